Background: an optimization exercise with open tools, aiming at small area. Do not read the settings as production practice.
The RTL was checked by simulation tests, not by an equivalence proof against the original design.
Runs are listed by start time; runs that overlapped did not see each other's results, and the first one shown may already differ from the original design.
Some runs may be left out. An edit can pass the tests and still lose a function that they never use.
Power is estimated from default activity; no workload was simulated.

==> flow/design.v <==
`timescale 1ns/10ps
module xula2 (
    clock,
    resetn,
    led,
    bcm14_txd,
    bcm15_rxd
);
input clock;
input resetn;
output [7:0] led;
reg [7:0] led;
input bcm14_txd;
output bcm15_rxd;
wire bcm15_rxd;
wire [8:0] lft2;
wire [8:0] lft3;
wire [8:0] lft0;
wire [8:0] lft1;
wire [8:0] lft6;
wire [8:0] lft7;
wire [8:0] lft4;
wire [8:0] lft5;
wire [8:0] lft8;
wire [8:0] lft9;
reg [31:0] myregister8;
reg [31:0] myregister9;
reg [31:0] myregister0;
reg [31:0] myregister1;
reg [31:0] myregister2;
reg [31:0] myregister3;
reg [31:0] myregister4;
reg [31:0] myregister5;
reg [31:0] myregister6;
reg [31:0] myregister7;
reg [27:0] memmap_mem_addr;
wire [8:0] rht14;
wire signed [9:0] res8;
wire signed [9:0] res9;
wire signed [9:0] res2;
wire signed [9:0] res3;
wire signed [9:0] res0;
wire signed [9:0] res1;
wire signed [9:0] res6;
wire signed [9:0] res7;
wire signed [9:0] res4;
wire signed [9:0] res5;
reg upd13;
reg upd12;
reg upd11;
reg upd10;
wire [8:0] z12;
wire [8:0] z13;
reg upd15;
reg upd14;
wire [2:0] flgs9;
wire [2:0] flgs8;
wire [2:0] flgs1;
wire [2:0] flgs0;
wire [2:0] flgs3;
wire [2:0] flgs2;
wire [2:0] flgs5;
wire [8:0] z14;
wire [2:0] flgs7;
wire [2:0] flgs6;
wire [2:0] flgs11;
wire [2:0] flgs10;
wire [2:0] flgs13;
wire [8:0] z15;
wire [2:0] flgs15;
wire [2:0] flgs14;
reg [31:0] myregister12;
reg [31:0] myregister13;
reg [31:0] myregister10;
reg [31:0] myregister11;
reg [31:0] myregister14;
reg [31:0] myregister15;
wire [8:0] z10;
wire signed [9:0] res10;
wire signed [9:0] res11;
wire signed [9:0] res12;
wire [8:0] z11;
wire signed [9:0] res14;
wire signed [9:0] res15;
reg glbl_tick_sec;
reg done12;
wire [8:0] z8;
wire [8:0] z9;
wire [8:0] rht9;
wire [8:0] rht6;
wire [8:0] rht7;
wire [8:0] z6;
wire [8:0] z7;
wire [8:0] z0;
wire [8:0] z1;
wire [8:0] z2;
wire [8:0] z3;
reg signed [9:0] lift12;
reg signed [9:0] lift13;
reg signed [9:0] lift10;
reg signed [9:0] lift11;
reg signed [9:0] lift14;
wire [2:0] flgs4;
wire [31:0] data_to_host6;
wire [31:0] data_to_host7;
wire [31:0] data_to_host4;
wire [31:0] data_to_host5;
wire [31:0] data_to_host2;
wire [31:0] data_to_host3;
wire [31:0] data_to_host0;
wire [31:0] data_to_host1;
reg done5;
reg done4;
reg done7;
reg done6;
reg [7:0] tone;
wire [8:0] rht8;
reg done3;
reg done2;
reg done9;
reg done8;
wire [8:0] z4;
wire [2:0] flgs12;
wire [8:0] z5;
wire [8:0] rht4;
wire [8:0] rht5;
wire [8:0] rht2;
wire [8:0] rht3;
wire [8:0] rht0;
wire [8:0] rht1;
reg memmap_done;
reg upd9;
reg upd8;
reg upd7;
reg upd6;
reg upd5;
wire [8:0] sam14;
reg upd3;
reg upd2;
reg upd1;
reg upd0;
wire [8:0] sam13;
reg [31:0] memmap_read_data;
wire reset;
wire [8:0] rht15;
wire [8:0] rht10;
wire [8:0] rht11;
wire [8:0] rht12;
wire [8:0] rht13;
reg [31:0] memmap_write_data;
reg done15;
reg done14;
reg done11;
reg done10;
reg done13;
reg memmap_write;
reg done0;
wire [8:0] sam3;
reg memmap_read;
reg signed [9:0] lift15;
wire signed [9:0] res13;
wire [8:0] sam9;
wire [8:0] sam8;
reg done1;
reg upd4;
wire [8:0] sam12;
reg [7:0] ledreg;
wire [8:0] sam11;
wire [8:0] sam2;
wire [8:0] sam10;
wire [8:0] sam15;
wire [8:0] lft10;
wire [8:0] lft11;
wire [8:0] lft12;
wire [8:0] lft13;
wire [8:0] lft14;
wire [8:0] lft15;
reg signed [9:0] lift0;
reg signed [9:0] lift1;
reg signed [9:0] lift2;
reg signed [9:0] lift3;
reg signed [9:0] lift4;
reg signed [9:0] lift5;
reg signed [9:0] lift6;
reg signed [9:0] lift7;
reg signed [9:0] lift8;
reg signed [9:0] lift9;
wire [8:0] sam1;
wire [8:0] sam0;
wire [8:0] sam7;
wire [8:0] sam6;
wire [8:0] sam5;
wire [8:0] sam4;
reg cmd_inst_fifobus_write;
reg cmd_inst_ready;
wire cmd_inst_fifobus_empty;
wire cmd_inst_fifobus_read_valid;
reg [3:0] cmd_inst_state;
wire [7:0] cmd_inst_fifobus_read_data;
reg [7:0] cmd_inst_bytemon;
reg [7:0] cmd_inst_fifobus_write_data;
wire cmd_inst_fifobus_full;
wire [31:0] cmd_inst_address;
wire [31:0] cmd_inst_data;
reg [3:0] cmd_inst_bb_per_addr;
reg cmd_inst_fifobus_read;
reg cmd_inst_error;
reg [5:0] cmd_inst_mmc_inst_tocnt;
reg [2:0] cmd_inst_mmc_inst_state;
wire [7:0] uart_inst_fbusrx_read_data;
wire uart_inst_fbusrx_read;
reg uart_inst_fbusrx_empty;
reg uart_inst_baudce16;
reg uart_inst_tx;
wire uart_inst_rx;
reg uart_inst_baudce;
reg uart_inst_fbustx_full;
wire uart_inst_fbusrx_read_valid;
wire [7:0] uart_inst_fbustx_write_data;
wire uart_inst_fbustx_write;
reg uart_inst_rx_inst_midbit;
reg [7:0] uart_inst_rx_inst_rxbyte;
reg uart_inst_rx_inst_rxinprog;
reg uart_inst_rx_inst_rxd;
reg [7:0] uart_inst_rx_inst_fbusrx_write_data;
reg [1:0] uart_inst_rx_inst_state;
reg [3:0] uart_inst_rx_inst_mcnt;
reg [3:0] uart_inst_rx_inst_bitcnt;
reg uart_inst_rx_inst_fbusrx_write;
reg [7:0] uart_inst_tx_inst_txbyte;
reg uart_inst_tx_inst_fbustx_empty;
reg uart_inst_tx_inst_fbustx_read;
reg [3:0] uart_inst_tx_inst_bitcnt;
reg [2:0] uart_inst_tx_inst_state;
wire [7:0] uart_inst_tx_inst_fbustx_read_data;
reg [10:0] uart_inst_baud_inst_cnt;
reg [3:0] uart_inst_baud_inst_cnt16;
reg [2:0] uart_inst_fifo_rx_inst_nvacant;
reg uart_inst_fifo_rx_inst_fbus_full;
reg [1:0] uart_inst_fifo_rx_inst_addr;
reg [2:0] uart_inst_fifo_rx_inst_ntenant;
wire uart_inst_fifo_rx_inst_fbus_clear;
wire [2:0] uart_inst_fifo_rx_inst_fbus_count;
reg [2:0] uart_inst_fifo_tx_inst_nvacant;
reg [1:0] uart_inst_fifo_tx_inst_addr;
reg [2:0] uart_inst_fifo_tx_inst_ntenant;
wire uart_inst_fifo_tx_inst_fbus_clear;
wire [2:0] uart_inst_fifo_tx_inst_fbus_count;
wire uart_inst_fifo_tx_inst_fbus_read_valid;
reg [13:0] tick_inst_mscnt;
reg [9:0] tick_inst_seccnt;
reg tick_inst_g2_increment;
reg [7:0] cmd_inst_packet [0:12-1];
reg [7:0] uart_inst_fifo_rx_inst_mem [0:4-1];
reg [7:0] uart_inst_fifo_tx_inst_mem [0:4-1];
reg uart_inst_synctx_inst_staps [0:3-1];
reg uart_inst_syncrx_inst_staps [0:3-1];
assign uart_inst_fifo_rx_inst_fbus_clear = 1'd0;
assign uart_inst_fifo_tx_inst_fbus_clear = 1'd0;
assign cmd_inst_address[32-1:24] = cmd_inst_packet[2];
assign cmd_inst_address[24-1:16] = cmd_inst_packet[3];
assign cmd_inst_address[16-1:8] = cmd_inst_packet[4];
assign cmd_inst_address[8-1:0] = cmd_inst_packet[5];
assign cmd_inst_data[32-1:24] = cmd_inst_packet[8];
assign cmd_inst_data[24-1:16] = cmd_inst_packet[9];
assign cmd_inst_data[16-1:8] = cmd_inst_packet[10];
assign cmd_inst_data[8-1:0] = cmd_inst_packet[11];
always @(posedge clock) begin: XULA2_JPEG0_RTL
    if ((upd0 == 1)) begin
        done0 <= 0;
        case (flgs0)
            'h7: begin
                lift0 <= ($signed(sam0) - ($signed($signed(lft0) >>> 1) + $signed($signed(rht0) >>> 1)));
            end
            'h5: begin
                lift0 <= ($signed(sam0) + ($signed($signed(lft0) >>> 1) + $signed($signed(rht0) >>> 1)));
            end
            'h6: begin
                lift0 <= ($signed(sam0) + $signed((($signed(lft0) + $signed(rht0)) + 2) >>> 2));
            end
            'h4: begin
                lift0 <= ($signed(sam0) - $signed((($signed(lft0) + $signed(rht0)) + 2) >>> 2));
            end
        endcase
    end
    else begin
        done0 <= 1;
    end
end
assign flgs15 = myregister15[30-1:27];
assign rht15 = myregister15[27-1:18];
assign sam15 = myregister15[18-1:9];
assign lft15 = myregister15[9-1:0];
assign res10 = lift10[9-1:0];
assign res11 = lift11[9-1:0];
assign res12 = lift12[9-1:0];
assign res13 = lift13[9-1:0];
assign res14 = lift14[9-1:0];
assign res15 = lift15[9-1:0];
assign z1 = res1;
assign res2 = lift2[9-1:0];
always @(cmd_inst_ready, cmd_inst_fifobus_empty) begin: XULA2_CMD_INST_BEH_FIFO_READ
    if ((cmd_inst_ready && (!cmd_inst_fifobus_empty))) begin
        cmd_inst_fifobus_read = 1'b1;
    end
    else begin
        cmd_inst_fifobus_read = 1'b0;
    end
end
always @(posedge clock, negedge reset) begin: XULA2_CMD_INST_MMC_INST_BEH_SM
    if (reset == 0) begin
        cmd_inst_mmc_inst_tocnt <= 0;
        cmd_inst_mmc_inst_state <= 3'b000;
    end
    else begin
        case (cmd_inst_mmc_inst_state)
            3'b000: begin
                if ((!memmap_done)) begin
                    cmd_inst_mmc_inst_state <= 3'b001;
                end
                else if (memmap_write) begin
                    cmd_inst_mmc_inst_state <= 3'b010;
                end
                else if (memmap_read) begin
                    cmd_inst_mmc_inst_state <= 3'b100;
                end
            end
            3'b001: begin
                if (memmap_done) begin
                    cmd_inst_mmc_inst_tocnt <= 0;
                    if (memmap_write) begin
                        cmd_inst_mmc_inst_state <= 3'b110;
                    end
                    else if (memmap_read) begin
                        cmd_inst_mmc_inst_state <= 3'b101;
                    end
                end
            end
            3'b010: begin
                cmd_inst_mmc_inst_state <= 3'b110;
                cmd_inst_mmc_inst_tocnt <= 0;
            end
            3'b100: begin
                cmd_inst_mmc_inst_state <= 3'b101;
            end
            3'b101: begin
                if (memmap_done) begin
                    cmd_inst_mmc_inst_state <= 3'b110;
                end
            end
            3'b110: begin
                if ((!(memmap_write || memmap_read))) begin
                    cmd_inst_mmc_inst_state <= 3'b000;
                end
            end
            default: begin
                if (1'b0 !== 1) begin
                    $display("*** AssertionError ***");
                end
            end
        endcase
    end
end
always @(posedge clock, negedge reset) begin: XULA2_CMD_INST_BEH_STATE_MACHINE
    integer ii;
    reg [8-1:0] bytecnt;
    integer val;
    integer idx;
    if (reset == 0) begin
        cmd_inst_fifobus_write <= 0;
        memmap_read <= 0;
        memmap_write <= 0;
        cmd_inst_bytemon <= 0;
        memmap_mem_addr <= 0;
        memmap_write_data <= 0;
        cmd_inst_packet[0] <= 0;
        cmd_inst_packet[1] <= 0;
        cmd_inst_packet[2] <= 0;
        cmd_inst_packet[3] <= 0;
        cmd_inst_packet[4] <= 0;
        cmd_inst_packet[5] <= 0;
        cmd_inst_packet[6] <= 0;
        cmd_inst_packet[7] <= 0;
        cmd_inst_packet[8] <= 0;
        cmd_inst_packet[9] <= 0;
        cmd_inst_packet[10] <= 0;
        cmd_inst_packet[11] <= 0;
        cmd_inst_state <= 4'b0000;
        cmd_inst_error <= 0;
        cmd_inst_ready <= 0;
        cmd_inst_fifobus_write_data <= 0;
        cmd_inst_bb_per_addr <= 0;
        bytecnt = 0;
    end
    else begin
        case (cmd_inst_state)
            4'b0000: begin
                cmd_inst_state <= 4'b0001;
                cmd_inst_ready <= 1'b1;
                bytecnt = 0;
            end
            4'b0001: begin
                if (cmd_inst_fifobus_read_valid) begin
                    for (ii=0; ii<2; ii=ii+1) begin
                        case (ii)
                            0: idx = 0;
                            default: idx = 7;
                        endcase
                        case (ii)
                            0: val = 222;
                            default: val = 202;
                        endcase
                        if (($signed({1'b0, bytecnt}) == idx)) begin
                            if (($signed({1'b0, cmd_inst_fifobus_read_data}) != val)) begin
                                cmd_inst_error <= 1'b1;
                                cmd_inst_state <= 4'b1001;
                            end
                        end
                    end
                    cmd_inst_packet[bytecnt] <= cmd_inst_fifobus_read_data;
                    bytecnt = (bytecnt + 1);
                end
                if ((bytecnt == 12)) begin
                    cmd_inst_ready <= 1'b0;
                    cmd_inst_state <= 4'b0010;
                end
            end
            4'b0010: begin
                cmd_inst_bb_per_addr <= cmd_inst_address[32-1:28];
                memmap_mem_addr <= cmd_inst_address[28-1:0];
                if (memmap_done !== 1) begin
                    $display("*** AssertionError ***");
                end
                bytecnt = 0;
                case (cmd_inst_packet[1])
                    'h1: begin
                        cmd_inst_state <= 4'b0101;
                    end
                    'h2: begin
                        memmap_write_data <= cmd_inst_data;
                        cmd_inst_state <= 4'b0011;
                    end
                    default: begin
                        cmd_inst_error <= 1'b1;
                        cmd_inst_state <= 4'b1001;
                    end
                endcase
            end
            4'b0011: begin
                if (memmap_done) begin
                    memmap_write <= 1'b1;
                    cmd_inst_state <= 4'b0100;
                end
            end
            4'b0100: begin
                memmap_write <= 1'b0;
                if (memmap_done) begin
                    cmd_inst_state <= 4'b0101;
                end
            end
            4'b0101: begin
                if (memmap_done) begin
                    memmap_read <= 1'b1;
                    cmd_inst_state <= 4'b0110;
                end
            end
            4'b0110: begin
                memmap_read <= 1'b0;
                if (memmap_done) begin
                    cmd_inst_packet[(8 + 0)] <= memmap_read_data[32-1:24];
                    cmd_inst_packet[(8 + 1)] <= memmap_read_data[24-1:16];
                    cmd_inst_packet[(8 + 2)] <= memmap_read_data[16-1:8];
                    cmd_inst_packet[(8 + 3)] <= memmap_read_data[8-1:0];
                    cmd_inst_state <= 4'b0111;
                end
            end
            4'b0111: begin
                cmd_inst_fifobus_write <= 1'b0;
                if ((bytecnt < 12)) begin
                    if ((!cmd_inst_fifobus_full)) begin
                        cmd_inst_fifobus_write <= 1'b1;
                        cmd_inst_fifobus_write_data <= cmd_inst_packet[bytecnt];
                        bytecnt = (bytecnt + 1);
                    end
                    cmd_inst_state <= 4'b1000;
                end
                else begin
                    cmd_inst_state <= 4'b1010;
                end
            end
            4'b1000: begin
                cmd_inst_fifobus_write <= 1'b0;
                cmd_inst_state <= 4'b0111;
            end
            4'b1001: begin
                if ((!cmd_inst_fifobus_read_valid)) begin
                    cmd_inst_state <= 4'b1010;
                    cmd_inst_ready <= 1'b0;
                end
            end
            4'b1010: begin
                cmd_inst_error <= 1'b0;
                cmd_inst_ready <= 1'b0;
                cmd_inst_state <= 4'b0000;
            end
            default: begin
                if (1'b0 !== 1) begin
                    $display("*** AssertionError ***");
                end
            end
        endcase
        cmd_inst_bytemon <= bytecnt;
    end
end
assign z14 = res14;
assign z12 = res12;
always @(posedge clock) begin: XULA2_JPEG4_RTL
    if ((upd4 == 1)) begin
        done4 <= 0;
        case (flgs4)
            'h7: begin
                lift4 <= ($signed(sam4) - ($signed($signed(lft4) >>> 1) + $signed($signed(rht4) >>> 1)));
            end
            'h5: begin
                lift4 <= ($signed(sam4) + ($signed($signed(lft4) >>> 1) + $signed($signed(rht4) >>> 1)));
            end
            'h6: begin
                lift4 <= ($signed(sam4) + $signed((($signed(lft4) + $signed(rht4)) + 2) >>> 2));
            end
            'h4: begin
                lift4 <= ($signed(sam4) - $signed((($signed(lft4) + $signed(rht4)) + 2) >>> 2));
            end
        endcase
    end
    else begin
        done4 <= 1;
    end
end
always @(posedge clock) begin: XULA2_BEH_MY_REGISTERS
    if (memmap_write) begin
        case (memmap_mem_addr)
            'h0: begin
                myregister0 <= memmap_write_data;
            end
            'h4: begin
                myregister1 <= memmap_write_data;
            end
            default: begin
                case (memmap_mem_addr)
                    'h8: begin
                        myregister2 <= memmap_write_data;
                    end
                    'hc: begin
                        myregister3 <= memmap_write_data;
                    end
                endcase
            end
        endcase
        case (memmap_mem_addr)
            'h10: begin
                myregister4 <= memmap_write_data;
            end
            'h14: begin
                myregister5 <= memmap_write_data;
            end
            default: begin
                case (memmap_mem_addr)
                    'h18: begin
                        myregister6 <= memmap_write_data;
                    end
                    'h1c: begin
                        myregister7 <= memmap_write_data;
                    end
                endcase
            end
        endcase
        case (memmap_mem_addr)
            'h20: begin
                myregister8 <= memmap_write_data;
            end
            'h24: begin
                myregister9 <= memmap_write_data;
            end
            default: begin
                case (memmap_mem_addr)
                    'h28: begin
                        myregister10 <= memmap_write_data;
                    end
                    'h2c: begin
                        myregister11 <= memmap_write_data;
                    end
                endcase
            end
        endcase
        case (memmap_mem_addr)
            'h30: begin
                myregister12 <= memmap_write_data;
            end
            'h34: begin
                myregister13 <= memmap_write_data;
            end
            default: begin
                case (memmap_mem_addr)
                    'h38: begin
                        myregister14 <= memmap_write_data;
                    end
                    'h3c: begin
                        myregister15 <= memmap_write_data;
                    end
                    'h40: begin
                    end
                    'h44: begin
                    end
                endcase
            end
        endcase
    end
end
always @(posedge clock, negedge reset) begin: XULA2_BEH_UPD
    if (reset == 0) begin
        upd0 <= 0;
        upd1 <= 0;
        upd2 <= 0;
        upd3 <= 0;
        upd4 <= 0;
        upd5 <= 0;
        upd6 <= 0;
        upd7 <= 0;
        upd8 <= 0;
        upd9 <= 0;
        upd10 <= 0;
        upd11 <= 0;
        upd12 <= 0;
        upd13 <= 0;
        upd14 <= 0;
        upd15 <= 0;
    end
    else if (memmap_write) begin
        if ((memmap_mem_addr == 'h40)) begin
            upd0 <= 1;
            upd1 <= 1;
            upd2 <= 1;
            upd3 <= 1;
            upd4 <= 1;
            upd5 <= 1;
            upd6 <= 1;
            upd7 <= 1;
            upd8 <= 1;
            upd9 <= 1;
            upd10 <= 1;
            upd11 <= 1;
            upd12 <= 1;
            upd13 <= 1;
            upd14 <= 1;
            upd15 <= 1;
        end
        if ((memmap_mem_addr == 'h44)) begin
            upd0 <= 0;
            upd1 <= 0;
            upd2 <= 0;
            upd3 <= 0;
            upd4 <= 0;
            upd5 <= 0;
            upd6 <= 0;
            upd7 <= 0;
            upd8 <= 0;
            upd9 <= 0;
            upd10 <= 0;
            upd11 <= 0;
            upd12 <= 0;
            upd13 <= 0;
            upd14 <= 0;
            upd15 <= 0;
        end
    end
end
assign data_to_host0 = ((z1 << 16) | z0);
assign data_to_host1 = ((z3 << 16) | z2);
assign data_to_host2 = ((z5 << 16) | z4);
assign data_to_host3 = ((z7 << 16) | z6);
assign data_to_host4 = ((z9 << 16) | z8);
assign data_to_host5 = ((z11 << 16) | z10);
assign data_to_host6 = ((z13 << 16) | z12);
assign data_to_host7 = ((z15 << 16) | z14);
always @(posedge clock, negedge reset) begin: XULA2_BEH_LED_CONTROL
    if (reset == 0) begin
        memmap_done <= 0;
        ledreg <= 0;
    end
    else begin
        memmap_done <= (!(memmap_write || memmap_read));
        if ((memmap_write && (memmap_mem_addr == 128))) begin
            ledreg <= memmap_write_data;
        end
    end
end
assign flgs3 = myregister3[30-1:27];
assign rht3 = myregister3[27-1:18];
assign sam3 = myregister3[18-1:9];
assign lft3 = myregister3[9-1:0];
assign flgs2 = myregister2[30-1:27];
assign rht2 = myregister2[27-1:18];
assign sam2 = myregister2[18-1:9];
assign lft2 = myregister2[9-1:0];
always @(posedge clock) begin: XULA2_JPEG9_RTL
    if ((upd9 == 1)) begin
        done9 <= 0;
        case (flgs9)
            'h7: begin
                lift9 <= ($signed(sam9) - ($signed($signed(lft9) >>> 1) + $signed($signed(rht9) >>> 1)));
            end
            'h5: begin
                lift9 <= ($signed(sam9) + ($signed($signed(lft9) >>> 1) + $signed($signed(rht9) >>> 1)));
            end
            'h6: begin
                lift9 <= ($signed(sam9) + $signed((($signed(lft9) + $signed(rht9)) + 2) >>> 2));
            end
            'h4: begin
                lift9 <= ($signed(sam9) - $signed((($signed(lft9) + $signed(rht9)) + 2) >>> 2));
            end
        endcase
    end
    else begin
        done9 <= 1;
    end
end
assign flgs14 = myregister14[30-1:27];
assign rht14 = myregister14[27-1:18];
assign sam14 = myregister14[18-1:9];
assign lft14 = myregister14[9-1:0];
assign flgs7 = myregister7[30-1:27];
assign rht7 = myregister7[27-1:18];
assign sam7 = myregister7[18-1:9];
assign lft7 = myregister7[9-1:0];
assign flgs6 = myregister6[30-1:27];
assign rht6 = myregister6[27-1:18];
assign sam6 = myregister6[18-1:9];
assign lft6 = myregister6[9-1:0];
assign flgs5 = myregister5[30-1:27];
assign rht5 = myregister5[27-1:18];
assign sam5 = myregister5[18-1:9];
assign lft5 = myregister5[9-1:0];
always @(posedge clock) begin: XULA2_JPEG3_RTL
    if ((upd3 == 1)) begin
        done3 <= 0;
        case (flgs3)
            'h7: begin
                lift3 <= ($signed(sam3) - ($signed($signed(lft3) >>> 1) + $signed($signed(rht3) >>> 1)));
            end
            'h5: begin
                lift3 <= ($signed(sam3) + ($signed($signed(lft3) >>> 1) + $signed($signed(rht3) >>> 1)));
            end
            'h6: begin
                lift3 <= ($signed(sam3) + $signed((($signed(lft3) + $signed(rht3)) + 2) >>> 2));
            end
            'h4: begin
                lift3 <= ($signed(sam3) - $signed((($signed(lft3) + $signed(rht3)) + 2) >>> 2));
            end
        endcase
    end
    else begin
        done3 <= 1;
    end
end
always @(posedge clock) begin: XULA2_JPEG2_RTL
    if ((upd2 == 1)) begin
        done2 <= 0;
        case (flgs2)
            'h7: begin
                lift2 <= ($signed(sam2) - ($signed($signed(lft2) >>> 1) + $signed($signed(rht2) >>> 1)));
            end
            'h5: begin
                lift2 <= ($signed(sam2) + ($signed($signed(lft2) >>> 1) + $signed($signed(rht2) >>> 1)));
            end
            'h6: begin
                lift2 <= ($signed(sam2) + $signed((($signed(lft2) + $signed(rht2)) + 2) >>> 2));
            end
            'h4: begin
                lift2 <= ($signed(sam2) - $signed((($signed(lft2) + $signed(rht2)) + 2) >>> 2));
            end
        endcase
    end
    else begin
        done2 <= 1;
    end
end
assign flgs9 = myregister9[30-1:27];
assign rht9 = myregister9[27-1:18];
assign sam9 = myregister9[18-1:9];
assign lft9 = myregister9[9-1:0];
assign flgs8 = myregister8[30-1:27];
assign rht8 = myregister8[27-1:18];
assign sam8 = myregister8[18-1:9];
assign lft8 = myregister8[9-1:0];
always @(posedge clock) begin: XULA2_JPEG7_RTL
    if ((upd7 == 1)) begin
        done7 <= 0;
        case (flgs7)
            'h7: begin
                lift7 <= ($signed(sam7) - ($signed($signed(lft7) >>> 1) + $signed($signed(rht7) >>> 1)));
            end
            'h5: begin
                lift7 <= ($signed(sam7) + ($signed($signed(lft7) >>> 1) + $signed($signed(rht7) >>> 1)));
            end
            'h6: begin
                lift7 <= ($signed(sam7) + $signed((($signed(lft7) + $signed(rht7)) + 2) >>> 2));
            end
            'h4: begin
                lift7 <= ($signed(sam7) - $signed((($signed(lft7) + $signed(rht7)) + 2) >>> 2));
            end
        endcase
    end
    else begin
        done7 <= 1;
    end
end
always @(posedge clock) begin: XULA2_JPEG6_RTL
    if ((upd6 == 1)) begin
        done6 <= 0;
        case (flgs6)
            'h7: begin
                lift6 <= ($signed(sam6) - ($signed($signed(lft6) >>> 1) + $signed($signed(rht6) >>> 1)));
            end
            'h5: begin
                lift6 <= ($signed(sam6) + ($signed($signed(lft6) >>> 1) + $signed($signed(rht6) >>> 1)));
            end
            'h6: begin
                lift6 <= ($signed(sam6) + $signed((($signed(lft6) + $signed(rht6)) + 2) >>> 2));
            end
            'h4: begin
                lift6 <= ($signed(sam6) - $signed((($signed(lft6) + $signed(rht6)) + 2) >>> 2));
            end
        endcase
    end
    else begin
        done6 <= 1;
    end
end
always @(posedge clock) begin: XULA2_JPEG5_RTL
    if ((upd5 == 1)) begin
        done5 <= 0;
        case (flgs5)
            'h7: begin
                lift5 <= ($signed(sam5) - ($signed($signed(lft5) >>> 1) + $signed($signed(rht5) >>> 1)));
            end
            'h5: begin
                lift5 <= ($signed(sam5) + ($signed($signed(lft5) >>> 1) + $signed($signed(rht5) >>> 1)));
            end
            'h6: begin
                lift5 <= ($signed(sam5) + $signed((($signed(lft5) + $signed(rht5)) + 2) >>> 2));
            end
            'h4: begin
                lift5 <= ($signed(sam5) - $signed((($signed(lft5) + $signed(rht5)) + 2) >>> 2));
            end
        endcase
    end
    else begin
        done5 <= 1;
    end
end
assign z9 = res9;
assign flgs0 = myregister0[30-1:27];
assign rht0 = myregister0[27-1:18];
assign sam0 = myregister0[18-1:9];
assign lft0 = myregister0[9-1:0];
always @(posedge clock, negedge reset) begin: XULA2_TICK_INST_G1_RTL_COUNT
    if (reset == 0) begin
        tick_inst_mscnt <= 0;
    end
    else begin
        if (1'b1) begin
            if (($signed({1'b0, tick_inst_mscnt}) == (12000 - 1))) begin
                tick_inst_mscnt <= 0;
            end
            else begin
                tick_inst_mscnt <= (tick_inst_mscnt + 1);
            end
        end
    end
end
always @(posedge clock) begin: XULA2_TICK_INST_G1_RTL_OVERFLOW
    if ((1'b1 && ($signed({1'b0, tick_inst_mscnt}) == (12000 - 2)))) begin
        tick_inst_g2_increment <= 1'b1;
    end
    else begin
        tick_inst_g2_increment <= 1'b0;
    end
end
always @(posedge clock, negedge reset) begin: XULA2_TICK_INST_G2_RTL_COUNT
    if (reset == 0) begin
        tick_inst_seccnt <= 0;
    end
    else begin
        if (tick_inst_g2_increment) begin
            if (($signed({1'b0, tick_inst_seccnt}) == (1000 - 1))) begin
                tick_inst_seccnt <= 0;
            end
            else begin
                tick_inst_seccnt <= (tick_inst_seccnt + 1);
            end
        end
    end
end
always @(posedge clock) begin: XULA2_TICK_INST_G2_RTL_OVERFLOW
    if ((tick_inst_g2_increment && ($signed({1'b0, tick_inst_seccnt}) == (1000 - 2)))) begin
        glbl_tick_sec <= 1'b1;
    end
    else begin
        glbl_tick_sec <= 1'b0;
    end
end
assign uart_inst_rx = uart_inst_syncrx_inst_staps[(3 - 1)];
always @(posedge clock) begin: XULA2_UART_INST_SYNCRX_INST_BEH_SYNC_STAGES
    integer ii;
    uart_inst_syncrx_inst_staps[0] <= bcm14_txd;
    for (ii=1; ii<3; ii=ii+1) begin
        uart_inst_syncrx_inst_staps[ii] <= uart_inst_syncrx_inst_staps[(ii - 1)];
    end
end
always @(posedge clock, negedge reset) begin: XULA2_UART_INST_BAUD_INST_RTLBAUD16
    if (reset == 0) begin
        uart_inst_baud_inst_cnt <= 0;
        uart_inst_baudce16 <= 0;
    end
    else begin
        if ((uart_inst_baud_inst_cnt >= 529)) begin
            uart_inst_baud_inst_cnt <= (uart_inst_baud_inst_cnt - 529);
            uart_inst_baudce16 <= 1'b1;
        end
        else begin
            uart_inst_baud_inst_cnt <= (uart_inst_baud_inst_cnt + 96);
            uart_inst_baudce16 <= 1'b0;
        end
    end
end
always @(posedge clock, negedge reset) begin: XULA2_UART_INST_BAUD_INST_RTLBAUD
    if (reset == 0) begin
        uart_inst_baud_inst_cnt16 <= 0;
        uart_inst_baudce <= 0;
    end
    else begin
        if (uart_inst_baudce16) begin
            uart_inst_baud_inst_cnt16 <= (uart_inst_baud_inst_cnt16 + 1);
            if ((uart_inst_baud_inst_cnt16 == 0)) begin
                uart_inst_baudce <= 1'b1;
            end
            else begin
                uart_inst_baudce <= 1'b0;
            end
        end
        else begin
            uart_inst_baudce <= 1'b0;
        end
    end
end
always @(posedge clock) begin: XULA2_UART_INST_RX_INST_RTLMID
    uart_inst_rx_inst_rxd <= uart_inst_rx;
    if (((uart_inst_rx_inst_rxd && (!uart_inst_rx)) && (uart_inst_rx_inst_state == 2'b00))) begin
        uart_inst_rx_inst_mcnt <= 0;
        uart_inst_rx_inst_rxinprog <= 1'b1;
    end
    else if ((uart_inst_rx_inst_rxinprog && (uart_inst_rx_inst_state == 2'b11))) begin
        uart_inst_rx_inst_rxinprog <= 1'b0;
    end
    else if (uart_inst_baudce16) begin
        uart_inst_rx_inst_mcnt <= (uart_inst_rx_inst_mcnt + 1);
    end
    if ((uart_inst_rx_inst_rxinprog && (uart_inst_rx_inst_mcnt == 7) && uart_inst_baudce16)) begin
        uart_inst_rx_inst_midbit <= 1'b1;
    end
    else begin
        uart_inst_rx_inst_midbit <= 1'b0;
    end
end
always @(posedge clock, negedge reset) begin: XULA2_UART_INST_RX_INST_RTLRX
    if (reset == 0) begin
        uart_inst_rx_inst_bitcnt <= 0;
        uart_inst_rx_inst_fbusrx_write_data <= 0;
        uart_inst_rx_inst_state <= 2'b00;
        uart_inst_rx_inst_rxbyte <= 0;
        uart_inst_rx_inst_fbusrx_write <= 0;
    end
    else begin
        uart_inst_rx_inst_fbusrx_write <= 1'b0;
        case (uart_inst_rx_inst_state)
            2'b00: begin
                if ((uart_inst_rx_inst_midbit && (!uart_inst_rx))) begin
                    uart_inst_rx_inst_state <= 2'b01;
                end
            end
            2'b01: begin
                if (uart_inst_rx_inst_midbit) begin
                    uart_inst_rx_inst_rxbyte[uart_inst_rx_inst_bitcnt] <= uart_inst_rx;
                    uart_inst_rx_inst_bitcnt <= (uart_inst_rx_inst_bitcnt + 1);
                end
                else if ((uart_inst_rx_inst_bitcnt == 8)) begin
                    uart_inst_rx_inst_state <= 2'b10;
                    uart_inst_rx_inst_bitcnt <= 0;
                end
            end
            2'b10: begin
                if (uart_inst_rx_inst_midbit) begin
                    uart_inst_rx_inst_state <= 2'b11;
                    uart_inst_rx_inst_fbusrx_write <= 1'b1;
                    uart_inst_rx_inst_fbusrx_write_data <= uart_inst_rx_inst_rxbyte;
                end
            end
            2'b11: begin
                uart_inst_rx_inst_state <= 2'b00;
                uart_inst_rx_inst_bitcnt <= 0;
            end
        endcase
    end
end
always @(posedge clock, negedge reset) begin: XULA2_UART_INST_TX_INST_RTLTX
    if (reset == 0) begin
        uart_inst_tx_inst_bitcnt <= 0;
        uart_inst_tx_inst_txbyte <= 0;
        uart_inst_tx_inst_state <= 3'b000;
        uart_inst_tx_inst_fbustx_read <= 0;
        uart_inst_tx <= 1;
    end
    else begin
        uart_inst_tx_inst_fbustx_read <= 1'b0;
        case (uart_inst_tx_inst_state)
            3'b000: begin
                if (((!uart_inst_tx_inst_fbustx_empty) && uart_inst_baudce)) begin
                    uart_inst_tx_inst_txbyte <= uart_inst_tx_inst_fbustx_read_data;
                    uart_inst_tx_inst_fbustx_read <= 1'b1;
                    uart_inst_tx_inst_state <= 3'b001;
                end
            end
            3'b001: begin
                if (uart_inst_baudce) begin
                    uart_inst_tx_inst_bitcnt <= 0;
                    uart_inst_tx <= 1'b0;
                    uart_inst_tx_inst_state <= 3'b010;
                end
            end
            3'b010: begin
                if (uart_inst_baudce) begin
                    uart_inst_tx_inst_bitcnt <= (uart_inst_tx_inst_bitcnt + 1);
                    uart_inst_tx <= uart_inst_tx_inst_txbyte[uart_inst_tx_inst_bitcnt];
                end
                else if ((uart_inst_tx_inst_bitcnt == 8)) begin
                    uart_inst_tx_inst_state <= 3'b011;
                    uart_inst_tx_inst_bitcnt <= 0;
                end
            end
            3'b011: begin
                if (uart_inst_baudce) begin
                    uart_inst_tx <= 1'b1;
                    uart_inst_tx_inst_state <= 3'b100;
                end
            end
            3'b100: begin
                if (uart_inst_baudce) begin
                    uart_inst_tx_inst_state <= 3'b000;
                end
            end
            default: begin
                if (1'b0 !== 1) begin
                    $display("*** AssertionError ***");
                end
            end
        endcase
    end
end
always @(posedge clock, negedge reset) begin: XULA2_UART_INST_FIFO_TX_INST_RTL_OCCUPANCY
    if (reset == 0) begin
        uart_inst_fifo_tx_inst_nvacant <= 4;
        uart_inst_fifo_tx_inst_ntenant <= 0;
    end
    else begin
        if (uart_inst_fifo_tx_inst_fbus_clear) begin
            uart_inst_fifo_tx_inst_nvacant <= 4;
            uart_inst_fifo_tx_inst_ntenant <= 0;
        end
        else if ((uart_inst_tx_inst_fbustx_read && (!uart_inst_fbustx_write))) begin
            uart_inst_fifo_tx_inst_nvacant <= (uart_inst_fifo_tx_inst_nvacant + 1);
            uart_inst_fifo_tx_inst_ntenant <= (uart_inst_fifo_tx_inst_ntenant - 1);
        end
        else if ((uart_inst_fbustx_write && (!uart_inst_tx_inst_fbustx_read))) begin
            uart_inst_fifo_tx_inst_nvacant <= (uart_inst_fifo_tx_inst_nvacant - 1);
            uart_inst_fifo_tx_inst_ntenant <= (uart_inst_fifo_tx_inst_ntenant + 1);
        end
    end
end
assign uart_inst_tx_inst_fbustx_read_data = uart_inst_fifo_tx_inst_mem[uart_inst_fifo_tx_inst_addr];
assign uart_inst_fifo_tx_inst_fbus_count = uart_inst_fifo_tx_inst_ntenant;
assign uart_inst_fifo_tx_inst_fbus_read_valid = (uart_inst_tx_inst_fbustx_read && (!uart_inst_tx_inst_fbustx_empty));
always @(posedge clock, negedge reset) begin: XULA2_UART_INST_FIFO_TX_INST_RTL_FIFO
    if (reset == 0) begin
        uart_inst_fbustx_full <= 0;
        uart_inst_tx_inst_fbustx_empty <= 1;
        uart_inst_fifo_tx_inst_addr <= 0;
    end
    else begin
        if (uart_inst_fifo_tx_inst_fbus_clear) begin
            uart_inst_fifo_tx_inst_addr <= 0;
            uart_inst_tx_inst_fbustx_empty <= 1'b1;
            uart_inst_fbustx_full <= 1'b0;
        end
        else if ((uart_inst_tx_inst_fbustx_read && (!uart_inst_fbustx_write))) begin
            uart_inst_fbustx_full <= 1'b0;
            if ((uart_inst_fifo_tx_inst_addr == 0)) begin
                uart_inst_tx_inst_fbustx_empty <= 1'b1;
            end
            else begin
                uart_inst_fifo_tx_inst_addr <= (uart_inst_fifo_tx_inst_addr - 1);
            end
        end
        else if ((uart_inst_fbustx_write && (!uart_inst_tx_inst_fbustx_read))) begin
            uart_inst_tx_inst_fbustx_empty <= 1'b0;
            if ((!uart_inst_tx_inst_fbustx_empty)) begin
                uart_inst_fifo_tx_inst_addr <= (uart_inst_fifo_tx_inst_addr + 1);
            end
            if (($signed({1'b0, uart_inst_fifo_tx_inst_addr}) == (4 - 2))) begin
                uart_inst_fbustx_full <= 1'b1;
            end
        end
    end
end
always @(posedge clock) begin: XULA2_UART_INST_FIFO_TX_INST_RTL_SRL_IN
    integer jj;
    if (uart_inst_fbustx_write) begin
        uart_inst_fifo_tx_inst_mem[0] <= uart_inst_fbustx_write_data;
        for (jj=1; jj<4; jj=jj+1) begin
            uart_inst_fifo_tx_inst_mem[jj] <= uart_inst_fifo_tx_inst_mem[(jj - 1)];
        end
    end
end
assign uart_inst_fbusrx_read = cmd_inst_fifobus_read;
assign cmd_inst_fifobus_empty = uart_inst_fbusrx_empty;
assign cmd_inst_fifobus_read_data = uart_inst_fbusrx_read_data;
assign cmd_inst_fifobus_read_valid = uart_inst_fbusrx_read_valid;
assign bcm15_rxd = uart_inst_synctx_inst_staps[(3 - 1)];
always @(posedge clock) begin: XULA2_UART_INST_SYNCTX_INST_BEH_SYNC_STAGES
    integer ii;
    uart_inst_synctx_inst_staps[0] <= uart_inst_tx;
    for (ii=1; ii<3; ii=ii+1) begin
        uart_inst_synctx_inst_staps[ii] <= uart_inst_synctx_inst_staps[(ii - 1)];
    end
end
always @(posedge clock, negedge reset) begin: XULA2_UART_INST_FIFO_RX_INST_RTL_OCCUPANCY
    if (reset == 0) begin
        uart_inst_fifo_rx_inst_nvacant <= 4;
        uart_inst_fifo_rx_inst_ntenant <= 0;
    end
    else begin
        if (uart_inst_fifo_rx_inst_fbus_clear) begin
            uart_inst_fifo_rx_inst_nvacant <= 4;
            uart_inst_fifo_rx_inst_ntenant <= 0;
        end
        else if ((uart_inst_fbusrx_read && (!uart_inst_rx_inst_fbusrx_write))) begin
            uart_inst_fifo_rx_inst_nvacant <= (uart_inst_fifo_rx_inst_nvacant + 1);
            uart_inst_fifo_rx_inst_ntenant <= (uart_inst_fifo_rx_inst_ntenant - 1);
        end
        else if ((uart_inst_rx_inst_fbusrx_write && (!uart_inst_fbusrx_read))) begin
            uart_inst_fifo_rx_inst_nvacant <= (uart_inst_fifo_rx_inst_nvacant - 1);
            uart_inst_fifo_rx_inst_ntenant <= (uart_inst_fifo_rx_inst_ntenant + 1);
        end
    end
end
assign uart_inst_fbusrx_read_data = uart_inst_fifo_rx_inst_mem[uart_inst_fifo_rx_inst_addr];
assign uart_inst_fifo_rx_inst_fbus_count = uart_inst_fifo_rx_inst_ntenant;
assign uart_inst_fbusrx_read_valid = (uart_inst_fbusrx_read && (!uart_inst_fbusrx_empty));
always @(posedge clock, negedge reset) begin: XULA2_UART_INST_FIFO_RX_INST_RTL_FIFO
    if (reset == 0) begin
        uart_inst_fifo_rx_inst_fbus_full <= 0;
        uart_inst_fbusrx_empty <= 1;
        uart_inst_fifo_rx_inst_addr <= 0;
    end
    else begin
        if (uart_inst_fifo_rx_inst_fbus_clear) begin
            uart_inst_fifo_rx_inst_addr <= 0;
            uart_inst_fbusrx_empty <= 1'b1;
            uart_inst_fifo_rx_inst_fbus_full <= 1'b0;
        end
        else if ((uart_inst_fbusrx_read && (!uart_inst_rx_inst_fbusrx_write))) begin
            uart_inst_fifo_rx_inst_fbus_full <= 1'b0;
            if ((uart_inst_fifo_rx_inst_addr == 0)) begin
                uart_inst_fbusrx_empty <= 1'b1;
            end
            else begin
                uart_inst_fifo_rx_inst_addr <= (uart_inst_fifo_rx_inst_addr - 1);
            end
        end
        else if ((uart_inst_rx_inst_fbusrx_write && (!uart_inst_fbusrx_read))) begin
            uart_inst_fbusrx_empty <= 1'b0;
            if ((!uart_inst_fbusrx_empty)) begin
                uart_inst_fifo_rx_inst_addr <= (uart_inst_fifo_rx_inst_addr + 1);
            end
            if (($signed({1'b0, uart_inst_fifo_rx_inst_addr}) == (4 - 2))) begin
                uart_inst_fifo_rx_inst_fbus_full <= 1'b1;
            end
        end
    end
end
always @(posedge clock) begin: XULA2_UART_INST_FIFO_RX_INST_RTL_SRL_IN
    integer jj;
    if (uart_inst_rx_inst_fbusrx_write) begin
        uart_inst_fifo_rx_inst_mem[0] <= uart_inst_rx_inst_fbusrx_write_data;
        for (jj=1; jj<4; jj=jj+1) begin
            uart_inst_fifo_rx_inst_mem[jj] <= uart_inst_fifo_rx_inst_mem[(jj - 1)];
        end
    end
end
assign uart_inst_fbustx_write = (cmd_inst_fifobus_write & (!uart_inst_fbustx_full));
assign uart_inst_fbustx_write_data = cmd_inst_fifobus_write_data;
assign cmd_inst_fifobus_full = uart_inst_fbustx_full;
assign res3 = lift3[9-1:0];
assign reset = resetn;
assign z15 = res15;
assign z13 = res13;
assign z10 = res10;
assign z11 = res11;
assign z3 = res3;
assign flgs1 = myregister1[30-1:27];
assign rht1 = myregister1[27-1:18];
assign sam1 = myregister1[18-1:9];
assign lft1 = myregister1[9-1:0];
always @(posedge clock, negedge reset) begin: XULA2_BEH_ASSIGN
    if (reset == 0) begin
        tone <= 0;
        led <= 0;
    end
    else begin
        if (glbl_tick_sec) begin
            tone <= ((~tone) & 1);
        end
        led <= (ledreg | tone[5-1:0]);
    end
end
assign z4 = res4;
assign flgs13 = myregister13[30-1:27];
assign rht13 = myregister13[27-1:18];
assign sam13 = myregister13[18-1:9];
assign lft13 = myregister13[9-1:0];
assign z6 = res6;
always @(posedge clock) begin: XULA2_JPEG8_RTL
    if ((upd8 == 1)) begin
        done8 <= 0;
        case (flgs8)
            'h7: begin
                lift8 <= ($signed(sam8) - ($signed($signed(lft8) >>> 1) + $signed($signed(rht8) >>> 1)));
            end
            'h5: begin
                lift8 <= ($signed(sam8) + ($signed($signed(lft8) >>> 1) + $signed($signed(rht8) >>> 1)));
            end
            'h6: begin
                lift8 <= ($signed(sam8) + $signed((($signed(lft8) + $signed(rht8)) + 2) >>> 2));
            end
            'h4: begin
                lift8 <= ($signed(sam8) - $signed((($signed(lft8) + $signed(rht8)) + 2) >>> 2));
            end
        endcase
    end
    else begin
        done8 <= 1;
    end
end
assign res6 = lift6[9-1:0];
assign res7 = lift7[9-1:0];
assign res4 = lift4[9-1:0];
always @(posedge clock) begin: XULA2_JPEG12_RTL
    if ((upd12 == 1)) begin
        done12 <= 0;
        case (flgs12)
            'h7: begin
                lift12 <= ($signed(sam12) - ($signed($signed(lft12) >>> 1) + $signed($signed(rht12) >>> 1)));
            end
            'h5: begin
                lift12 <= ($signed(sam12) + ($signed($signed(lft12) >>> 1) + $signed($signed(rht12) >>> 1)));
            end
            'h6: begin
                lift12 <= ($signed(sam12) + $signed((($signed(lft12) + $signed(rht12)) + 2) >>> 2));
            end
            'h4: begin
                lift12 <= ($signed(sam12) - $signed((($signed(lft12) + $signed(rht12)) + 2) >>> 2));
            end
        endcase
    end
    else begin
        done12 <= 1;
    end
end
assign res8 = lift8[9-1:0];
assign res9 = lift9[9-1:0];
assign z8 = res8;
always @(posedge clock) begin: XULA2_JPEG11_RTL
    if ((upd11 == 1)) begin
        done11 <= 0;
        case (flgs11)
            'h7: begin
                lift11 <= ($signed(sam11) - ($signed($signed(lft11) >>> 1) + $signed($signed(rht11) >>> 1)));
            end
            'h5: begin
                lift11 <= ($signed(sam11) + ($signed($signed(lft11) >>> 1) + $signed($signed(rht11) >>> 1)));
            end
            'h6: begin
                lift11 <= ($signed(sam11) + $signed((($signed(lft11) + $signed(rht11)) + 2) >>> 2));
            end
            'h4: begin
                lift11 <= ($signed(sam11) - $signed((($signed(lft11) + $signed(rht11)) + 2) >>> 2));
            end
        endcase
    end
    else begin
        done11 <= 1;
    end
end
assign z2 = res2;
assign res5 = lift5[9-1:0];
always @(posedge clock) begin: XULA2_JPEG10_RTL
    if ((upd10 == 1)) begin
        done10 <= 0;
        case (flgs10)
            'h7: begin
                lift10 <= ($signed(sam10) - ($signed($signed(lft10) >>> 1) + $signed($signed(rht10) >>> 1)));
            end
            'h5: begin
                lift10 <= ($signed(sam10) + ($signed($signed(lft10) >>> 1) + $signed($signed(rht10) >>> 1)));
            end
            'h6: begin
                lift10 <= ($signed(sam10) + $signed((($signed(lft10) + $signed(rht10)) + 2) >>> 2));
            end
            'h4: begin
                lift10 <= ($signed(sam10) - $signed((($signed(lft10) + $signed(rht10)) + 2) >>> 2));
            end
        endcase
    end
    else begin
        done10 <= 1;
    end
end
assign z5 = res5;
assign res1 = lift1[9-1:0];
assign flgs4 = myregister4[30-1:27];
assign rht4 = myregister4[27-1:18];
assign sam4 = myregister4[18-1:9];
assign lft4 = myregister4[9-1:0];
assign res0 = lift0[9-1:0];
assign z0 = res0;
always @(posedge clock, negedge reset) begin: XULA2_BEH_MY_RET_REG
    if (reset == 0) begin
        memmap_read_data <= 0;
    end
    else if (memmap_read) begin
        if ((memmap_mem_addr == 72)) begin
            memmap_read_data <= data_to_host0;
        end
        if ((memmap_mem_addr == 76)) begin
            memmap_read_data <= data_to_host1;
        end
        if ((memmap_mem_addr == 80)) begin
            memmap_read_data <= data_to_host2;
        end
        if ((memmap_mem_addr == 84)) begin
            memmap_read_data <= data_to_host3;
        end
        if ((memmap_mem_addr == 88)) begin
            memmap_read_data <= data_to_host4;
        end
        if ((memmap_mem_addr == 92)) begin
            memmap_read_data <= data_to_host5;
        end
        if ((memmap_mem_addr == 96)) begin
            memmap_read_data <= data_to_host6;
        end
        if ((memmap_mem_addr == 100)) begin
            memmap_read_data <= data_to_host7;
        end
    end
end
assign z7 = res7;
always @(posedge clock) begin: XULA2_JPEG13_RTL
    if ((upd13 == 1)) begin
        done13 <= 0;
        case (flgs13)
            'h7: begin
                lift13 <= ($signed(sam13) - ($signed($signed(lft13) >>> 1) + $signed($signed(rht13) >>> 1)));
            end
            'h5: begin
                lift13 <= ($signed(sam13) + ($signed($signed(lft13) >>> 1) + $signed($signed(rht13) >>> 1)));
            end
            'h6: begin
                lift13 <= ($signed(sam13) + $signed((($signed(lft13) + $signed(rht13)) + 2) >>> 2));
            end
            'h4: begin
                lift13 <= ($signed(sam13) - $signed((($signed(lft13) + $signed(rht13)) + 2) >>> 2));
            end
        endcase
    end
    else begin
        done13 <= 1;
    end
end
assign flgs12 = myregister12[30-1:27];
assign rht12 = myregister12[27-1:18];
assign sam12 = myregister12[18-1:9];
assign lft12 = myregister12[9-1:0];
assign flgs11 = myregister11[30-1:27];
assign rht11 = myregister11[27-1:18];
assign sam11 = myregister11[18-1:9];
assign lft11 = myregister11[9-1:0];
assign flgs10 = myregister10[30-1:27];
assign rht10 = myregister10[27-1:18];
assign sam10 = myregister10[18-1:9];
assign lft10 = myregister10[9-1:0];
always @(posedge clock) begin: XULA2_JPEG1_RTL
    if ((upd1 == 1)) begin
        done1 <= 0;
        case (flgs1)
            'h7: begin
                lift1 <= ($signed(sam1) - ($signed($signed(lft1) >>> 1) + $signed($signed(rht1) >>> 1)));
            end
            'h5: begin
                lift1 <= ($signed(sam1) + ($signed($signed(lft1) >>> 1) + $signed($signed(rht1) >>> 1)));
            end
            'h6: begin
                lift1 <= ($signed(sam1) + $signed((($signed(lft1) + $signed(rht1)) + 2) >>> 2));
            end
            'h4: begin
                lift1 <= ($signed(sam1) - $signed((($signed(lft1) + $signed(rht1)) + 2) >>> 2));
            end
        endcase
    end
    else begin
        done1 <= 1;
    end
end
always @(posedge clock) begin: XULA2_JPEG15_RTL
    if ((upd15 == 1)) begin
        done15 <= 0;
        case (flgs15)
            'h7: begin
                lift15 <= ($signed(sam15) - ($signed($signed(lft15) >>> 1) + $signed($signed(rht15) >>> 1)));
            end
            'h5: begin
                lift15 <= ($signed(sam15) + ($signed($signed(lft15) >>> 1) + $signed($signed(rht15) >>> 1)));
            end
            'h6: begin
                lift15 <= ($signed(sam15) + $signed((($signed(lft15) + $signed(rht15)) + 2) >>> 2));
            end
            'h4: begin
                lift15 <= ($signed(sam15) - $signed((($signed(lft15) + $signed(rht15)) + 2) >>> 2));
            end
        endcase
    end
    else begin
        done15 <= 1;
    end
end
always @(posedge clock) begin: XULA2_JPEG14_RTL
    if ((upd14 == 1)) begin
        done14 <= 0;
        case (flgs14)
            'h7: begin
                lift14 <= ($signed(sam14) - ($signed($signed(lft14) >>> 1) + $signed($signed(rht14) >>> 1)));
            end
            'h5: begin
                lift14 <= ($signed(sam14) + ($signed($signed(lft14) >>> 1) + $signed($signed(rht14) >>> 1)));
            end
            'h6: begin
                lift14 <= ($signed(sam14) + $signed((($signed(lft14) + $signed(rht14)) + 2) >>> 2));
            end
            'h4: begin
                lift14 <= ($signed(sam14) - $signed((($signed(lft14) + $signed(rht14)) + 2) >>> 2));
            end
        endcase
    end
    else begin
        done14 <= 1;
    end
end
endmodule
==> flow/run.sh <==
#!/bin/bash
# synth_recipe.tcl (not shown) runs the flow's synth.tcl, then flattens the netlist and writes it again
# the make line also repeats each setting of config.mk as NAME=value (left out here)
make -C /OpenROAD-flow-scripts/flow DESIGN_CONFIG=/design/flow/config.mk WORK_HOME=/design/flow/orfs CLKGATE_MAP_FILE= SYNTH_SCRIPT=/design/flow/synth_recipe.tcl finish
==> flow/config.mk <==
export PLATFORM = sky130hd
export DESIGN_NAME = xula2
export DESIGN_NICKNAME = xula2
export VERILOG_FILES = /design/flow/design.v
export SDC_FILE = /design/flow/constraint.sdc
export NUM_CORES = 4
export LEC_CHECK = 0
export CAP_MARGIN = 20
export CORE_MARGIN = 2
export CORE_UTILIZATION = 40
export SLEW_MARGIN = 20
==> flow/constraint.sdc <==
create_clock -name core_clock -period 10.0 [get_ports {clock}]
set_input_delay 2.0000 -clock core_clock [delete_from_list [all_inputs] [get_ports {clock}]]
set_output_delay 2.0000 -clock core_clock [all_outputs]
set_load 0.01 [all_outputs]
==> results of run 1 <==
cells in the final DEF, fill, tap and decap left out, types with 46 or more instances in the layout:
cell type / count
a21oi_1: 337
o31ai_1: 46
ha_1: 456
nand2b_1: 90
edfxtp_1: 688
a21o_1: 65
and2_1: 54
nor2b_1: 101
nor3_1: 80
a211oi_1: 56
nor2_1: 403
o22ai_1: 71
o21ai_0: 395
nand3_1: 171
mux2i_1: 75
clkbuf_16: 113
mux2_2: 112
buf_4: 70
inv_1: 436
nand2_1: 512
a31oi_1: 82
xnor2_1: 227
fa_1: 144
dfrtp_1: 289
xor2_1: 189
state kept, by name, indices dropped and copies added, names as in the netlist, 14 cells and up:
signal / cells
myregister2: 30
myregister11: 30
myregister15: 30
memmap_write_data: 30
uart_inst_fifo_rx_inst_mem: 32
myregister0: 30
myregister1: 30
myregister12: 30
myregister13: 30
myregister7: 30
myregister6: 30
myregister8: 30
uart_inst_fifo_tx_inst_mem: 32
cmd_inst_packet: 96
myregister5: 30
myregister10: 30
myregister3: 30
memmap_mem_addr: 28
myregister4: 30
myregister14: 30
tick_inst_mscnt: 14
myregister9: 30
memmap_read_data: 18
kinds of logic after synthesis:
group | Yosys count | share of synthesized area
muxes | 189 | 0.03262
buffers and inverters | 620 | 0.03704
and+or+nand+nor | 1700 | 0.1318
adders and majority gates | 600 | 0.1362
xor gates and xnor gates | 416 | 0.05778
DFF | 1006 | 0.4527
AOI/OAI and AO/OA | 1483 | 0.1519
worst max-delay path: cells and delay by family (launching register included):
kind	cells	cell delay, ns
xor gates and xnor gates	4	0.87
adders and majority gates	3	1.13
buffers and inverters	2	0.17
DFF	1	0.35
AOI/OAI and AO/OA	8	1.60
and+or+nand+nor	3	0.37
stage by stage:
stage                     instances  area [µm²]  setup WS [ns]    util
final                          8180       69390          5.206  0.4437
after global routing           8178       69380          4.877  0.4437
after CTS                      8178       69370          5.204  0.4436
after detailed placement       7970       65650          5.249  0.4198
after global placement         7970       65650          5.322  0.4198
after floorplan                6014       63060          5.271       -
final cells by class:
| type | instances | area [µm²] |
|---|---|---|
| fillers | 14700 | 87000 |
| diodes | 2 | 5.005 |
| repair buffers | 81 | 640.6 |
| well taps | 2058 | 2575 |
| inverters | 437 | 1640 |
| clock buffers | 144 | 3014 |
| flip-flops and latches | 1006 | 28560 |
| clock inverters | 64 | 710.7 |
| multi-input cells | 4388 | 32240 |
worst max-delay path by stage:
stage / start / cells after the start / end
3_5_place_dp: myregister4[1] / 20 / lift4[8]
2_1_floorplan: memmap_mem_addr[17] / 5 / myregister0[0]
4_1_cts: myregister4[1] / 20 / lift4[8]
5_1_grt: myregister4[1] / 20 / lift4[8]
3_3_place_gp: myregister4[1] / 20 / lift4[8]
6_report: myregister4[1] / 20 / lift4[8]
per-layer routing:
metal | vias up | global-route usage
met5 | - | 0
met4 | 0 | 0.06839
met3 | 234 | 0.02490
met2 | 1308 | 0.3346
met1 | 22550 | 0.2941
li1 | 21860 | -
==> results.toml, run 1 <==
[grt]
grt_usage = 0.2088
grt_overflow_total = 0
grt_pass1_vias = 44200
antenna_found_initial = 21
grt_start_max_net_pins = 106
grt_pass1_wl_um = 262200

[min_path]
whs_endpoint = "uart_inst_syncrx_inst_staps[1]"
hold_depth = 0
min_from = "uart_inst_syncrx_inst_staps[0]"
hp-class = "reg -> reg"

[yosys]
yosysUniqueCellTypes = 100
yosysTopAreaCellShare = 0.3276
synth_edf_count = 688
syn_inst = 6014
ys_top_cells_by_area = "edfxtp_1 33%, dfrtp_1 12%, ha_1 9.0%"
yosys.area.top_type = "edfxtp_1"
ys_async_sr_fraction = 0.3012
syn-num-nets = 6617
avgSynthCellArea_um2 = 10.49
synth_flop_cell = "edfxtp_1"
synth.most_common_cell = "edfxtp_1"
synth_seq_cells = 1006
ys_seq_area_frac = 0.4527
synth_warnings = 6
synthesis.area_um2 = 63060
synth_common_cells = "688 x edfxtp_1, 512 x nand2_1, 456 x ha_1, 436 x inv_1, 415 x nor2_1"

[clocking]
cts_setup_buffers = 0
numClockSinks = 1006
clk_path_buf_depth = 3
clkSlewWorstSetupHoldPaths_ns = 0.06
cts_tree = "built"
cts_hold_buf = 0
clk_latency_ns = 0.75
cts_htree_levels = 3
cts-root-buf = "clkbuf_16"
cts_buffers = 109
cts_resized = 0

[timing]
hold_viol_final = 0
worst_pin_slew_ns = 1.068
finClkSkew_ns = 0.04436
slew_headroom = 0.2769
hold_ws_ns = 0.3266
grt_setup_unrepaired = "false"
max_freq_mhz = 208.6
fin_crit_ns = 4.794
slew_viol_final = 0
setup_viol = 0
tns_ns = 0
fin_crit_sh = 0.4794

[route]
wl_met1_um = 77910
via_count = 45950
dr_wl_met3_um = 9857
dr.max_layer_used = "met4"
drtPass1Iterations = 6
via_per_inst = 5.617
drcViolationCount = 0
wl_per_cell_um = 20.83
drtIter0Drc = 4489
postRouteAntennaNets = 0
dr_wl_met2_um = 77610
drt-total-wl_um = 170400

[floorplan]
ios = 12
num_rows = 145
fp.coreArea_um2 = 156400
die_area_um2 = 160800
start_util = 0.4032
die_x_um = 401.1
dieHeight_um = 401.1

[place]
gp_congestion = 0.9068
place_hpwl_um = 118300
portBuffers = 11

[finish]
drive_gt1_frac = 0.07108
final_nets = 6626
syn_to_final_growth_pct = 10.03

[setup_path]
crit_fanout = 5
crit_top_cell = "xnor2_1"
critPathKind = "reg -> reg"
arrival_ns = 5.23
timing.rr.end = "lift4[8]"
startpoint_type = "flop"
cp.required_ns = 10.44
r2r_slack_ns = 5.21
r2r_cells = 20
end_kind = "flop"
slowest_stage = "fa_1"
slowest_delay_ns = 0.47
path_cells = "inv_1 > ha_1 > inv_1 > nand3_1 > fa_1 > o21bai_1 > a21oi_1 > xnor2_1 > nand2b_1 > o21ai_0 > xnor2_1 > a221oi_1 > ha_1 > a21boi_0 > o21a_1 > o21ai_0 > nand2b_1 > a21oi_1 > xor2_1 > xnor2_1"
rr_startpoint = "myregister4[1]"

[run]
maxCapViolCount = 0

[status]
outcome = "timing/DRC/antenna clean"
Power of run 1 is not shown: the default activity estimate is doubtful for this run.
==> run 2, diff against run 1 <==
==> flow/design.v (replaced) <==
`timescale 1ns/10ps
module xula2 (
    clock,
    resetn,
    led,
    bcm14_txd,
    bcm15_rxd
);
input clock;
input resetn;
output [7:0] led;
input bcm14_txd;
output bcm15_rxd;
reg rxs;                     
reg [6:0] tmr;               
reg [3:0] bitc;              
reg [3:0] bytec;             
reg busy;                    
reg txm;                     
reg txo;                     
reg [3:0] c;                 
wire tend = (tmr == 7'd103);
wire tmid = (tmr == 7'd52);
wire dbit = (bitc != 4'd0) && (bitc != 4'd9);    
reg [69:0] pbuf;             
reg w;                       
wire [27:0] ax = {pbuf[3:0], pbuf[15:8], pbuf[23:16], pbuf[31:24]};
wire [29:0] dx = {pbuf[45:40], pbuf[53:46], pbuf[61:54], pbuf[69:62]};
wire [27:0] ar = {pbuf[33:30], pbuf[45:38], pbuf[53:46], pbuf[61:54]};
wire lane_wr = w && (ax[27:6] == 22'd0) && (ax[1:0] == 2'd0);
wire upd_on  = w && (ax == 28'h40);
wire upd_off = w && (ax == 28'h44);
wire led_wr  = w && (ax == 28'h80);
wire rd      = (ar[27:7] == 21'd0) && (ar[1:0] == 2'd0) &&
               (ar[6:2] >= 5'd18) && (ar[6:2] <= 5'd25);
wire [2:0] rk = ar[4:2] - 3'd2;      
wire exec = txm && (bytec == 4'd0);                     
wire cap  = txm && (bytec == 4'd11) && (bitc == 4'd9);   
wire [8:0] lft = dx[8:0];
wire [8:0] sam = dx[17:9];
wire [8:0] rht = dx[26:18];
wire [2:0] flg = dx[29:27];
wire [8:0] h = {lft[8], lft[8:1]} + {rht[8], rht[8:1]};
wire cq = h[0] | (lft[0] & rht[0]);
wire half = flg[0];
wire minus = ~(flg[1] ^ flg[0]);
wire [8:0] x = half ? h : {h[8], h[8:1]};
wire cin = half ? minus : (minus ? ~cq : cq);
wire [8:0] fres = sam + (x ^ {9{minus}}) + {8'd0, cin};
reg [303:0] ring;
wire [18:0] cur = ring[303:285];     
wire [18:0] nxl = ring[284:266];     
wire we = exec && lane_wr && (c == ax[5:2]);
wire [8:0] pn = we ? fres : cur[17:9];
wire en = we ? flg[2] : cur[18];
reg upd;
wire [8:0] zn = (upd && cur[18]) ? cur[17:9] : cur[8:0];
always @(posedge clock) begin
    ring <= {ring[284:0], en, pn, zn};
end
reg [8:0] dh, dl;            
reg [7:0] ledreg;
always @(posedge clock, negedge resetn) begin
    if (!resetn) begin
        dh <= 9'd0;
        dl <= 9'd0;
        upd <= 1'b0;
        ledreg <= 8'd0;
    end else begin
        if (cap && rd && (c == {rk, 1'b0})) begin
            dl <= cur[8:0];
            dh <= nxl[8:0];
        end
        if (exec && upd_on) upd <= 1'b1;
        if (exec && upd_off) upd <= 1'b0;
        if (exec && led_wr) ledreg <= dx[7:0];
    end
end
wire [2:0] j = bitc[2:0] - 3'd1;
reg txbit;
always @(*) begin
    case (bytec)
        4'd0: txbit = 8'hde >> j;
        4'd1: txbit = (j == 3'd0) ? ~w : (j == 3'd1) ? w : 1'b0;
        4'd7: txbit = 8'hca >> j;
        4'd8: txbit = (j == 3'd0) & dh[8];
        4'd9: txbit = dh[j];
        4'd10: txbit = (j == 3'd0) & dl[8];
        4'd11: txbit = dl[j];
        default: txbit = pbuf[0];
    endcase
end
wire rx_shift = busy && !txm && tmid && dbit &&
                (((bytec >= 4'd2) && (bytec <= 4'd6)) || (bytec >= 4'd9) ||
                 ((bytec == 4'd8) && (bitc <= 4'd6)));
wire tx_shift = txm && tend && dbit && (bytec >= 4'd2) && (bytec <= 4'd6);
always @(posedge clock) begin
    rxs <= bcm14_txd;
    if (rx_shift || tx_shift)
        pbuf <= {(txm ? pbuf[0] : rxs), pbuf[69:1]};
    if (busy && !txm && tmid && (bytec == 4'd1) && (bitc == 4'd2))
        w <= rxs;
end
always @(posedge clock, negedge resetn) begin
    if (!resetn) begin
        tmr <= 7'd0;
        bitc <= 4'd0;
        bytec <= 4'd0;
        busy <= 1'b0;
        txm <= 1'b0;
        txo <= 1'b1;
        c <= 4'd0;
    end else begin
        c <= c + 4'd1;
        txo <= txm ? ((bitc == 4'd0) ? 1'b0 : (bitc == 4'd9) ? 1'b1 : txbit) : 1'b1;
        if (txm) begin
            tmr <= tend ? 7'd0 : tmr + 7'd1;
            if (tend) begin
                if (bitc == 4'd9) begin
                    bitc <= 4'd0;
                    bytec <= bytec + 4'd1;
                end else begin
                    bitc <= bitc + 4'd1;
                end
            end
            if (cap && (tmr == 7'd20)) begin
                txm <= 1'b0;
                bytec <= 4'd0;
                bitc <= 4'd0;
            end
        end else if (!busy) begin
            tmr <= 7'd0;
            bitc <= 4'd0;
            if (!rxs) busy <= 1'b1;
        end else begin
            tmr <= tend ? 7'd0 : tmr + 7'd1;
            if (tend) bitc <= bitc + 4'd1;
            if (tmid && (bitc == 4'd9)) begin
                busy <= 1'b0;
                if (bytec == 4'd11) begin
                    txm <= 1'b1;
                    bytec <= 4'd0;
                    tmr <= 7'd0;
                    bitc <= 4'd0;
                end else begin
                    bytec <= bytec + 4'd1;
                end
            end
        end
    end
end
assign bcm15_rxd = txo;
reg [23:0] lf;
reg tone;
wire lf_end = (lf == 24'h4948fa);
wire lf_fb = ~(lf[23] ^ lf[22] ^ lf[21] ^ lf[16]);
always @(posedge clock, negedge resetn) begin
    if (!resetn) begin
        lf <= 24'hcf90ec;
        tone <= 1'b0;
    end else begin
        lf <= lf_end ? 24'd0 : {lf[22:0], lf_fb};
        if (lf_end) tone <= ~tone;
    end
end
assign led = ledreg | {7'd0, tone};
endmodule
==> results.toml, run 2 <==
[setup_path]
timing.rr.end = "ring[17]"
rr_startpoint = "pbuf[63]"
arrival_ns = 4.19
critPathKind = "reg -> reg"
slowest_delay_ns = 0.55
critPathCapture = "ring[17]"
crit_cells = 16
critPathBufInv = 1
cp.required_ns = 10.44
crit_start = "pbuf[63]"
end_kind = "flop"
crit_family = "compound AO/OA/AOI/OAI gates"
r2r_slack_ns = 6.25
crit_top_cell = "xnor2_1"
crit_fanout = 4
startpoint_type = "flop"
path_cells = "ha_1 > inv_1 > fa_1 > nor2b_1 > o31a_1 > o311ai_0 > nand3_1 > nand3_1 > xnor2_1 > ha_1 > or2_2 > a21oi_1 > a31oi_1 > xnor2_1 > xnor2_1 > mux2_2"
slowest_stage = "o311ai_0"
r2r_cells = 16

[grt]
grt_overflow_total = 0
grt_pass1_vias = 6097
grt_start_max_net_pins = 75
grt_usage = 0.1159
antenna_found_initial = 1
grt_pass1_wl_um = 31710

[yosys]
synth_flop_cell = "dfxtp_1"
ys_seq_area_frac = 0.7636
syn-num-nets = 919
synth_seq_cells = 450
yosysTopAreaCellShare = 0.4613
synthesis.area_um2 = 13240
synth_common_cells = "305 x dfxtp_1, 71 x edfxtp_1, 60 x dfrtp_1, 43 x mux2_2, 33 x ha_1"
syn_inst = 880
ys_async_sr_fraction = 0.1644
yosysUniqueCellTypes = 60
synth.most_common_cell = "dfxtp_1"
ys_top_cells_by_area = "dfxtp_1 46%, edfxtp_1 16%, dfrtp_1 11%"
avgSynthCellArea_um2 = 15.04
synth_warnings = 1
yosys.area.top_type = "dfxtp_1"
synth_edf_count = 71

[clocking]
cts_buffers = 42
cts-root-buf = "clkbuf_16"
clkSlewWorstSetupHoldPaths_ns = 0.06
cts_htree_levels = 2
numClockSinks = 450
clk_path_buf_depth = 3
cts_resized = 0
cts_setup_buffers = 0
cts_hold_buf = 0
cts_tree = "built"
clk_latency_ns = 0.56

[timing]
layout_setup_ws_ns = 6.247
hold_viol_final = 0
fin_crit_ns = 3.753
fin_crit_sh = 0.3753
slew_viol_final = 0
setup_viol = 0
worst_pin_slew_ns = 0.9437
max_freq_mhz = 266.4
tns_ns = 0
finClkSkew_ns = 0.02305
grt_setup_unrepaired = "false"
slew_headroom = 0.3709

[finish]
design_area_um2 = 15210
syn_to_final_growth_pct = 14.94
final_util = 0.4676
reg_top3 = "ring x304, pbuf x70, lf x24"
largest-register = "ring"
finalNonFillerCells = 1378
final_nets = 942
largest_reg_flops = 304
final_common_cell = "dfxtp_1"
most-common-layout-cells = "305 x dfxtp_1, 71 x edfxtp_1, 60 x dfrtp_1, 43 x mux2_2, 43 x clkbuf_16"
antennaDiodeCount = 0
drive_gt1_frac = 0.1560
multi_input_area_um2 = 2884
ff_latch_area_um2 = 10110
fill_cells = 2923

[place]
dpl_cell_area_um2 = 13760
place_hpwl_um = 11930
dp.cells = 1301
gp_congestion = 0.7770
place_ws_ns = 6.264
portBuffers = 11

[status]
outcome = "timing/DRC/antenna clean"

[route]
postRouteAntennaNets = 0
drt-total-wl_um = 19250
wl_per_cell_um = 13.97
via_per_inst = 4.520
drcViolationCount = 0
drtPass1Iterations = 4
drtIter0Drc = 287
via_count = 6229

[floorplan]
die_area_um2 = 34560
num_rows = 66
die_x_um = 185.9
fp.coreArea_um2 = 32540
start_util = 0.4068
dieHeight_um = 185.9
ios = 12

[pwr]
ir_drop_uv = 152.2
total_leakage_power_uw = 0.005974
power_density_nw_per_um2 = 234.3

[min_path]
hp-class = "reg -> reg"
min_from = "ring[22]"

[run]
maxCapViolCount = 0
==> run 2: cell types whose count changed after synthesis, moves of 322 or more <==
cell      previous run  this run
edfxtp_1           688        71
nand2_1            512        29
ha_1               456        33
inv_1              436        26
nor2_1             415        30
o21ai_0            395        24
a21oi_1            337        15
==> run 2: how the worst min path moves through the flow <==
stage | slack, ns | cells after the start | end
detailed placement | 0.31 | 0 | ring[156]
finish | 0.31 | 0 | ring[41]
floorplan | 0.31 | 0 | ring[100]
global placement | 0.31 | 0 | ring[64]
global route | 0.32 | 0 | ring[41]
CTS | 0.31 | 0 | ring[41]
==> run 2: final cells by class <==
| type | instances | area share |
|---|---|---|
| Multi-Input combinational cell | 370 | 0.1896 |
| Timing Repair Buffer | 12 | 0.007566 |
| Clock buffer | 55 | 0.07763 |
| Sequential cell | 450 | 0.6643 |
| Tap cell | 442 | 0.03635 |
| Inverter | 27 | 0.006661 |
| Clock inverter | 22 | 0.01793 |
==> run 2: power breakdown <==
group / switching [µW] / leakage [µW] / internal, µW / total [µW]
Combinational: 43.9 / 0.00129 / 34.7 / 78.6
Sequential: 27.9 / 0.00396 / 1850 / 1880
Clock: 677 / 0.000721 / 929 / 1610
==> run 2: per-stage QoR <==
| step | hold slack (ns) | power (µW) |
|---|---|---|
| floorplan | 0.3096 | 1974 |
| global placement | 0.3097 | 1996 |
| detailed placement | 0.3121 | 1998 |
| CTS | 0.3109 | 3615 |
| global route | 0.3177 | 3705 |
| finish | 0.3075 | 3565 |
==> run 2: per-layer routing <==
layer / GRT usage / wire [µm] / up-vias
met5: 0 / 0 / -
met2: 0.1658 / 8160 / 80
met3: 0.02504 / 714 / 30
met1: 0.1736 / 10020 / 3053
met4: 0.03906 / 356 / 0
li1: - / - / 3066
==> run 2: logic make-up after synthesis <==
kind of cell	share of synthesized area
AO/OA/AOI/OAI	0.03914
AND/OR/NAND/NOR	0.06589
adder cells (fa/ha/maj)	0.03573
buffers and inverters	0.01966
multiplexers	0.05019
XOR/XNOR	0.02581
flip-flops	0.7636
==> run 3, diff against run 2 <==
==> flow/design.v (replaced) <==
`timescale 1ns/10ps
module xula2 (
    clock,
    resetn,
    led,
    bcm14_txd,
    bcm15_rxd
);
input clock;
input resetn;
output [7:0] led;
input bcm14_txd;
output bcm15_rxd;
reg rxs;                     
reg [2:0] tk;                
reg [3:0] bitc;              
reg [3:0] bytec;             
reg busy;                    
reg txm;                     
reg txo;                     
reg [3:0] c;                 
wire tick = (c == 4'd15);
wire tend = tick && (tk == (bitc[0] ? 3'd5 : 3'd6));    
wire tmid = tick && (tk == 3'd3);                       
wire dbit = (bitc != 4'd0) && (bitc != 4'd9);    
wire [2:0] j = bitc[2:0] - 3'd1;                  
wire rxd = busy && !txm && tmid && dbit;          
reg [39:0] ech;              
reg w;                       
reg [8:0] lc, sc, rc;        
reg [2:0] fg;                
wire [27:0] ax = {ech[3:0], ech[15:8], ech[23:16], ech[31:24]};
wire lane_wr = w && (ax[27:6] == 22'd0) && (ax[1:0] == 2'd0);
wire upd_on  = w && (ax == 28'h40);
wire upd_off = w && (ax == 28'h44);
wire led_wr  = w && (ax == 28'h80);
wire rd      = (ax[27:7] == 21'd0) && (ax[1:0] == 2'd0) &&
               (ax[6:2] >= 5'd18) && (ax[6:2] <= 5'd25);
wire [2:0] rk = ax[4:2] - 3'd2;      
wire exec = txm && (bytec == 4'd0);                     
wire cap  = txm && (bytec == 4'd11) && (bitc == 4'd9);   
wire [17:0] cur;
wire ev = exec && lane_wr && (c == ax[5:2]) && (tk == 3'd0);
wire k0 = (bitc == 4'd0);
wire half = fg[0];
wire minus = ~(fg[1] ^ fg[0]);
reg ch, hp, cf;              
wire l1 = lc[2];             
wire r1 = rc[4];             
wire s1 = sc[1];             
wire chi = ch & ~k0;
wire hk = l1 ^ r1 ^ chi;
wire chn = (l1 & r1) | (chi & (l1 ^ r1));
wire cq = hk | (lc[1] & rc[3]);
wire cin = half ? minus : (minus ^ cq);
wire xm = (half ? hp : hk) ^ minus;
wire fo = s1 ^ xm ^ cf;
wire cfn = k0 ? cin : ((s1 & xm) | (cf & (s1 ^ xm)));
always @(posedge clock) begin
    if (ev) begin
        ch <= chn;
        hp <= hk;
        cf <= cfn;
    end
end
reg [287:0] ring;
assign cur = ring[287:270];          
wire [17:0] nxl = ring[269:252];     
reg upd;
wire pz = ev && k0 && !fg[2] && !upd;    
wire pf = ev && !k0 && fg[2];            
wire [8:0] pn = pz ? cur[8:0] : pf ? {fo, cur[17:10]} : cur[17:9];
wire [8:0] zn = upd ? cur[17:9] : cur[8:0];
always @(posedge clock) begin
    ring <= {ring[269:0], pn, zn};
end
reg [8:0] dh, dl;            
reg dv;
reg [7:0] ledreg;
wire dcap = cap && rd && (c == {rk, 1'b0});
always @(posedge clock) begin
    if (dcap) begin
        dl <= cur[8:0];
        dh <= nxl[8:0];
    end
end
always @(posedge clock, negedge resetn) begin
    if (!resetn) begin
        dv <= 1'b0;
        upd <= 1'b0;
        ledreg <= 8'd0;
    end else begin
        if (dcap) dv <= 1'b1;
        if (exec && upd_on) upd <= 1'b1;
        if (exec && upd_off) upd <= 1'b0;
        if (exec && led_wr) ledreg <= lc[8:1];
    end
end
reg txbit;
always @(*) begin
    case (bytec)
        4'd0: txbit = 8'hde >> j;
        4'd1: txbit = (j == 3'd0) ? ~w : (j == 3'd1) ? w : 1'b0;
        4'd7: txbit = 8'hca >> j;
        4'd8: txbit = dv & (j == 3'd0) & dh[8];
        4'd9: txbit = dv & dh[j];
        4'd10: txbit = dv & (j == 3'd0) & dl[8];
        4'd11: txbit = dv & dl[j];
        default: txbit = ech[0];
    endcase
end
wire ech_rx = rxd && (bytec >= 4'd2) && (bytec <= 4'd6);
wire ech_tx = txm && tend && dbit && (bytec >= 4'd2) && (bytec <= 4'd6);
wire rc_rx = rxd && (((bytec == 4'd8) && (j <= 3'd2)) || ((bytec == 4'd9) && (j >= 3'd2)));
wire fg_rx = rxd && (bytec == 4'd8) && (j >= 3'd3) && (j <= 3'd5);
wire sc_rx = rxd && (((bytec == 4'd9) && (j <= 3'd1)) || ((bytec == 4'd10) && (j >= 3'd1)));
wire lc_rx = rxd && (((bytec == 4'd10) && (j == 3'd0)) || (bytec == 4'd11));
wire lr_ev = ev && (bitc <= 4'd6);   
always @(posedge clock) begin
    rxs <= bcm14_txd;
    if (ech_rx || ech_tx)
        ech <= {(txm ? ech[0] : rxs), ech[39:1]};
    if (rxd && (bytec == 4'd1) && (j == 3'd1))
        w <= rxs;
    if (rc_rx || lr_ev)
        rc <= {(txm ? rc[0] : rxs), rc[8:1]};
    if (lc_rx || lr_ev)
        lc <= {(txm ? lc[0] : rxs), lc[8:1]};
    if (sc_rx || ev)
        sc <= {(txm ? sc[0] : rxs), sc[8:1]};
    if (fg_rx)
        fg <= {rxs, fg[2:1]};
end
always @(posedge clock) begin
    if (txm || busy) begin
        if (tick) tk <= tend ? 3'd0 : tk + 3'd1;
        if (tend) bitc <= (bitc == 4'd9) ? 4'd0 : bitc + 4'd1;
        if (!txm && tmid && (bitc == 4'd9)) begin
            tk <= 3'd0;
            bitc <= 4'd0;
        end
    end else begin
        tk <= 3'd0;
        bitc <= 4'd0;
    end
end
always @(posedge clock, negedge resetn) begin
    if (!resetn) begin
        bytec <= 4'd0;
        busy <= 1'b0;
        txm <= 1'b0;
        txo <= 1'b1;
        c <= 4'd0;
    end else begin
        c <= c + 4'd1;
        txo <= txm ? ((bitc == 4'd0) ? 1'b0 : (bitc == 4'd9) ? 1'b1 : txbit) : 1'b1;
        if (txm) begin
            if (tend && (bitc == 4'd9)) bytec <= bytec + 4'd1;
            if (cap && tick && (tk == 3'd1)) begin
                txm <= 1'b0;
                bytec <= 4'd0;
            end
        end else if (!busy) begin
            if (!rxs) busy <= 1'b1;
        end else if (tmid && (bitc == 4'd9)) begin
            busy <= 1'b0;
            if (bytec == 4'd11) begin
                txm <= 1'b1;
                bytec <= 4'd0;
            end else begin
                bytec <= bytec + 4'd1;
            end
        end
    end
end
assign bcm15_rxd = txo;
reg [23:0] lf;
reg tone;
wire lf_x = (lf == 24'h35dcde);
wire lf_fb = ~(lf[23] ^ lf[22] ^ lf[21] ^ lf[16]) ^ lf_x;
always @(posedge clock, negedge resetn) begin
    if (!resetn) begin
        lf <= 24'hd844be;
        tone <= 1'b0;
    end else begin
        lf <= {lf[22:0], lf_fb};
        if (lf_x) tone <= ~tone;
    end
end
assign led = ledreg | {7'd0, tone};
endmodule
--- a/flow/config.mk
+++ b/flow/config.mk
@@ -8,4 +8,7 @@
 export CAP_MARGIN = 20
 export CORE_MARGIN = 2
-export CORE_UTILIZATION = 40
+export CORE_UTILIZATION = 70
+export CTS_BUF_LIST = sky130_fd_sc_hd__clkbuf_8
+export CTS_CLUSTER_DIAMETER = 50
+export CTS_CLUSTER_SIZE = 16
 export SLEW_MARGIN = 20
==> results.toml, run 3 <==
[yosys]
synth.most_common_cell = "dfxtp_1"
synth_common_cells = "296 x dfxtp_1, 92 x edfxtp_1, 40 x nand2_1, 33 x dfrtp_1, 25 x nor2_1"
avgSynthCellArea_um2 = 15.42
ys_async_sr_fraction = 0.1060
ys_seq_area_frac = 0.8082
syn-num-nets = 813
synth_warnings = 1
ys_top_cells_by_area = "dfxtp_1 49%, edfxtp_1 23%, dfrtp_1 6.8%"
yosysTopAreaCellShare = 0.4859
syn_inst = 791
yosysUniqueCellTypes = 64
yosys.area.top_type = "dfxtp_1"
synthesis.area_um2 = 12190
synth_flop_cell = "dfxtp_1"
synth_edf_count = 92
synth_seq_cells = 434

[finish]
final_nets = 832
multi_input_area_um2 = 2106
fill_cells = 982
final_common_cell = "dfxtp_1"
drive_gt1_frac = 0.1173
most-common-layout-cells = "296 x dfxtp_1, 92 x edfxtp_1, 41 x clkbuf_8, 40 x nand2_1, 33 x dfrtp_1"
reg_top3 = "ring x288, ech x40, lf x24"
largest-register = "ring"
ff_latch_area_um2 = 9856
largest_reg_flops = 288
syn_to_final_growth_pct = 7.726

[floorplan]
die_x_um = 136.0
ios = 12
num_rows = 48
start_util = 0.7099
dieHeight_um = 136.0
die_area_um2 = 18490
fp.coreArea_um2 = 17180

[min_path]
hp-class = "reg -> reg"

[grt]
met1_usage = 0.3006
antenna_found_initial = 2
grt_pass1_vias = 5940
grt-busiest-layer = "met2"
grt_util_met3 = 0.04773
grtUsageMet2 = 0.3314
grt_usage = 0.2146
grt_start_max_net_pins = 47
grt_overflow_total = 0
grt_pass1_wl_um = 30390

[route]
wl_per_cell_um = 18.06
drtPass1Iterations = 8
drt-total-wl_um = 19020
drtIter0Drc = 544
postRouteAntennaNets = 0
via_per_inst = 5.566
via_count = 5861
drcViolationCount = 0

[timing]
worst_pin_slew_ns = 1.005
fin_crit_sh = 0.3709
grt_setup_unrepaired = "false"
slew_headroom = 0.3247
finClkSkew_ns = 0.02234
slew_viol_final = 0
hold_viol_final = 0
setup_viol = 0
layout_setup_ws_ns = 6.291
fin_crit_ns = 3.709
tns_ns = 0
max_freq_mhz = 269.6

[setup_path]
critPathKind = "reg -> out"
end_kind = "primary output"
crit_fanout = 2
r2r_slack_ns = 6.31
arrival_ns = 1.71
cp.required_ns = 8.00
startpoint_type = "flop"

[clocking]
clk_path_buf_depth = 3
cts_htree_levels = 2
clkSlewWorstSetupHoldPaths_ns = 0.10
cts-root-buf = "clkbuf_8"
cts_setup_buffers = 0
cts_resized = 0
clk_latency_ns = 0.55
cts_tree = "built"
numClockSinks = 434
cts_hold_buf = 0
cts_buffers = 35

[place]
portBuffers = 11
gp_congestion = 0.9515
place_ws_ns = 6.356
place_hpwl_um = 12010

[status]
outcome = "timing/DRC/antenna clean"

[run]
maxCapViolCount = 0
run 3: changes by cell type after synthesis, moves of 11 or more:
cell,delta
o211ai_1,+12
ha_1,-16
nor2b_1,-16
edfxtp_1,+21
dfrtp_1,-27
nor4_1,+11
xnor2_1,-12
nand2_1,+11
mux2_2,-25
xor2_1,-11
run 3: final cells by class:
type                       instances  area share
sequential                       434      0.7503
multi-input combinational        302      0.1603
clock buffer                      41     0.04296
tap                              225     0.02143
timing repair buffer              14    0.009906
clock inverter                    13    0.008382
inverter                          23    0.006572
antenna                            1   0.0001905
run 3: metrics by stage:
stage	utilization	instance area (µm²)	hold WS (ns)	std cells
after floorplan	-	12190	0.3096	791
after global placement	0.7252	12460	0.3099	998
after detailed placement	0.7252	12460	0.3121	998
after CTS	0.7645	13130	0.3246	1052
after global routing	0.7646	13130	0.3239	1052
final	0.7648	13140	0.3159	1053
run 3: cells by family (layout without fill, tap and decap cells):
family | Yosys count | count (layout) | synth area share
buffers and inverters | 55 | 91 | 0.02011
AND/OR/NAND/NOR | 169 | 169 | 0.07726
multiplexers | 24 | 24 | 0.02257
flip-flops | 434 | 434 | 0.8082
other | 0 | 1 | 0
AO/OA/AOI/OAI | 74 | 74 | 0.03961
XOR/XNOR | 16 | 16 | 0.01149
adder cells (fa/ha/maj) | 19 | 19 | 0.02073
run 3: layer usage:
layer / part of all wire / wire length, µm
met1: 0.46 / 8710
met2: 0.47 / 8855
met3: 0.052 / 980
met4: 0.025 / 476
met5: 0 / 0
run 3: critical path, stage by stage, from the launching register on:
cell             delay, ns
dfrtp_1               0.40
or2_2                 0.30
clkdlybuf4s50_1       0.48
run 3: worst paths after layout:
kind / start / endpoint / depth (start not counted)
max in group asynchronous: resetn / lf[9] / 1
min in group asynchronous: resetn / c[2] / 1
max: tone / led[0] / 2
min: ring[211] / ring[229] / 0
max reg2reg: bitc[0] / ring[17] / 11
min reg2reg: ring[211] / ring[229] / 0
Power of run 3 is not shown: the default activity estimate is doubtful for this run.
==> run 4, diff against run 3 <==
--- a/flow/design.v
+++ b/flow/design.v
@@ -28,5 +28,7 @@
 reg [39:0] ech;              
 reg w;                       
-reg [8:0] lc, sc, rc;        
+reg [8:0] rc;                
+reg s9;                      
+reg cy;                      
 reg [2:0] fg;                
 wire [27:0] ax = {ech[3:0], ech[15:8], ech[23:16], ech[31:24]};
@@ -40,26 +42,31 @@
 wire exec = txm && (bytec == 4'd0);                     
 wire cap  = txm && (bytec == 4'd11) && (bitc == 4'd9);   
+wire half = fg[0];
+wire minus = ~(fg[1] ^ fg[0]);
+wire sstop = busy && tmid && (bitc == 4'd9) && (bytec == 4'd11);
+wire sadd = (rxd && (bytec == 4'd11)) || sstop;
+wire a0 = (bitc == 4'd1);                        
+wire sa = sstop ? s9 : (rxs & ~(a0 & half));
+wire sb = rc[0] & ~(a0 & half);
+wire sc_in = cy & ~a0;
+wire ssum = sa ^ sb ^ sc_in;
+wire scy = (sa & sb) | (sc_in & (sa ^ sb));
 wire [17:0] cur;
 wire ev = exec && lane_wr && (c == ax[5:2]) && (tk == 3'd0);
 wire k0 = (bitc == 4'd0);
-wire half = fg[0];
-wire minus = ~(fg[1] ^ fg[0]);
-reg ch, hp, cf;              
-wire l1 = lc[2];             
-wire r1 = rc[4];             
-wire s1 = sc[1];             
-wire chi = ch & ~k0;
-wire hk = l1 ^ r1 ^ chi;
-wire chn = (l1 & r1) | (chi & (l1 ^ r1));
-wire cq = hk | (lc[1] & rc[3]);
-wire cin = half ? minus : (minus ^ cq);
-wire xm = (half ? hp : hk) ^ minus;
-wire fo = s1 ^ xm ^ cf;
-wire cfn = k0 ? cin : ((s1 & xm) | (cf & (s1 ^ xm)));
+reg ci, cf;                  
+wire xs = half ? ((bitc == 4'd8) ? s9 : rc[1]) : ((bitc >= 4'd7) ? s9 : rc[2]);
+wire cie = k0 ? rc[1] : ci;
+wire xm = (half ? xs : (xs ^ cie)) ^ minus;
+wire cfe = k0 ? minus : cf;
+wire sk = cur[9];
+wire fo = sk ^ xm ^ cfe;
 always @(posedge clock) begin
+    if (sadd) cy <= scy;
+    if (rxd && (bytec == 4'd10) && (bitc == 4'd1)) s9 <= rxs;
+    if (sstop) s9 <= s9 ^ rc[0] ^ scy;
     if (ev) begin
-        ch <= chn;
-        hp <= hk;
-        cf <= cfn;
+        ci <= xs & cie;
+        cf <= (sk & xm) | (cfe & (sk ^ xm));
     end
 end
@@ -68,7 +75,13 @@
 wire [17:0] nxl = ring[269:252];     
 reg upd;
-wire pz = ev && k0 && !fg[2] && !upd;    
-wire pf = ev && !k0 && fg[2];            
-wire [8:0] pn = pz ? cur[8:0] : pf ? {fo, cur[17:10]} : cur[17:9];
+wire pz = ev && (bitc == 4'd9) && !fg[2] && !upd;   
+wire pf = ev && (bitc != 4'd9) && fg[2];             
+wire pl = busy && lane_wr && fg[2] && (c == ax[5:2]) && (tk == 3'd3);
+wire pld = pl && (((bytec == 4'd9) && (bitc >= 4'd1) && (bitc <= 4'd2)) ||
+                  ((bytec == 4'd10) && (bitc >= 4'd2) && (bitc <= 4'd8)));
+wire prot = pl && (bytec == 4'd11) && (bitc >= 4'd1) && (bitc <= 4'd2);
+wire [8:0] pn = pz ? cur[8:0] :
+                (pf || pld || prot) ? {(pf ? fo : pld ? rxs : cur[9]), cur[17:10]} :
+                cur[17:9];
 wire [8:0] zn = upd ? cur[17:9] : cur[8:0];
 always @(posedge clock) begin
@@ -94,5 +107,5 @@
         if (exec && upd_on) upd <= 1'b1;
         if (exec && upd_off) upd <= 1'b0;
-        if (exec && led_wr) ledreg <= lc[8:1];
+        if (exec && led_wr) ledreg <= rc[7:0];
     end
 end
@@ -114,7 +127,5 @@
 wire rc_rx = rxd && (((bytec == 4'd8) && (j <= 3'd2)) || ((bytec == 4'd9) && (j >= 3'd2)));
 wire fg_rx = rxd && (bytec == 4'd8) && (j >= 3'd3) && (j <= 3'd5);
-wire sc_rx = rxd && (((bytec == 4'd9) && (j <= 3'd1)) || ((bytec == 4'd10) && (j >= 3'd1)));
-wire lc_rx = rxd && (((bytec == 4'd10) && (j == 3'd0)) || (bytec == 4'd11));
-wire lr_ev = ev && (bitc <= 4'd6);   
+wire rc_rot = rxd && (bytec == 4'd10) && (bitc <= 4'd3);    
 always @(posedge clock) begin
     rxs <= bcm14_txd;
@@ -123,10 +134,6 @@
     if (rxd && (bytec == 4'd1) && (j == 3'd1))
         w <= rxs;
-    if (rc_rx || lr_ev)
-        rc <= {(txm ? rc[0] : rxs), rc[8:1]};
-    if (lc_rx || lr_ev)
-        lc <= {(txm ? lc[0] : rxs), lc[8:1]};
-    if (sc_rx || ev)
-        sc <= {(txm ? sc[0] : rxs), sc[8:1]};
+    if (rc_rx || rc_rot || sadd || ev)
+        rc <= {(sadd ? (led_wr ? rxs : ssum) : (rc_rx ? rxs : rc[0])), rc[8:1]};
     if (fg_rx)
         fg <= {rxs, fg[2:1]};
--- a/flow/config.mk
+++ b/flow/config.mk
@@ -8,5 +8,5 @@
 export CAP_MARGIN = 20
 export CORE_MARGIN = 2
-export CORE_UTILIZATION = 70
+export CORE_UTILIZATION = 80
 export CTS_BUF_LIST = sky130_fd_sc_hd__clkbuf_8
 export CTS_CLUSTER_DIAMETER = 50
==> results.toml, run 4 <==
[status]
outcome = "timing/DRC/antenna clean"

[floorplan]
dieHeight_um = 125.0
start_util = 0.8117
fp.coreArea_um2 = 14420
die_x_um = 125.0
die_area_um2 = 15620
num_rows = 44
ios = 12

[clocking]
cts_tree = "built"
cts_hold_buf = 0
cts_setup_buffers = 0
clk_latency_ns = 0.60
cts-root-buf = "clkbuf_8"
clk_path_buf_depth = 3
clkSlewWorstSetupHoldPaths_ns = 0.11
numClockSinks = 417
cts_buffers = 31
cts_htree_levels = 1
cts_resized = 0

[yosys]
yosysTopAreaCellShare = 0.5061
syn_inst = 759
synth_warnings = 1
synth_edf_count = 75
avgSynthCellArea_um2 = 15.42
ys_top_cells_by_area = "dfxtp_1 51%, edfxtp_1 19%, dfrtp_1 7.1%"
synth.most_common_cell = "dfxtp_1"
synthesis.area_um2 = 11710
yosys.area.top_type = "dfxtp_1"
synth_flop_cell = "dfxtp_1"
syn-num-nets = 784
synth_common_cells = "296 x dfxtp_1, 75 x edfxtp_1, 36 x nor2_1, 33 x dfrtp_1, 27 x nand2_1"
ys_seq_area_frac = 0.7982
synth_seq_cells = 417
ys_async_sr_fraction = 0.1103
yosysUniqueCellTypes = 68

[finish]
reg_top3 = "ring x288, ech x40, lf x24"
final_common_cell = "dfxtp_1"
largest-register = "ring"
finalNonFillerCells = 979
most-common-layout-cells = "296 x dfxtp_1, 75 x edfxtp_1, 36 x nor2_1, 34 x inv_1, 33 x dfrtp_1"
antennaDiodeCount = 0
largest_reg_flops = 288
drive_gt1_frac = 0.1107
fill_cells = 557
final_nets = 805
syn_to_final_growth_pct = 6.434

[place]
dp.cells = 931
portBuffers = 11
gp_congestion = 0.8921
place_hpwl_um = 14520

[route]
drcViolationCount = 0
via_per_inst = 6.036
wl_per_cell_um = 22.72
drtIter0Drc = 608
postRouteAntennaNets = 0
drt-total-wl_um = 22240
via_count = 5909
drtPass1Iterations = 7

[setup_path]
cp.required_ns = 8.00
slowest_stage = "clkdlybuf4s50_1"
critPathKind = "reg -> out"
path_cells = "or2_2 > clkdlybuf4s50_1"
startpoint_type = "flop"
arrival_ns = 1.75
crit_fanout = 2
slowest_delay_ns = 0.48
critPathBufInv = 1
end_kind = "primary output"
crit_family = "buffers and inverters"

[grt]
met1_usage = 0.3868
grt_pass1_vias = 6198
antenna_found_initial = 1
grt_usage = 0.2915
grt_start_max_net_pins = 47
grt_util_met3 = 0.05006
grt_pass1_wl_um = 34870
grt-busiest-layer = "met2"
grtUsageMet2 = 0.4946
grt_overflow_total = 0

[timing]
grt_setup_unrepaired = "false"
hold_viol_final = 0
setup_viol = 0
worst_pin_slew_ns = 0.9301
finClkSkew_ns = 0.02688
fin_crit_ns = 3.751
max_freq_mhz = 266.6
slew_viol_final = 0
slew_headroom = 0.3799
tns_ns = 0
fin_crit_sh = 0.3751

[min_path]
hp-class = "reg -> reg"

[run]
maxCapViolCount = 0
run 4: changes by cell type in the layout (fill, tap and decap cells not counted), sizes merged, moves of 5 or more:
cell	previous run	this run
edfxtp	92	75
nand3	9	15
nand2	40	28
nor2	25	36
a21oi	22	27
clkbuf	41	32
xor2	10	5
nor4	20	9
mux2i	5	15
o211ai	13	2
inv	32	38
o21ai	15	10
xnor2	6	12
run 4: layout make-up:
| cell class | instances | area, µm² | share of cell area |
|---|---|---|---|
| timing repair buffer | 12 | 115.1 | 0.009238 |
| multi-input combinational | 295 | 2155 | 0.1729 |
| sequential | 417 | 9345 | 0.7500 |
| clock inverter | 16 | 88.84 | 0.007129 |
| clock buffer | 32 | 440.4 | 0.03534 |
| inverter | 23 | 86.33 | 0.006928 |
| tap | 184 | 230.2 | 0.01848 |
run 4: worst paths after layout:
path / slack (ns) / to / startpoint / cells past startpoint
min in group asynchronous: 1.38 / c[3] / resetn / 1
max in group asynchronous: 8.19 / bytec[1] / resetn / 1
worst max register to register: 6.28 / rc[8] / bitc[0] / 8
worst min-delay path: 0.32 / ring[114] / ring[96] / 0
worst min register to register: 0.32 / ring[114] / ring[96] / 0
worst max-delay path: 6.25 / led[0] / tone / 2
run 4: kinds of logic after synthesis:
group | Yosys count | synth area share
DFF | 417 | 0.7982
and+or+nand+nor | 145 | 0.06551
AOI/OAI and AO/OA | 73 | 0.04211
buffers and inverters | 47 | 0.01881
muxes | 38 | 0.03783
adders and majority gates | 22 | 0.02479
xor gates and xnor gates | 17 | 0.01272
run 4: per-layer routing:
layer / wire, µm / vias up
met3: 1646 / 90
met2: 11160 / 305
li1: - / 2643
met5: 0 / -
met4: 839 / 0
met1: 8600 / 2871
run 4: stage by stage:
step / setup WS (ns) / util / area (µm²) / hold WS, ns
2_1_floorplan: 5.084 / - / 11710 / 0.3096
3_3_place_gp: 6.562 / 0.8270 / 11930 / 0.3121
3_5_place_dp: 6.413 / 0.8270 / 11930 / 0.3121
4_1_cts: 6.214 / 0.8637 / 12460 / 0.3260
5_1_grt: 6.097 / 0.8639 / 12460 / 0.3254
6_report: 6.249 / 0.8639 / 12460 / 0.3154
Power of run 4 is not shown: the default activity estimate is doubtful for this run.
==> run 5, diff against run 4 <==
==> flow/flow/run.sh (new file) <==
#!/bin/bash
# The standard layout (standard.sh, all steps) with two changes:
#  - clock tree synthesis without dummy loads (-dont_use_dummy_load), with
#    clkbuf_8 buffers, clusters of at most 16 sinks and 50 um;
#  - port buffers of sky130_fd_sc_hd__buf_1 instead of the default cell.
# Each tool's output goes to the ORFS logs; standard.sh's own output goes to
# standard.log in this folder.
set -e
CTS="-sink_clustering_enable -repair_clock_nets -dont_use_dummy_load -buf_list sky130_fd_sc_hd__clkbuf_8 -sink_clustering_size 16 -sink_clustering_max_diameter 50"
BPA="-buffer_cell sky130_fd_sc_hd__buf_1"
printf 'export CTS_ARGS = %s\nexport BUFFER_PORTS_ARGS = %s\n' "$CTS" "$BPA" >> config.mk
export CTS_ARGS="$CTS"
export BUFFER_PORTS_ARGS="$BPA"
bash standard.sh > standard.log 2>&1
==> flow/standard.sh (new file) <==
#!/bin/bash
# synth_recipe.tcl (not shown) runs the flow's synth.tcl, then flattens the netlist and writes it again
# the make line also repeats each setting of config.mk as NAME=value (left out here)
make -C /OpenROAD-flow-scripts/flow DESIGN_CONFIG=/design/flow/config.mk WORK_HOME=/design/flow/orfs CLKGATE_MAP_FILE= SYNTH_SCRIPT=/design/flow/synth_recipe.tcl "${@:-finish}"
--- a/flow/config.mk
+++ b/flow/config.mk
@@ -13,2 +13,4 @@
 export CTS_CLUSTER_SIZE = 16
 export SLEW_MARGIN = 20
+export CTS_ARGS = -sink_clustering_enable -repair_clock_nets -dont_use_dummy_load -buf_list sky130_fd_sc_hd__clkbuf_8 -sink_clustering_size 16 -sink_clustering_max_diameter 50
+export BUFFER_PORTS_ARGS = -buffer_cell sky130_fd_sc_hd__buf_1
removed: flow/run.sh
==> results.toml, run 5 <==
[status]
outcome = "timing/DRC/antenna clean"

[yosys]
avgSynthCellArea_um2 = 15.42
ys_top_cells_by_area = "dfxtp_1 51%, edfxtp_1 19%, dfrtp_1 7.1%"
synth.most_common_cell = "dfxtp_1"
synth-compound-area-share = 0.04211
synthSimpleGateAreaFrac = 0.06551
synth_warnings = 1
synth_fa_ha_area_frac = 0.02479
synthesis.area_um2 = 11710
synth_common_cells = "296 x dfxtp_1, 75 x edfxtp_1, 36 x nor2_1, 33 x dfrtp_1, 27 x nand2_1"
synth_flop_cell = "dfxtp_1"
synth_top_family_by_area = "simple AND/OR/NAND/NOR gates"
ys_seq_area_frac = 0.7982
yosysUniqueCellTypes = 68
synth_edf_count = 75
yosys.area.top_type = "dfxtp_1"
syn-num-nets = 784
synth-xor-area-share = 0.01272
ys_async_sr_fraction = 0.1103
synth.area.mux_share = 0.03783
yosysTopAreaCellShare = 0.5061
synth_seq_cells = 417
syn_inst = 759

[setup_path]
arrival_ns = 4.17
crit_fanout = 17
cp.required_ns = 10.45
end_kind = "flop"
critPathKind = "reg -> reg"
startpoint_type = "flop"
r2r_slack_ns = 6.29

[floorplan]
fp.coreArea_um2 = 14420
die_area_um2 = 15620
num_rows = 44
dieHeight_um = 125.0
die_x_um = 125.0
ios = 12
start_util = 0.8117

[place]
gp_congestion = 0.9057
portBuffers = 11
place_hpwl_um = 14410

[timing]
fin_crit_sh = 0.3713
hold_viol_final = 0
tns_ns = 0
setup_viol = 0
slew_headroom = 0.3895
worst_pin_slew_ns = 0.9158
grt_setup_unrepaired = "false"
max_freq_mhz = 269.3
finClkSkew_ns = 0.06513
fin_crit_ns = 3.713
slew_viol_final = 0

[route]
drtPass1Iterations = 8
drtIter0Drc = 619
via_count = 5808
postRouteAntennaNets = 0
drt-total-wl_um = 21160
wl_per_cell_um = 21.99
via_per_inst = 6.037
drcViolationCount = 0

[clocking]
cts_tree = "built"
clkSlewWorstSetupHoldPaths_ns = 0.10
cts_htree_levels = 1
cts_setup_buffers = 0
cts_hold_buf = 0
cts_resized = 0
clk_path_buf_depth = 3
cts-root-buf = "clkbuf_8"
numClockSinks = 417
cts_buffers = 31
clk_latency_ns = 0.59

[finish]
largest-register = "ring"
multi_input_area_um2 = 2155
drive_gt1_frac = 0.1054
largest_reg_flops = 288
fill_cells = 592
ff_latch_area_um2 = 9345
syn_to_final_growth_pct = 5.023
final_nets = 805
most-common-layout-cells = "296 x dfxtp_1, 75 x edfxtp_1, 36 x nor2_1, 33 x dfrtp_1, 31 x clkbuf_8"
antennaDiodeCount = 0
final_common_cell = "dfxtp_1"
reg_top3 = "ring x288, ech x40, lf x24"

[grt]
grt_overflow_total = 0
grt_pass1_wl_um = 33980
grt_pass1_vias = 6129
antenna_found_initial = 0
grt_usage = 0.2813
grt_start_max_net_pins = 47

[run]
maxCapViolCount = 0

[min_path]
hp-class = "reg -> reg"
-- run 5: cell count changes in the layout (fill, tap and decap cells not counted) --
cell and delta:
clkbuf_8 -1, buf_1 +10, inv_1 -11, clkinv_2 -1, inv_6 -1, inv_12 -1
inv_8 -1, clkdlybuf4s50_1 -10, inv_4 -1
-- run 5: cell families (layout without fill, tap and decap cells) --
group                    after synthesis  after routing
flip-flops                           417            417
AND/OR/NAND/NOR                      145            145
AO/OA/AOI/OAI                         73             73
buffers and inverters                 47             66
multiplexers                          38             38
adder cells (fa/ha/maj)               22             22
XOR/XNOR                              17             17
-- run 5: layout make-up --
class,count,area share
Sequential cell,417,0.7601
Clock buffer,31,0.03470
Multi-Input combinational cell,295,0.1752
Tap cell,184,0.01872
Inverter,23,0.007021
Timing Repair Buffer,12,0.004274
-- run 5: critical path, stage by stage (launching register included) --
cell	delay, ns
dfxtp_1	0.74
inv_1	0.28
ha_1	0.33
nand3b_1	0.13
mux2i_1	0.19
nand2_1	0.08
o21a_1	0.12
ha_1	0.28
inv_1	0.04
o21ai_0	0.20
xor2_1	0.12
fa_1	0.52
inv_1	0.05
a31o_2	0.20
a32oi_1	0.17
a21oi_1	0.10
-- run 5: metrics by stage --
| stage | utilization | hold slack, ns | setup WS (ns) | instances | area [µm²] |
|---|---|---|---|---|---|
| after floorplan | - | 0.3096 | 5.084 | 759 | 11710 |
| after global placement | 0.8227 | 0.3116 | 6.524 | 931 | 11870 |
| after detailed placement | 0.8227 | 0.3121 | 6.376 | 931 | 11870 |
| after CTS | 0.8523 | 0.2902 | 6.359 | 962 | 12290 |
| after global routing | 0.8524 | 0.2935 | 6.116 | 962 | 12300 |
| final | 0.8524 | 0.2900 | 6.287 | 962 | 12300 |
-- run 5: worst paths after layout --
| kind | from | end | cells past startpoint |
|---|---|---|---|
| min in group asynchronous | resetn | upd | 1 |
| min reg2reg | ring[137] | ring[155] | 0 |
| max in group asynchronous | resetn | bytec[1] | 1 |
| max | bitc[0] | ring[17] | 15 |
| min | ring[137] | ring[155] | 0 |
| max reg2reg | bitc[0] | ring[17] | 15 |
-- run 5: metal layers --
metal	vias to the layer above	track usage	routed length [µm]
met4	0	0.09935	817
met2	275	0.4818	10590
met1	2825	0.3665	8388
li1	2626	-	-
met3	82	0.05349	1359
met5	-	0	0
Power of run 5 is not shown: the default activity estimate is doubtful for this run.

==> afterwards: timing with drivers on the ports <==
Ports are ideal in the flow. The routed layouts listed here were re-timed in OpenROAD.
Step 1, drivers: a clkbuf_16 drives clock and a buf_2 each remaining input, both assumed.
Step 2 also shifts input and output timing later by t, the mid clock arrival at the registers, as if the neighbouring blocks saw the same clock.
Slacks: no drivers / after step 1 / after step 2; pairs: no drivers / after step 1.
run | t, ns | slack for setup (ns) | latest minus earliest clock arrival (ns) | worst data-port slew with drivers (ns) | cell pins on the clock port's net
run 1 | 0.802 | 5.206 / 5.206 / 5.206 | 0.047 / 0.047 | 0.05 | 1
run 2 | 0.593 | 6.247 / 6.247 / 6.247 | 0.025 / 0.025 | 0.04 | 1
run 3 | 0.578 | 6.291 / 6.252 / 6.313 | 0.025 / 0.026 | 0.03 | 1
run 4 | 0.630 | 6.249 / 6.210 / 6.283 | 0.030 / 0.030 | 0.03 | 1
run 5 | 0.601 | 6.287 / 6.287 / 6.287 | 0.065 / 0.065 | 0.03 | 1
After both steps setup and hold are still met in every run listed.
